Source: an optimization exercise on an open RTL-to-GDS flow (aim: small area). Production flows keep margins and buffers that such runs may drop. Where RTL was checked, it was by simulation tests only, not by an equivalence proof against the original. Runs are listed by start time; runs that overlapped did not see each other's results, and the first one shown may already differ from the original design. Some runs may be left out. An edit can pass the tests and still lose a function that they never use. The RTL of runs 2 and 3 was laid out without a check of its function. No activity file was given, so power comes from the tool's default toggle rates.

File: design/flow/config.mk
export PLATFORM = sky130hd
export DESIGN_NAME = exe
export DESIGN_NICKNAME = exe
export VERILOG_FILES = /design/flow/design.v
export SDC_FILE = /design/flow/constraint.sdc
export NUM_CORES = 8
export LEC_CHECK = 0
export CAP_MARGIN = 20
export CORE_MARGIN = 2
export CORE_UTILIZATION = 40
export SETUP_SLACK_MARGIN = 0.3
export SLEW_MARGIN = 20
File: design/flow/run.sh
#!/bin/bash
# synth_recipe.tcl (not shown) runs the flow's synth.tcl, then flattens the netlist and writes it again
# the make line also repeats each setting of config.mk as NAME=value (left out here)
make -C /OpenROAD-flow-scripts/flow DESIGN_CONFIG=/design/flow/config.mk WORK_HOME=/design/flow/orfs CLKGATE_MAP_FILE= SYNTH_SCRIPT=/design/flow/synth_recipe.tcl finish
File: design/flow/constraint.sdc
create_clock -name core_clock -period 8.5 [get_ports {clk}]
set_input_delay 1.7000 -clock core_clock [delete_from_list [all_inputs] [get_ports {clk}]]
set_output_delay 1.7000 -clock core_clock [all_outputs]
set_load 0.01 [all_outputs]
File: design/flow/design.v
`timescale 1ns / 1ps
module alu(a,b,aluctrl,o_p,zero,shift_amt,flag,shift_ctrl);
input [31:0] a,b;
input [4:0] shift_amt;
input [3:0] aluctrl;
input shift_ctrl;
output reg [31:0]o_p;
output reg zero;
output reg flag;
always@(*)
begin
flag = 1'b0;
case(aluctrl)
default :begin
o_p = 32'b0;
zero = 1'b0;
end 
4'b0000 : begin
{flag,o_p} = a + b;
zero = (o_p==32'b0);
end
4'b0001 : begin
o_p = a-b;
zero = (o_p==32'b0);
end
4'b0010 : begin
o_p = a & b;
end
4'b0011 : begin
o_p = a | b;
end
4'b0100 : begin
if(shift_ctrl==1'b0)
begin
o_p = ($signed(b)>>>shift_amt);
end
else
begin
o_p = ($signed(b)>>>a);
end
end
4'b0101 : begin
o_p = ~(a | b);
end
4'b0110 : begin 
o_p = a^b;
end
4'b0111 : begin
if(shift_ctrl==1'b0)
begin
o_p = (b<<shift_amt);
end
else
begin
o_p = (b<<a);
end
end 
4'b1000 : begin
if(shift_ctrl==1'b0)
begin
o_p = (b>>shift_amt);
end
else
begin
o_p = (b>>a);
end
end
4'b1001 : begin
o_p = ($signed(a) > $signed(b));
end
4'b1010 : begin
o_p= ($signed(a) < $signed(b));
end
4'b1011 : begin
o_p= (a==b);
end
4'b1100 : begin
o_p= (a!=b);
end
4'b1101 : begin
o_p= (a<b);
end
4'b1110 : begin
o_p= ($signed(a) <= $signed(b));
end
endcase
if(o_p==32'b0)
begin
zero = 1'b1;
end
else
begin
zero=1'b0;
end
end
endmodule
`timescale 1ns / 1ps
module decode(instr,immi,rs,rt,rd,aluselect,regdest,memwrite,regwrite,memtoreg,branch,jump,aluctrl,shift,targ_addr,offset,shift_ctrl,immidiate);
input [31:0] instr;
output reg [31:0] immi;
output reg [4:0] rs,rt,rd;
output  reg [4:0] shift;
output reg  [25:0] targ_addr;
output  reg aluselect,regdest,memwrite,regwrite,memtoreg;
output  reg [3:0] aluctrl;
output  reg branch,jump;
output reg [15:0] offset;
output reg shift_ctrl,immidiate;
always@(instr)
begin
 rs = instr[25:21];
 rt =instr[20:16];
 rd =instr[15:11];
 shift=instr[10:6];
targ_addr=instr[25:0];
immi=32'h0000;
branch = 0;
jump=0;
aluselect=1'b0;
regdest=1'b0;
memwrite=0;
regwrite=0;
memtoreg=1'b0;
aluctrl=4'b0000;
immidiate=0;
shift_ctrl=0;
offset=instr[15:0];
if(instr[15]==1)
begin
 immi={16'hFFFF,instr[15:0]};
end
else if(instr[15]==0)
begin
immi={16'h0000,instr[15:0]};
end
if(instr[31:26]==6'b000000)   
begin
branch = 0;
jump=0;
aluselect=0;
regdest=1;
memwrite=0;
regwrite=1;
memtoreg=0;
if(instr[5:0]==6'b100000)	 
begin
aluctrl=4'b0000;
end
else if(instr[5:0]==6'b100010)  
begin
aluctrl=4'b0001;
end
else if(instr[5:0]==6'b101010)  
begin
aluctrl=4'b1010;
end
else if(instr[5:0]==6'b101011)  
begin
aluctrl=4'b1101;
end
else if(instr[5:0]==6'b100100)	 
begin
aluctrl = 4'b0010;
immidiate=1;
end
else if(instr[5:0]==6'b100101)	 
begin
aluctrl = 4'b0011;
immidiate=1;
end
else if(instr[5:0]==6'b100111)		 
begin
aluctrl = 4'b0101;
end
else if(instr[5:0]==6'b100110)		 
begin
aluctrl = 4'b0110;
immidiate=1;
end
else if(instr[5:0]==6'b000000)		 
begin
if(instr[10:6]==5'b00000)				
begin
shift_ctrl=1'b1;
end
aluctrl = 4'b0111;
end
else if(instr[5:0]==6'b000010)		 
begin
if(instr[10:6]==5'b00000)
begin
shift_ctrl=1'b1;
end
aluctrl = 4'b1000;
end
else if(instr[5:0]==6'b000011)		 
begin
if(instr[10:6]==5'b00000)
begin
shift_ctrl=1'b1;
end
aluctrl = 4'b0100;
end
end
else if (instr[31:26]==6'b001000)   
begin
branch=0;
jump=0;
aluctrl=4'b0000;
aluselect=1;
regdest=0;
memwrite=0;
regwrite=1;
memtoreg=0;
end
else if(instr[31:26]==6'b001100)  
begin
branch=0;
jump=0;
aluctrl=4'b0010;
aluselect=1;
regdest=0;
memwrite=0;
regwrite=1;
memtoreg=0;
immidiate=1;
end
else if(instr[31:26]==6'b001101)  
begin
branch=0;
jump=0;
aluctrl=4'b0011;
aluselect=1;
regdest=0;
memwrite=0;
regwrite=1;
memtoreg=0;
immidiate=1;
end
else if(instr[31:26]==6'b001110)  
begin
branch=0;
jump=0;
aluctrl=4'b0110;
aluselect=1;
regdest=0;
memwrite=0;
regwrite=1;
memtoreg=0;
immidiate=1;
end
else if(instr[31:26]==6'b001010)  
begin
branch=0;
jump=0;
aluctrl=4'b1010;
aluselect=1;
regdest=0;
memwrite=0;
regwrite=1;
memtoreg=0;
end
else if(instr[31:26]==6'b001011)  
begin
branch=0;
jump=0;
aluctrl=4'b1101;
aluselect=1;
regdest=0;
memwrite=0;
regwrite=1;
memtoreg=0;
immidiate=1;
end
else if(instr[31:26]==6'b100011)  
begin
branch=0;
jump=0;
aluctrl=4'b0000;
aluselect=1;
regdest=0;
memwrite=0;
regwrite=1;
memtoreg=1;
end
else if(instr[31:26]==6'b101011)  
begin
branch=0;
jump=0;
aluctrl=4'b0000;
aluselect=1;
regdest=0;
memwrite=1;
regwrite=0;
memtoreg=0;
end
else if(instr[31:26]==6'b000100)  
begin
branch=1;
jump=0;
aluctrl=4'b0001;
aluselect=0;
regdest=0;
memwrite=0;
regwrite=0;
memtoreg=0;
end
else if(instr[31:26]==6'b000101)  
begin
branch=1;
jump=0;
aluctrl=4'b1011;
aluselect=0;
regdest=0;
memwrite=0;
regwrite=0;
memtoreg=0;
end
else if(instr[31:26]==6'b000110)  
begin
branch=1;
jump=0;
aluselect=0;
regdest=0;
memwrite=0;
regwrite=0;
memtoreg=0;
aluctrl=4'b1001;
end
else if(instr[31:26]==6'b000111)  
begin
branch=1;
jump=0;
aluselect=0;
regdest=0;
memwrite=0;
regwrite=0;
memtoreg=0;
aluctrl=4'b1110;
end
else if(instr[31:26]==6'b000010)  
begin
branch=0;
jump=1;
aluctrl=4'b0000;
aluselect=0;
regdest=0;
memwrite=0;
regwrite=0;
memtoreg=0;
end
end
endmodule
`timescale 1ns / 1ps
module exe(clk,rst,o_p,instr,imem_addr,imem_data,dmem_addr,dmem_wdata,dmem_we,dmem_re,dmem_rdata);
input clk;
input rst;
output [31:0] instr;
output reg [31:0] o_p;
output [31:0] imem_addr;
input [31:0] imem_data;
output [31:0] dmem_addr;
output [31:0] dmem_wdata;
output dmem_we;
output dmem_re;
input [31:0] dmem_rdata;
  wire branch,jump,flag,zero;
 wire [31:0] immi;
 wire [4:0] rs,rt,rd;
  wire [4:0] shift;
 wire  [25:0] targ_addr;
  wire aluselect,regdest,memwrite,regwrite,memtoreg,shift_ctrl,immidiate;
  wire [3:0] aluctrl;
 wire [15:0] offset;
reg [4:0] Rd;
wire [31:0] A;
wire [31:0] o_p_alu,o_p_mem;
wire [31:0] reg_B;
reg [31:0] B;
reg [31:0] reg_file[1:31];    
reg [31:0] pc;
wire [29:0] PC_add;
wire [29:0] PC_jump;
reg [29:0] PC_1;
reg [29:0] PC_2;
reg [31:0] instr_out;
assign PC_jump = {pc[31:28],targ_addr[25:0]};
assign PC_add = pc[31:2] + 30'd1;
always@(*)
begin
if(branch == 1'b1 & zero == 1'b1)
begin
PC_1 = PC_add + {{14{offset[15]}},offset[15:0]}-1;
end
else
begin
PC_1 = PC_add;
end
end
always@(*)
begin
if(jump == 1'b1)
begin
PC_2 = PC_jump;
end
else
begin
PC_2 = PC_1;
end
end
always@(posedge clk)
begin
if(rst)
begin
instr_out <= 32'b0;
pc <= 32'b0;
end
else
begin
instr_out <= imem_data;
pc[31:0] <= {PC_2,{2{1'b0}}};
end
end
assign imem_addr = pc;
assign instr = instr_out;
decode modu(instr,immi,rs,rt,rd,aluselect,regdest,memwrite,regwrite,memtoreg,branch,jump,aluctrl,shift,targ_addr,offset,shift_ctrl,immidiate);
assign A = (rs == 5'd0) ? 32'b0 : reg_file[rs];
assign reg_B = (rt == 5'd0) ? 32'b0 : reg_file[rt];
always@(*)
begin
if(regdest==1)
begin
Rd=rd;
end
else
begin
Rd=rt;
end
if(aluselect==1)
begin
if(immidiate==0)
begin
B=immi;
end
else
begin
B={16'b0,offset};
end
end
else
begin
B=reg_B;
end
end
alu g1(A,B,aluctrl,o_p_alu,zero,shift,flag,shift_ctrl);
assign o_p_mem = dmem_rdata;
assign dmem_addr = o_p_alu;
assign dmem_wdata = reg_B;
assign dmem_we = memwrite & ~rst;
assign dmem_re = regwrite & memtoreg & ~rst;
always@(posedge clk)
begin
if(rst)
begin
o_p <= 32'b0;
end
else
begin
if(regwrite==1 && memtoreg==0)
begin
o_p <= o_p_alu;
end
if(regwrite==1 && memtoreg==1)
begin
o_p <= o_p_mem;
end
if(memwrite==1)
begin
o_p <= reg_B;
end
end
end
always@(posedge clk)
begin
if(!rst && regwrite==1 && Rd != 5'd0)
begin
if(memtoreg==0)
reg_file[Rd] <= o_p_alu;
else
reg_file[Rd] <= o_p_mem;
end
end
endmodule
==> results of run 1 <==
## final timing paths
check                             end  depth (start not counted)
setup / recovery        dmem_addr[31]                         28
hold / removal    o_p[3]$_SDFFE_PP0P_                          2
setup reg to reg    pc[27]$_SDFF_PP0_                         33
hold reg to reg   o_p[3]$_SDFFE_PP0P_                          2
## cells by family (layout without fill, tap and decap cells)
kind of cell / after synthesis / after routing
flip-flops: 1086 / 1086
buffers and inverters: 561 / 1393
AND/OR/NAND/NOR: 1208 / 1208
multiplexers: 801 / 801
AO/OA/AOI/OAI: 1205 / 1206
other: 1 / 9
adder cells (fa/ha/maj): 157 / 157
XOR/XNOR: 76 / 76
## cells in the mapped netlist, drive strengths merged (41+ instances only)
| cell type | instances |
|---|---|
| clkbuf | 169 |
| a21oi | 234 |
| nor3 | 115 |
| o22ai | 59 |
| o21ai | 178 |
| mux4 | 379 |
| xnor2 | 46 |
| a22oi | 94 |
| and3 | 41 |
| nand3 | 93 |
| ha | 154 |
| buf | 205 |
| o211ai | 49 |
| nor2b | 62 |
| inv | 184 |
| a221oi | 73 |
| a31oi | 48 |
| dfxtp | 94 |
| a22o | 41 |
| nor2 | 399 |
| nand2 | 264 |
| mux2 | 103 |
| edfxtp | 992 |
| mux2i | 319 |
| a211oi | 85 |
## worst max-delay path: cells and delay by family, from the launching register on
kind                       cells  cell delay (ns)
AOI/OAI and AO/OA             12             2.29
DFF                            1             0.50
and+or+nand+nor                4             0.92
buffers and inverters          9             1.59
muxes                          1             0.08
xor gates and xnor gates       1             0.13
adders and majority gates      1             0.30
## area by class of cell
class	count	area (um^2)
clock inverters	75	767
well taps	2160	2700
inverters	187	702
fillers	13914	80500
diodes	7	17.5
multi-input cells	3450	31600
clock buffers	143	3090
flip-flops and latches	1086	31700
repair buffers	988	9180
## through the flow
step           hold WS, ns  instances  worst slack, ns  setup TNS, ns  utilization [%]
3_5_place_dp         0.500       7712           -0.196         -0.335             45.5
6_report             0.514       8096            0.192              0             49.8
5_1_grt              0.525       8091           0.0774              0             49.8
2_1_floorplan        0.546       5096            0.767              0                -
4_1_cts              0.517       8032            0.150              0             49.2
3_3_place_gp         0.491       7712           -0.231         -0.585             45.5
## metal layers
| metal | vias up | track usage, % | part of all wire (%) |
|---|---|---|---|
| met5 | - | 0 | 0.019 |
| met4 | 10 | 26.0 | 8.4 |
| met3 | 1011 | 8.80 | 11 |
| met2 | 3999 | 56.3 | 44 |
| met1 | 27398 | 45.7 | 36 |
| li1 | 21820 | - | - |
## flip-flops by register name (all words and copies together), names as in the netlist
register and count:
pc 30, o_p 32, instr_out 32, reg_file 992
## report_power, final
| group | internal, mW | switching, mW |
|---|---|---|
| sequential | 6.60 | 0.0693 |
| combinational | 1.98 | 3.53 |
| clock | 2.93 | 2.25 |
## repair_timing
action / CTS / global route
gates resized for setup: 227 / 104
endpoints found under the setup margin: 45 / 32
cloned: 5 / 4
endpoints found under the hold margin: 0 / 0
pin swaps: 68 / 66
setup buffers: 97 / 52
==> results.cfg, run 1 <==
[layout]
syn_to_final_growth_pct = 23.8
finalNetCount = 6054
final_common_cell = edfxtp_1
mostFrequentLayoutCells = edfxtp_1, buf_4, mux4_2, nor2_1, mux2i_1
drive_above_1_share_pct = 29.0
design_area_um2 = 79700

[detailed_routing]
drtAntennaViolNets = 0
drt_pre_antenna_iters = 8
drt_iter0_markers = 7473
drt_wl_total_mm = 308
drcViolationCount = 0
avgViaCountPerCell = 6.70
wl_per_cell_um = 38.1
routed-via-count = 54238

[worst_setup_path]
cp_common_cell = buf_4
cp_data_required_time_ns = 6.80
cp_max_fo = 15
crit_type = reg -> out
crit_slowest_cell = dfxtp_4
start_kind = flop
end_kind = output pin
crit_path_start = instr_out[18]$_SDFF_PP0_
r2r-start = instr_out[18]$_SDFF_PP0_
max_stage_delay_ns = 0.50
worstPathArrival_ns = 6.61
r2r_slack_ns = 0.77

[clocking]
ctsHoldBuffers = 0
clk_pin_slew_worst_paths_ns = 0.07
root_buffer = clkbuf_16
clockBufferDepth = 3
clock-sinks = 1086
tritoncts = yes
clkLatencyLatePin_ns = 0.78
numCtsBuffers = 118
htreeDepth = 3

[yosys]
synth.top_cell.area_share_pct = 46.3
synth_edf_count = 992
synthCells = 5095
synth-xor-area-share_pct = 1.03
ys_async_sr_fraction_pct = 0
synthSimpleGateAreaFrac_pct = 9.09
ys_types = 114
synth_compound_area_share_pct = 13.3
synth.area.top_cells = edfxtp_1, mux4_2, mux2i_1, ha_1, dfxtp_1
synth_top_family_by_area = multiplexers
synthMuxAreaShare_pct = 20.0
postSynthAreaPerCell_um2 = 12.6
yosys_register_bits = 1086
syn_area_um2 = 64400
synth_ff_type = edfxtp_1
synthAdderAreaFrac_pct = 3.09
synth_seq_area_share_pct = 49.2
yosysWarnings = 3
yosys.area.top_type = edfxtp_1

[job]
maxCapViolCount = 0

[grt]
grt_usage_pct = 36.8
grt-ovfl-total = 0
grt_max_degree = 46
grt_pass1_vias = 52143
grt_pass1_wl_mm = 419
grt_antenna_before_repair = 14

[timing]
fin_skew_ns = 0.0583
min_period_ns = 8.31
maxSlewViolCount = 0
worst_slew_pin_slew_ns = 1.17
fin_crit_sh_pct = 97.7
clock.fmax_mhz = 120
finalHoldViolCount = 0
maxSlewHeadroom_pct = 21.8
setup_viol = 0
rsz0062_at_grt = yes

[run_status]
status = no timing/DRC/antenna violations

[die]
core_um2 = 160000
die_w_um = 405
start_util_pct = 40.2
die_y_um = 405
rows = 147
dieArea_um2 = 164000
ios = 228

[min_path]
worstHoldStart = o_p[3]$_SDFFE_PP0P_
hold_class = reg -> reg

[power]
peakVddDrop_mv = 0.185
p_per_area_nw_per_um2 = 218
p_total_mw = 17.4
p_leak_nw = 27.9

[placement]
placed_area_um2 = 72900
gp_congestion = 1.00
port_buffers = 225
hpwlAfterDp_mm = 216
==> run 2: changes to the inputs <==
==> design/flow/design.v (replaced) <==
module alu (
    input  [31:0] a,
    input  [31:0] b,           
    input  [31:0] rt,          
    input  [4:0]  sh,          
    input         sub,
    input         sel_add, sel_slt, sel_sltu,
    input         sel_and, sel_or, sel_xor, sel_nor,
    input         sel_sll, sel_srl, sel_sra,
    output [31:0] sum,         
    output [31:0] result,
    output        eq,          
    output        lt           
);
    wire [31:0] bx = b ^ {32{sub}};
    add32 u_add (.a(a), .b(bx), .ci(sub), .s(sum));
    wire [31:0] x = a ^ b;
    assign eq = ~|x;
    assign lt = (a[31] ^ b[31]) ? a[31] : sum[31];
    wire ltu  = (a[31] ^ b[31]) ? b[31] : sum[31];
    wire        var_sh = (sh == 5'd0);
    wire [4:0]  amt    = var_sh ? a[4:0] : sh;
    wire        big    = var_sh & (|a[31:5]);
    wire        fill   = sel_sra & rt[31];
    wire [31:0] rt_rev;
    genvar i;
    generate
        for (i = 0; i < 32; i = i + 1) begin : g_rev
            assign rt_rev[i] = rt[31 - i];
        end
    endgenerate
    wire [31:0] s0 = sel_sll ? rt_rev : rt;
    wire [31:0] s1 = amt[0] ? {fill, s0[31:1]} : s0;
    wire [31:0] s2 = amt[1] ? {{2{fill}}, s1[31:2]} : s1;
    wire [31:0] s3 = amt[2] ? {{4{fill}}, s2[31:4]} : s2;
    wire [31:0] s4 = amt[3] ? {{8{fill}}, s3[31:8]} : s3;
    wire [31:0] s5 = amt[4] ? {{16{fill}}, s4[31:16]} : s4;
    wire [31:0] sr = big ? {32{fill}} : s5;
    wire [31:0] sl;
    generate
        for (i = 0; i < 32; i = i + 1) begin : g_rev2
            assign sl[i] = sr[31 - i];
        end
    endgenerate
    assign result = ({32{sel_add}} & sum)
                  | ({32{sel_and}} & (a & b))
                  | ({32{sel_or}}  & (a | b))
                  | ({32{sel_xor}} & x)
                  | ({32{sel_nor}} & ~(a | b))
                  | ({32{sel_sll}} & sl)
                  | ({32{sel_srl | sel_sra}} & sr)
                  | {31'b0, (sel_slt & lt) | (sel_sltu & ltu)};
endmodule
module add32 (
    input  [31:0] a,
    input  [31:0] b,
    input         ci,
    output [31:0] s
);
    wire [31:0] p = a ^ b;
    wire [31:0] g = a & b;
    reg  [31:0] G, P;
    integer i, d;
    always @(*) begin
        G = g;
        P = p;
        G[0] = g[0] | (p[0] & ci);
        for (d = 1; d < 32; d = d * 2)
            for (i = 0; i < 32; i = i + 1)
                if ((i / d) % 2 == 1) begin
                    G[i] = G[i] | (P[i] & G[(i / d) * d - 1]);
                    P[i] = P[i] & P[(i / d) * d - 1];
                end
    end
    assign s = p ^ {G[30:0], ci};
endmodule
module decode (
    input  [31:0] instr,
    output        regwrite,    
    output        regdest,     
    output        memwrite,    
    output        memread,     
    output        use_imm,     
    output        imm_zext,    
    output        sub,         
    output        sel_add,     
    output        sel_slt,     
    output        sel_sltu,    
    output        sel_and,
    output        sel_or,
    output        sel_xor,
    output        sel_nor,
    output        sel_sll,
    output        sel_srl,
    output        sel_sra,
    output        branch,
    output        jump
);
    wire [5:0] op = instr[31:26];
    wire [5:0] fn = instr[5:0];
    wire rtype = (op == 6'b000000);
    wire addi  = (op == 6'b001000);
    wire andi  = (op == 6'b001100);
    wire ori   = (op == 6'b001101);
    wire xori  = (op == 6'b001110);
    wire slti  = (op == 6'b001010);
    wire sltiu = (op == 6'b001011);
    wire lw    = (op == 6'b100011);
    wire sw    = (op == 6'b101011);
    wire r_sub  = rtype & (fn == 6'b100010);
    wire r_slt  = rtype & (fn == 6'b101010);
    wire r_sltu = rtype & (fn == 6'b101011);
    wire r_and  = rtype & (fn == 6'b100100);
    wire r_or   = rtype & (fn == 6'b100101);
    wire r_nor  = rtype & (fn == 6'b100111);
    wire r_xor  = rtype & (fn == 6'b100110);
    wire r_sll  = rtype & (fn == 6'b000000);
    wire r_srl  = rtype & (fn == 6'b000010);
    wire r_sra  = rtype & (fn == 6'b000011);
    wire r_add  = rtype & ~(r_sub | r_slt | r_sltu | r_and | r_or | r_nor | r_xor |
                            r_sll | r_srl | r_sra);
    assign branch   = (op[5:2] == 4'b0001);
    assign jump     = (op == 6'b000010);
    assign regwrite = rtype | addi | andi | ori | xori | slti | sltiu | lw;
    assign regdest  = rtype;
    assign memwrite = sw;
    assign memread  = lw;
    assign use_imm  = ~rtype & ~branch;
    assign imm_zext = andi | ori | xori | sltiu;
    assign sub      = r_sub | r_slt | r_sltu | slti | sltiu | branch;
    assign sel_add  = r_add | r_sub | addi;
    assign sel_slt  = r_slt | slti;
    assign sel_sltu = r_sltu | sltiu;
    assign sel_and  = r_and | andi;
    assign sel_or   = r_or | ori;
    assign sel_xor  = r_xor | xori;
    assign sel_nor  = r_nor;
    assign sel_sll  = r_sll;
    assign sel_srl  = r_srl;
    assign sel_sra  = r_sra;
endmodule
module exe (clk, rst, o_p, instr, imem_addr, imem_data, dmem_addr, dmem_wdata,
            dmem_we, dmem_re, dmem_rdata);
    input         clk;
    input         rst;
    output reg [31:0] o_p;
    output [31:0] instr;
    output [31:0] imem_addr;
    input  [31:0] imem_data;
    output [31:0] dmem_addr;
    output [31:0] dmem_wdata;
    output        dmem_we;
    output        dmem_re;
    input  [31:0] dmem_rdata;
    reg [31:0] instr_q;
    reg [29:0] pc;                  
    reg [31:0] rf [1:31];           
    assign instr     = instr_q;
    assign imem_addr = {pc, 2'b00};
    wire regwrite, regdest, memwrite, memread, use_imm, imm_zext, sub;
    wire sel_add, sel_slt, sel_sltu, sel_and, sel_or, sel_xor, sel_nor;
    wire sel_sll, sel_srl, sel_sra, branch, jump;
    decode u_dec (
        .instr(instr_q), .regwrite(regwrite), .regdest(regdest),
        .memwrite(memwrite), .memread(memread), .use_imm(use_imm),
        .imm_zext(imm_zext), .sub(sub), .sel_add(sel_add), .sel_slt(sel_slt),
        .sel_sltu(sel_sltu), .sel_and(sel_and), .sel_or(sel_or),
        .sel_xor(sel_xor), .sel_nor(sel_nor), .sel_sll(sel_sll),
        .sel_srl(sel_srl), .sel_sra(sel_sra), .branch(branch), .jump(jump));
    wire [4:0]  rs  = instr_q[25:21];
    wire [4:0]  rt  = instr_q[20:16];
    wire [4:0]  rd  = instr_q[15:11];
    wire [15:0] imm = instr_q[15:0];
    reg [31:0] a, rtv;
    integer k;
    always @(*) begin
        a   = 32'd0;
        rtv = 32'd0;
        for (k = 1; k < 32; k = k + 1) begin
            a   = a   | ({32{rs == k}} & rf[k]);
            rtv = rtv | ({32{rt == k}} & rf[k]);
        end
    end
    wire [31:0] immx = {imm_zext ? 16'd0 : {16{imm[15]}}, imm};
    wire [31:0] b   = use_imm ? immx : rtv;
    wire [31:0] sum, result;
    wire        eq, lt;
    alu u_alu (
        .a(a), .b(b), .rt(rtv), .sh(instr_q[10:6]), .sub(sub),
        .sel_add(sel_add), .sel_slt(sel_slt), .sel_sltu(sel_sltu),
        .sel_and(sel_and), .sel_or(sel_or), .sel_xor(sel_xor), .sel_nor(sel_nor),
        .sel_sll(sel_sll), .sel_srl(sel_srl), .sel_sra(sel_sra),
        .sum(sum), .result(result), .eq(eq), .lt(lt));
    wire cond  = instr_q[27] ? (lt | eq) : eq;
    wire taken = branch & (cond ^ instr_q[26]);
    wire [29:0] pc_seq;
    wire [31:0] pc_br_s;
    wire [30:0] inc_c;    
    assign inc_c[0] = 1'b1;
    genvar gi;
    generate
        for (gi = 0; gi < 30; gi = gi + 1) begin : g_inc
            assign inc_c[gi + 1] = inc_c[gi] & pc[gi];
            assign pc_seq[gi]    = pc[gi] ^ inc_c[gi];
        end
    endgenerate
    add32 u_pcadd (.a({2'b00, pc}), .b({{16{imm[15]}}, imm}), .ci(1'b0), .s(pc_br_s));
    wire [29:0] pc_br = pc_br_s[29:0];
    wire [29:0] pc_next = jump ? {pc[29:26], instr_q[25:0]} : (taken ? pc_br : pc_seq);
    always @(posedge clk) begin
        if (rst) begin
            instr_q <= 32'd0;
            pc      <= 30'd0;
        end else begin
            instr_q <= imem_data;
            pc      <= pc_next;
        end
    end
    assign dmem_addr  = sum;
    assign dmem_wdata = rtv;
    assign dmem_we    = memwrite & ~rst;
    assign dmem_re    = memread & ~rst;
    wire [31:0] wdata = memread ? dmem_rdata : result;
    wire [4:0]  wreg  = regdest ? rd : rt;
    always @(posedge clk) begin
        if (rst)
            o_p <= 32'd0;
        else if (regwrite)
            o_p <= wdata;
        else if (memwrite)
            o_p <= rtv;
    end
    always @(posedge clk) begin
        if (!rst && regwrite && wreg != 5'd0)
            rf[wreg] <= wdata;
    end
endmodule
==> run 2 against run 1 <==
  * Non-clock buffer count fell by 149
  * Flip-flop and latch count did not move
  * Clock skew rose by 0.016 ns
  * Hold slack got worse by 0.012 ns
  * Core utilization fell by 0.14 points
  * Clock power rose by 11%
  * Via count rose by 12%
  * Cell count fell by 1.8%
  * Sequential power fell by 7.8%
  * Cell area fell by 8.1%
  * Power fell by 11%
==> results.cfg, run 2 <==
[run_status]
status = no timing/DRC/antenna violations

[grt]
grt_max_degree = 60
grt_pass1_vias = 54892
grt_antenna_before_repair = 44
grt-ovfl-total = 0
grt_usage_pct = 45.8
grt_pass1_wl_mm = 476

[worst_setup_path]
r2r_slack_ns = 1.13
cp_max_fo = 12
reg2regPathDepth = 17
r2r-end = rf[17][28]$_DFFE_PP_
start_kind = flop
cp_data_required_time_ns = 6.80
crit_type = reg -> out
endpoint = dmem_addr[23]
worstPathArrival_ns = 6.67
crit_path_start = instr_q[23]$_SDFF_PP0_
end_kind = output pin
r2r-start = instr_q[21]$_SDFF_PP0_

[detailed_routing]
drcViolationCount = 0
drtAntennaViolNets = 0
drt_pre_antenna_iters = 13
wl_per_cell_um = 45.6
avgViaCountPerCell = 7.66
drt_iter0_markers = 13231
drt_wl_total_mm = 362
routed-via-count = 60905

[clocking]
clkLatencyLatePin_ns = 0.85
htreeDepth = 3
clk_pin_slew_worst_paths_ns = 0.07
clock-sinks = 1086
ctsHoldBuffers = 0
tritoncts = yes
root_buffer = clkbuf_16
numCtsBuffers = 118
clockBufferDepth = 3

[placement]
gp_congestion = 1.08
hpwlAfterDp_mm = 240
port_buffers = 225
place_ws_ns = 0.204

[power]
peakVddDrop_mv = 0.185
p_per_area_nw_per_um2 = 210
p_leak_nw = 29.9

[yosys]
yosys.area.top_type = edfxtp_1
synth_commonest_cells = edfxtp_1, and3_1, clkbuf_1, nor2_1, a2111oi_0
yosysWarnings = 2
syn_area_um2 = 59500
postSynthAreaPerCell_um2 = 11.1
synth_ff_type = edfxtp_1
synth.top_cell.area_share_pct = 50.1
ys_async_sr_fraction_pct = 0
synth_seq_area_share_pct = 53.3
synth_edf_count = 992
synthCells = 5343
yosys_register_bits = 1086
synth.area.top_cells = edfxtp_1, and3_1, a2111oi_0, dfxtp_1, ha_1
ys_types = 104
yosysMostFrequentCell = edfxtp_1

[die]
core_um2 = 148000
die_w_um = 390
rows = 141
ios = 228
start_util_pct = 40.3
dieArea_um2 = 152000
die_y_um = 390

[timing]
worst_slew_pin_slew_ns = 1.37
maxSlewHeadroom_pct = 8.89
fin_tns_setup_ns = 0
clock.fmax_mhz = 119
setup_ws_ns = 0.131
maxSlewViolCount = 0
fin_crit_sh_pct = 98.5
rsz0062_at_grt = yes
fin_skew_ns = 0.0739
finalHoldViolCount = 0
setup_viol = 0
min_period_ns = 8.37

[layout]
top_regs = rf (992), instr_q (32), o_p (32)
top_register = rf
syn_to_final_growth_pct = 23.3
finalNetCount = 6091
mostFrequentLayoutCells = edfxtp_1, and3_1, buf_4, clkdlybuf4s50_1, a2111oi_0
final_common_cell = edfxtp_1
drive_above_1_share_pct = 18.9
largest_register_ffs = 992

[min_path]
hold_class = reg -> reg

[job]
maxCapViolCount = 0
run 2: cell count changes after synthesis, moves of 54 or more:
cell       before  now
mux4_2        379    5
a22oi_1        93  173
and3_1         38  987
a2111oi_0       8  263
mux2i_1       316   65
mux2_2         79   14
a211oi_1       84   30
clkbuf_1      169  354
a21oi_1       228  145
o21ai_0       152   80
nor2_1        398  281
nand4_1        29  117
nand2_1       262  198
run 2: worst min-delay path by stage:
| stage | from | endpoint | slack [ns] | depth (start not counted) |
|---|---|---|---|---|
| finish | o_p[21]$_SDFFE_PP0P_ | o_p[21]$_SDFFE_PP0P_ | 0.50 | 2 |
| global route | o_p[21]$_SDFFE_PP0P_ | o_p[21]$_SDFFE_PP0P_ | 0.53 | 2 |
| CTS | o_p[21]$_SDFFE_PP0P_ | o_p[21]$_SDFFE_PP0P_ | 0.50 | 2 |
| detailed placement | o_p[21]$_SDFFE_PP0P_ | o_p[21]$_SDFFE_PP0P_ | 0.50 | 2 |
| global placement | o_p[21]$_SDFFE_PP0P_ | o_p[21]$_SDFFE_PP0P_ | 0.49 | 2 |
| floorplan | o_p[28]$_SDFFE_PP0P_ | o_p[28]$_SDFFE_PP0P_ | 0.52 | 2 |
run 2: cell type report:
| cell class | count | area, um^2 |
|---|---|---|
| fillers | 13136 | 74400 |
| flip-flops and latches | 1086 | 31700 |
| multi-input cells | 3695 | 26800 |
| repair buffers | 839 | 7570 |
| clock buffers | 130 | 3000 |
| well taps | 1930 | 2410 |
| clock inverters | 93 | 1230 |
| inverters | 126 | 473 |
| diodes | 52 | 130 |
run 2: where the power goes:
part	switching, mW	total, mW	leakage [nW]	internal [mW]
combinational	2.33	3.50	18.0	1.16
clock	2.49	5.74	2.01	3.25
sequential	0.0599	6.15	9.91	6.09
run 2: metal layers:
layer  wire length (um)  vias to the layer above  track usage, %
met5                499                        -            1.85
met4              39800                       32            38.4
met3              63500                     2175            23.4
met2             139000                     6885            61.9
met1             119000                    29254            53.4
li1                   -                    22559               -
run 2: logic make-up (layout without fill, tap and decap cells):
logic type,after synthesis,after routing,share of synthesized area (%)
compound gates,1211,1211,15.8
fa+ha+maj,159,159,3.47
xor+xnor,71,71,1.05
other cells,1,54,0.00631
flops,1086,1086,53.3
mux,84,84,1.55
simple gates,2160,2168,20.9
buf+inv,571,1188,3.97
run 2: repair_timing:
action                                  in CTS  in global routing
pin swaps                                   28                 24
cloned                                       6                  2
endpoints found under the setup margin      24                 22
gates resized for setup                    127                118
buffers inserted                            64                 29
run 2: stage by stage:
step	hold WS (ns)	instance area, um^2	util [%]	total power [mW]	std cells
after detailed placement	0.495	67200	45.5	9.42	7571
final	0.503	73300	49.6	15.4	7951
after CTS	0.504	72400	49.1	15.1	7864
after global placement	0.489	67100	45.4	9.42	7565
after floorplan	0.518	59500	-	7.64	5344
after global routing	0.527	73200	49.6	15.6	7913
run 2: worst max-delay path, stage by stage (launching register included):
cell and delay [ns]:
dfxtp_2 0.40, buf_6 0.21, buf_4 0.22, or3b_4 0.49, nor2_2 0.57, buf_4 0.57, a22oi_1 0.19, nand4_1 0.12
nor3_1 0.05, nand2_1 0.29, ha_1 0.34, and4_1 0.22, o21ai_0 0.08, o22ai_1 0.13, buf_4 0.15, a211o_4 0.38
buf_4 0.17, a21oi_2 0.13, nor2b_1 0.06, nor2_1 0.12, o21bai_1 0.09, xor2_1 0.14, buf_4 0.14, clkdlybuf4s50_1 0.53
==> run 3: changes to the inputs <==
--- a/design/flow/design.v
+++ b/design/flow/design.v
@@ -13,7 +13,7 @@
     output        lt           
 );
     wire [31:0] bx = b ^ {32{sub}};
-    add32 u_add (.a(a), .b(bx), .ci(sub), .s(sum));
+    assign sum = a + bx + {31'b0, sub};
     wire [31:0] x = a ^ b;
     assign eq = ~|x;
     assign lt = (a[31] ^ b[31]) ? a[31] : sum[31];
@@ -50,29 +50,6 @@
                   | ({32{sel_sll}} & sl)
                   | ({32{sel_srl | sel_sra}} & sr)
                   | {31'b0, (sel_slt & lt) | (sel_sltu & ltu)};
-endmodule
-module add32 (
-    input  [31:0] a,
-    input  [31:0] b,
-    input         ci,
-    output [31:0] s
-);
-    wire [31:0] p = a ^ b;
-    wire [31:0] g = a & b;
-    reg  [31:0] G, P;
-    integer i, d;
-    always @(*) begin
-        G = g;
-        P = p;
-        G[0] = g[0] | (p[0] & ci);
-        for (d = 1; d < 32; d = d * 2)
-            for (i = 0; i < 32; i = i + 1)
-                if ((i / d) % 2 == 1) begin
-                    G[i] = G[i] | (P[i] & G[(i / d) * d - 1]);
-                    P[i] = P[i] & P[(i / d) * d - 1];
-                end
-    end
-    assign s = p ^ {G[30:0], ci};
 endmodule
 module decode (
     input  [31:0] instr,
@@ -155,6 +132,9 @@
     reg [31:0] instr_q;
     reg [29:0] pc;                  
     reg [31:0] rf [1:31];           
+    wire [31:0] wdata;
+    wire [4:0]  wreg;
+    wire        rf_we;
     assign instr     = instr_q;
     assign imem_addr = {pc, 2'b00};
     wire regwrite, regdest, memwrite, memread, use_imm, imm_zext, sub;
@@ -171,15 +151,29 @@
     wire [4:0]  rt  = instr_q[20:16];
     wire [4:0]  rd  = instr_q[15:11];
     wire [15:0] imm = instr_q[15:0];
-    reg [31:0] a, rtv;
+    wire [4:0] rs_f = imem_data[25:21];
+    wire [4:0] rt_f = imem_data[20:16];
+    reg [31:0] a_f, rt_fv;
     integer k;
     always @(*) begin
-        a   = 32'd0;
-        rtv = 32'd0;
+        a_f   = 32'd0;
+        rt_fv = 32'd0;
         for (k = 1; k < 32; k = k + 1) begin
-            a   = a   | ({32{rs == k}} & rf[k]);
-            rtv = rtv | ({32{rt == k}} & rf[k]);
-        end
+            a_f   = a_f   | ({32{rs_f == k}} & rf[k]);
+            rt_fv = rt_fv | ({32{rt_f == k}} & rf[k]);
+        end
+    end
+    assign rf_we = ~rst & regwrite;
+    wire wr_any = rf_we & (wreg != 5'd0);
+    wire fwd_a  = wr_any & (wreg == rs_f);
+    wire fwd_b  = wr_any & (wreg == rt_f);
+    reg [31:0] a, rtv;              
+    always @(posedge clk) begin
+        a <= fwd_a ? wdata : a_f;
+        if (rst)
+            rtv <= 32'd0;
+        else
+            rtv <= fwd_b ? wdata : rt_fv;
     end
     wire [31:0] immx = {imm_zext ? 16'd0 : {16{imm[15]}}, imm};
     wire [31:0] b   = use_imm ? immx : rtv;
@@ -193,9 +187,8 @@
         .sum(sum), .result(result), .eq(eq), .lt(lt));
     wire cond  = instr_q[27] ? (lt | eq) : eq;
     wire taken = branch & (cond ^ instr_q[26]);
-    wire [29:0] pc_seq;
-    wire [31:0] pc_br_s;
-    wire [30:0] inc_c;    
+    wire [29:0] pc_seq;             
+    wire [30:0] inc_c;
     assign inc_c[0] = 1'b1;
     genvar gi;
     generate
@@ -204,8 +197,7 @@
             assign pc_seq[gi]    = pc[gi] ^ inc_c[gi];
         end
     endgenerate
-    add32 u_pcadd (.a({2'b00, pc}), .b({{16{imm[15]}}, imm}), .ci(1'b0), .s(pc_br_s));
-    wire [29:0] pc_br = pc_br_s[29:0];
+    wire [29:0] pc_br   = pc + {{14{imm[15]}}, imm};
     wire [29:0] pc_next = jump ? {pc[29:26], instr_q[25:0]} : (taken ? pc_br : pc_seq);
     always @(posedge clk) begin
         if (rst) begin
@@ -220,8 +212,8 @@
     assign dmem_wdata = rtv;
     assign dmem_we    = memwrite & ~rst;
     assign dmem_re    = memread & ~rst;
-    wire [31:0] wdata = memread ? dmem_rdata : result;
-    wire [4:0]  wreg  = regdest ? rd : rt;
+    assign wdata = memread ? dmem_rdata : result;
+    assign wreg  = regdest ? rd : rt;
     always @(posedge clk) begin
         if (rst)
             o_p <= 32'd0;
@@ -231,7 +223,7 @@
             o_p <= rtv;
     end
     always @(posedge clk) begin
-        if (!rst && regwrite && wreg != 5'd0)
+        if (rf_we && wreg != 5'd0)
             rf[wreg] <= wdata;
     end
 endmodule
==> run 3 against run 2 <==
  * Still clean
  * Worst setup slack improved by 0.56 ns
  * Power fell by 3.7%
  * Hold slack got worse by 0.0063 ns
  * Clock skew fell by 0.028 ns
  * Synthesized cell count fell by 14%
  * Core utilization fell by 2.3 points
  * Critical path type unchanged
  * Largest cell class unchanged
==> results.cfg, run 3 <==
[die]
die_w_um = 382
dieArea_um2 = 146000
start_util_pct = 40.3
die_y_um = 382
rows = 138
core_um2 = 142000
ios = 228

[timing]
fin_crit_sh_pct = 91.9
finalHoldViolCount = 0
worst_slew_pin_slew_ns = 1.32
maxSlewViolCount = 0
setup_viol = 0
rsz0062_at_grt = no
fin_skew_ns = 0.0455
maxSlewHeadroom_pct = 11.9
clock.fmax_mhz = 128
setup_ws_ns = 0.689
fin_tns_setup_ns = 0
min_period_ns = 7.81

[yosys]
yosysMostFrequentCell = edfxtp_1
synth_edf_count = 992
synth_ff_type = edfxtp_1
yosysWarnings = 1
ys_types = 92
synth.top_cell.area_share_pct = 52.2
yosys.area.top_type = edfxtp_1
synth.area.top_cells = edfxtp_1, dfxtp_1, a221oi_1, a22o_1, a22oi_1
postSynthAreaPerCell_um2 = 12.4
synthCells = 4614
yosys_register_bits = 1150
synth_commonest_cells = edfxtp_1, a221oi_1, a22o_1, clkbuf_1, a22oi_1
ys_async_sr_fraction_pct = 0
synth_seq_area_share_pct = 57.8
syn_area_um2 = 57000

[power]
peakVddDrop_mv = 0.186
intPower_mw = 10.4
comb_power_share_pct = 18.8
pwr-share-seq_pct = 44.6
p_clk_share_pct = 36.6
p_leak_nw = 22.7
p_per_area_nw_per_um2 = 221
switching_power_mw = 4.37
switching_share_pct = 29.5

[worst_setup_path]
r2r-start = instr_q[29]$_SDFF_PP0_
worstPathArrival_ns = 6.11
cp_max_fo = 20
crit_type = reg -> out
start_kind = flop
end_kind = output pin
r2r_slack_ns = 1.74
r2r-end = rf[21][28]$_DFFE_PP_
cp_data_required_time_ns = 6.80
reg2regPathDepth = 15

[layout]
design_area_um2 = 67000
mostFrequentLayoutCells = edfxtp_1, a221oi_1, a22o_1, a22oi_1, clkdlybuf4s50_1
final_common_cell = edfxtp_1
top_register = rf
syn_to_final_growth_pct = 17.5
largest_register_ffs = 992
drive_above_1_share_pct = 12.7
stdcell_count = 6846
nFillCells = 12514
finalNetCount = 5061

[clocking]
ctsHoldBuffers = 0
clockBufferDepth = 3
numCtsBuffers = 116
htreeDepth = 3
root_buffer = clkbuf_16
tritoncts = yes
clock-sinks = 1150
clkLatencyLatePin_ns = 0.77
clk_pin_slew_worst_paths_ns = 0.07

[detailed_routing]
drt_wl_total_mm = 300
drt_iter0_markers = 12244
routed-via-count = 52321
avgViaCountPerCell = 7.64
drt_pre_antenna_iters = 12
drcViolationCount = 0
wl_per_cell_um = 43.9
drtAntennaViolNets = 0

[grt]
grt_usage_pct = 39.7
grt-ovfl-total = 0
grt_pass1_wl_mm = 403
grt_max_degree = 53
grt_pass1_vias = 48700
grt_antenna_before_repair = 20

[min_path]
worstHoldStart = o_p[0]$_SDFFE_PP0P_
whs_path_depth = 2
min_to = o_p[0]$_SDFFE_PP0P_
hold_class = reg -> reg

[placement]
hpwlAfterDp_mm = 181
gp_congestion = 1.03
placed_area_um2 = 62900
place_ws_ns = 1.34
port_buffers = 225
dp_cells = 6611

[job]
maxCapViolCount = 0

[run_status]
status = no timing/DRC/antenna violations
==> run 3: changes by cell type in the layout (fill, tap and decap cells not counted), moves of 34 or more <==
cell       change
buf_4        -323
a2111oi_0    -196
dfxtp_1       +74
diode_2       -41
nor2_2        -35
a22oi_1       +98
and3_1       -970
a221oi_1     +232
a2111oi_1     -34
a222oi_1      +57
buf_12        -41
a22o_1       +314
xnor2_1       +41
nand3b_1      -41
==> run 3: layout make-up <==
class                   count  area [um^2]  area share [%]
flip-flops and latches   1150        33000            49.2
clock inverters            73          845            1.26
inverters                 122          458           0.683
multi-input cells        2997        23100            34.5
diodes                     11         27.5          0.0411
repair buffers            455         4090            6.11
clock buffers             148         3140            4.68
well taps                1890         2360            3.53
==> run 3: power by group through the flow <==
stage	logic (mW)	registers [mW]	clock network, mW
finish	2.78	6.61	5.41
global route	2.88	6.61	5.62
CTS	2.66	6.60	5.39
detailed placement	2.65	6.72	0
global placement	2.65	6.72	0
floorplan	1.38	6.65	0
==> run 3: metal layers <==
layer	global-route usage, %	wire [um]	share of wire [%]
met1	47.8	100000	33
met2	57.5	122000	41
met3	15.8	48400	16
met4	28.7	29200	9.7
met5	0.529	257	0.086
==> run 3: how the worst max path moves through the flow <==
stage / start / to / slack (ns) / cells past startpoint
after floorplan: instr_q[31]$_SDFF_PP0_ / dmem_addr[24] / 2.29 / 15
after CTS: instr_q[27]$_SDFF_PP0_ / dmem_addr[24] / 0.50 / 14
after global placement: instr_q[27]$_SDFF_PP0_ / dmem_addr[24] / 1.29 / 14
after detailed placement: instr_q[27]$_SDFF_PP0_ / dmem_addr[24] / 1.34 / 14
after global routing: instr_q[29]$_SDFF_PP0_ / dmem_addr[24] / 0.33 / 15
final: instr_q[29]$_SDFF_PP0_ / dmem_addr[31] / 0.69 / 14
==> run 3: through the flow <==
step | util (%) | power (mW) | hold slack, ns
finish | 47.3 | 14.8 | 0.496
global route | 47.3 | 15.1 | 0.539
CTS | 47.2 | 14.7 | 0.499
detailed placement | 44.4 | 9.37 | 0.489
global placement | 44.4 | 9.37 | 0.484
floorplan | - | 8.03 | 0.513
==> run 3: cell families after synthesis <==
| group | synth area share [%] |
|---|---|
| and+or+nand+nor | 8.85 |
| DFF | 57.8 |
| buffers and inverters | 3.19 |
| AOI/OAI and AO/OA | 22.7 |
| adders and majority gates | 3.40 |
| muxes | 2.80 |
| xor gates and xnor gates | 1.31 |
| other | 0.00658 |
==> run 3: timing repair <==
item,CTS,global route
setup buffers,0,0
endpoints found under the setup margin,0,2
gates resized for setup,0,1
hold endpoints to repair,0,0
==> run 3: critical path: stages (launching register included) <==
cell and delay, ns:
dfxtp_1 0.48, or3_1 0.52, nor2_4 0.49, buf_4 0.38
mux2i_1 0.39, xnor2_1 0.11, ha_1 0.28, a211oi_1 0.23
nor3b_1 0.10, o41a_1 0.38, a22o_1 0.28, nor4_1 0.38
nor2_1 0.10, xor2_1 0.55, clkdlybuf4s50_1 0.67
==> run 4: changes to the inputs <==
--- a/design/flow/design.v
+++ b/design/flow/design.v
@@ -187,16 +187,7 @@
         .sum(sum), .result(result), .eq(eq), .lt(lt));
     wire cond  = instr_q[27] ? (lt | eq) : eq;
     wire taken = branch & (cond ^ instr_q[26]);
-    wire [29:0] pc_seq;             
-    wire [30:0] inc_c;
-    assign inc_c[0] = 1'b1;
-    genvar gi;
-    generate
-        for (gi = 0; gi < 30; gi = gi + 1) begin : g_inc
-            assign inc_c[gi + 1] = inc_c[gi] & pc[gi];
-            assign pc_seq[gi]    = pc[gi] ^ inc_c[gi];
-        end
-    endgenerate
+    wire [29:0] pc_seq  = pc + 30'd1;
     wire [29:0] pc_br   = pc + {{14{imm[15]}}, imm};
     wire [29:0] pc_next = jump ? {pc[29:26], instr_q[25:0]} : (taken ? pc_br : pc_seq);
     always @(posedge clk) begin
==> run 4 against run 3 <==
  * Still clean on timing, DRC and antenna
  * Hold slack got worse by 0.0071 ns
  * Via count is 5.0% lower
  * Clock skew is 0.039 ns higher
  * Non-clock buffer count up 1
  * Combinational power decreased by 3%
  * Cell area fell by 1.6%
  * Wire length fell by 3.4%
  * Critical endpoint is now dmem_addr[25]
  * Largest power group unchanged
==> results.cfg, run 4 <==
[power]
intPower_mw = 10.6
p_clk_share_pct = 37.9
peakVddDrop_mv = 0.188
switching_power_mw = 4.34
pwr-share-seq_pct = 44.1
p_per_area_nw_per_um2 = 227
comb_power_share_pct = 18.0
p_leak_nw = 23.0
switching_share_pct = 29.0

[timing]
finalHoldViolCount = 0
clock.fmax_mhz = 126
fin_skew_ns = 0.0843
min_period_ns = 7.91
fin_tns_setup_ns = 0
fin_crit_sh_pct = 93.0
maxSlewViolCount = 0
setup_viol = 0
worst_slew_pin_slew_ns = 1.41
maxSlewHeadroom_pct = 4.96
holdWs_ns = 0.489
rsz0062_at_grt = yes

[yosys]
synth_seq_area_share_pct = 59.1
synth_commonest_cells = edfxtp_1, a221oi_1, a22o_1, clkbuf_1, nor2_1
ys_types = 87
ys_async_sr_fraction_pct = 0
yosys.area.top_type = edfxtp_1
postSynthAreaPerCell_um2 = 12.6
yosysMostFrequentCell = edfxtp_1
yosysWarnings = 1
synth_ff_type = edfxtp_1
synthCells = 4425
yosys_register_bits = 1150
synth.top_cell.area_share_pct = 53.4
synth.area.top_cells = edfxtp_1, a221oi_1, a22o_1, dfxtp_1, mux2i_1
syn_area_um2 = 55700
synth_edf_count = 992

[detailed_routing]
drcViolationCount = 0
drtAntennaViolNets = 0
wl_per_cell_um = 44.1
met3WireLength_mm = 48.3
drt_wl_total_mm = 290
wl_met2_mm = 119
route.top_layer_used = met5
drt_pre_antenna_iters = 13
routed-via-count = 49715
drt_iter0_markers = 11224
met1_length_mm = 95.9
avgViaCountPerCell = 7.56

[grt]
grt_pass1_wl_mm = 386
grt-ovfl-total = 0
grt_max_degree = 54
grt_antenna_before_repair = 12
grt_pass1_vias = 46187
grt_usage_pct = 39.4

[clocking]
ctsHoldBuffers = 0
root_buffer = clkbuf_16
clkLatencyLatePin_ns = 0.81
clockBufferDepth = 3
tritoncts = yes
clk_pin_slew_worst_paths_ns = 0.05
numCtsBuffers = 119
clock-sinks = 1150
htreeDepth = 3

[layout]
finalNetCount = 4864
final_core_util_pct = 47.8
largest_register_ffs = 992
top_register = rf
nFillCells = 12172
syn_to_final_growth_pct = 18.2
final_common_cell = edfxtp_1
drive_above_1_share_pct = 12.7
mostFrequentLayoutCells = edfxtp_1, a221oi_1, a22o_1, clkdlybuf4s50_1, buf_4

[worst_setup_path]
cp.depth = 17
cp_max_fo = 30
r2r-end = pc[26]$_SDFFE_PP0N_
crit_type = reg -> out
cp_top_family = compound AO/OA/AOI/OAI gates
worstPathArrival_ns = 6.21
end_kind = output pin
reg2regPathDepth = 33
max_stage_delay_ns = 0.69
path_buf_inv = 3
crit_path_start = instr_q[28]$_SDFF_PP0_
start_kind = flop
r2r-start = instr_q[2]$_SDFF_PP0_
r2r_slack_ns = 0.76
crit_slowest_cell = a221oi_1
endpoint = dmem_addr[25]
cp_data_required_time_ns = 6.80
cp_cell_sequence = o21bai_1 -> and2_1 -> buf_12 -> mux2i_1 -> xnor2_1 -> ha_1 -> a21o_1 -> a21oi_1 -> nor2_1 -> a311oi_1 -> o31a_1 -> buf_4 -> o21ai_1 -> a221oi_1 -> o31ai_1 -> xnor2_1 -> clkdlybuf4s50_1
cp_common_cell = xnor2_1

[die]
rows = 136
dieArea_um2 = 142000
core_um2 = 138000
start_util_pct = 40.4
die_w_um = 377
ios = 228
die_y_um = 377

[placement]
hpwlAfterDp_mm = 175
port_buffers = 225
gp_congestion = 0.997

[run_status]
status = no timing/DRC/antenna violations

[job]
maxCapViolCount = 0

[min_path]
hold_class = reg -> reg
[run 4: changes by cell type after synthesis, sizes merged, moves of 37 or more]
cell and delta:
mux2i +131, a221oi +64, o211ai -37, a22oi -131, mux4 -37, a22o +57, nor2 -57, nand3 -40
[run 4: cell families (layout without fill, tap and decap cells)]
family,after synthesis,in the layout,synth area share (%)
xor+xnor,96,96,1.51
flops,1150,1150,59.1
buf+inv,445,795,3.06
mux,230,230,4.24
simple gates,849,849,7.55
compound gates,1529,1529,21.7
fa+ha+maj,125,125,2.83
other cells,1,7,0.00673
[run 4: routing by layer]
metal  vias to the layer above  global-route usage (%)
met5                         -                       0
met2                      5358                    57.2
met3                      1610                    17.8
met1                     23969                    46.3
li1                      18766                       -
met4                        12                    27.3
[run 4: per-stage QoR]
step	instances	instance area [um^2]	total power, mW	setup WS [ns]
finish	6575	65900	14.9	0.592
global route	6570	65900	15.2	0.295
CTS	6567	65800	14.8	0.322
detailed placement	6343	61600	9.25	0.278
global placement	6342	61600	9.25	0.287
floorplan	4426	55700	7.91	1.28
[run 4: power by group through the flow]
stage,logic (mW),registers (mW),clock network (mW)
after floorplan,1.26,6.65,0
after global placement,2.55,6.70,0
after detailed placement,2.55,6.70,0
after CTS,2.56,6.57,5.65
after global routing,2.76,6.58,5.87
final,2.69,6.58,5.66
[run 4: tightest hold or removal path: cells and delay by family (launching register included)]
kind,cells,cell delay [ns]
flops,1,0.33
simple gates,1,0.06
compound gates,1,0.05
[run 4: final cells by class]
type / instances / area (um^2) / share of cell area (%)
flip-flops and latches: 1150 / 33000 / 50.0
multi-input cells: 2831 / 22000 / 33.4
repair buffers: 456 / 4090 / 6.21
clock buffers: 139 / 3060 / 4.65
well taps: 1794 / 2240 / 3.41
clock inverters: 85 / 1120 / 1.70
inverters: 115 / 432 / 0.655
diodes: 5 / 12.5 / 0.0190
[run 4: worst min-delay path by stage]
stage / end / from / cells past startpoint / slack, ns
detailed placement: pc[21]$_SDFF_PP0_ / instr_q[21]$_SDFF_PP0_ / 2 / 0.46
floorplan: pc[22]$_SDFF_PP0_ / instr_q[22]$_SDFF_PP0_ / 2 / 0.48
global placement: pc[21]$_SDFF_PP0_ / instr_q[21]$_SDFF_PP0_ / 2 / 0.45
finish: pc[19]$_SDFF_PP0_ / instr_q[19]$_SDFF_PP0_ / 2 / 0.49
global route: pc[21]$_SDFF_PP0_ / instr_q[21]$_SDFF_PP0_ / 2 / 0.49
CTS: pc[21]$_SDFF_PP0_ / instr_q[21]$_SDFF_PP0_ / 2 / 0.47
[run 4: what timing repair did]
item,4_1_cts,5_1_grt
gates resized for setup,2,10
buffers inserted,0,1
pin swaps,0,0
cloned,0,0
endpoints found under the setup margin,2,12
==> run 5: changes to the inputs <==
--- a/design/flow/config.mk
+++ b/design/flow/config.mk
@@ -7,6 +7,9 @@
 export LEC_CHECK = 0
 export CAP_MARGIN = 20
 export CORE_MARGIN = 2
-export CORE_UTILIZATION = 40
+export CORE_UTILIZATION = 75
+export CTS_BUF_LIST = sky130_fd_sc_hd__clkbuf_8
+export CTS_CLUSTER_DIAMETER = 80
+export CTS_CLUSTER_SIZE = 30
 export SETUP_SLACK_MARGIN = 0.3
 export SLEW_MARGIN = 20
==> run 5 against run 4 <==
  * Synthesized cell count unchanged
  * Synthesized area unchanged
  * The run now fails in 5_1_grt
==> results.cfg, run 5 <==
[yosys]
synth_compound_area_share_pct = 21.7
syn_area_um2 = 55700
yosysWarnings = 1
synthSimpleGateAreaFrac_pct = 7.55
synth_commonest_cells = edfxtp_1, a221oi_1, a22o_1, clkbuf_1, nor2_1
yosys.area.top_type = edfxtp_1
synth_edf_count = 992
ys_types = 87
yosysMostFrequentCell = edfxtp_1
ys_async_sr_fraction_pct = 0
postSynthAreaPerCell_um2 = 12.6
synth_top_family_by_area = compound AO/OA/AOI/OAI gates
synth.top_cell.area_share_pct = 53.4
synth_ff_type = edfxtp_1
yosys_register_bits = 1150
synthMuxAreaShare_pct = 4.24
synth-xor-area-share_pct = 1.51
synth.area.top_cells = edfxtp_1, a221oi_1, a22o_1, dfxtp_1, mux2i_1
synthCells = 4425
synth_seq_area_share_pct = 59.1
synthAdderAreaFrac_pct = 2.83

[timing]
endpoint_type = register data pin
worstEndpointGrtRepair = pc[26]$_SDFFE_PP0N_/D

[placement]
place_ws_ns = 0.0982
port_buffers = 225
gp_congestion = 1.06
dp_cells = 5453
hpwlAfterDp_mm = 155

[die]
start_util_pct = 76.1
ios = 228
rows = 99
die_y_um = 277
die_w_um = 277

[clocking]
root_buffer = clkbuf_8
clockBufferDepth = 3
ctsHoldBuffers = 0
numCtsBuffers = 48
htreeDepth = 2
clock-sinks = 1150

[grt]
grt-ovfl-total = 101
grt_antenna_before_repair = 40
grt_max_degree = 88
grt_usage_pct = 83.6

[run_status]
status = did not finish
first-error = [ERROR GRT-0232] Routing congestion too high. Check the congestion heatmap in the GUI.
failing_step = 5_1_grt
==> run 5: cells by family after synthesis <==
logic type | Yosys count
AO/OA/AOI/OAI | 1529
adder cells (fa/ha/maj) | 125
multiplexers | 230
XOR/XNOR | 96
AND/OR/NAND/NOR | 849
flip-flops | 1150
other | 1
buffers and inverters | 445
==> run 5: power by group through the flow <==
stage,sequential [mW],clock [mW],combinational [mW]
floorplan,6.65,0,1.26
global placement,6.71,0,2.34
detailed placement,6.72,0,2.39
CTS,6.59,2.25,2.42
==> run 5: how the worst max path moves through the flow <==
| stage | from | endpoint | cells past startpoint |
|---|---|---|---|
| after CTS | instr_q[5]$_SDFF_PP0_ | pc[26]$_SDFFE_PP0N_ | 34 |
| after detailed placement | instr_q[5]$_SDFF_PP0_ | pc[26]$_SDFFE_PP0N_ | 34 |
| after global placement | instr_q[5]$_SDFF_PP0_ | pc[26]$_SDFFE_PP0N_ | 34 |
| after floorplan | instr_q[5]$_SDFF_PP0_ | pc[29]$_SDFFE_PP0N_ | 30 |
==> run 5: routing by layer <==
| layer | global-route usage [%] | overflow |
|---|---|---|
| met1 | 83.4 | 11 |
| met2 | 94.2 | 43 |
| met3 | 76.5 | 11 |
| met4 | 79.6 | 36 |
| met5 | 53.6 | 0 |
==> run 5: through the flow <==
| step | instance area (um^2) | power (mW) |
|---|---|---|
| after floorplan | 55700 | 7.91 |
| after CTS | 61000 | 11.3 |
| after detailed placement | 60100 | 9.11 |
| after global placement | 60100 | 9.06 |
==> run 5: repair_timing <==
item | CTS
endpoints found under the setup margin | 3
pin swaps | 1
cloned | 0
setup buffers | 1
resized for setup | 3
==> run 6: changes to the inputs <==
--- a/design/flow/design.v
+++ b/design/flow/design.v
@@ -7,6 +7,7 @@
     input         sel_add, sel_slt, sel_sltu,
     input         sel_and, sel_or, sel_xor, sel_nor,
     input         sel_sll, sel_srl, sel_sra,
+    input         sel_st,      
     output [31:0] sum,         
     output [31:0] result,
     output        eq,          
@@ -18,6 +19,14 @@
     assign eq = ~|x;
     assign lt = (a[31] ^ b[31]) ? a[31] : sum[31];
     wire ltu  = (a[31] ^ b[31]) ? b[31] : sum[31];
+    wire [3:0] f = {sel_and | sel_or, sel_or | sel_xor, sel_or | sel_xor, sel_nor};
+    wire [31:0] lg;
+    genvar j;
+    generate
+        for (j = 0; j < 32; j = j + 1) begin : g_lg
+            assign lg[j] = f[{a[j], b[j]}];
+        end
+    endgenerate
     wire        var_sh = (sh == 5'd0);
     wire [4:0]  amt    = var_sh ? a[4:0] : sh;
     wire        big    = var_sh & (|a[31:5]);
@@ -35,20 +44,22 @@
     wire [31:0] s3 = amt[2] ? {{4{fill}}, s2[31:4]} : s2;
     wire [31:0] s4 = amt[3] ? {{8{fill}}, s3[31:8]} : s3;
     wire [31:0] s5 = amt[4] ? {{16{fill}}, s4[31:16]} : s4;
-    wire [31:0] sr = big ? {32{fill}} : s5;
+    wire [31:0] sr = s5;
     wire [31:0] sl;
     generate
         for (i = 0; i < 32; i = i + 1) begin : g_rev2
             assign sl[i] = sr[31 - i];
         end
     endgenerate
+    wire sr_en  = (sel_srl | sel_sra) & ~big;
+    wire sl_en  = sel_sll & ~big;
+    wire fill_v = sel_sra & big & rt[31];
     assign result = ({32{sel_add}} & sum)
-                  | ({32{sel_and}} & (a & b))
-                  | ({32{sel_or}}  & (a | b))
-                  | ({32{sel_xor}} & x)
-                  | ({32{sel_nor}} & ~(a | b))
-                  | ({32{sel_sll}} & sl)
-                  | ({32{sel_srl | sel_sra}} & sr)
+                  | lg
+                  | ({32{sel_st}}  & rt)
+                  | ({32{sl_en}} & sl)
+                  | ({32{sr_en}} & sr)
+                  | {32{fill_v}}
                   | {31'b0, (sel_slt & lt) | (sel_sltu & ltu)};
 endmodule
 module decode (
@@ -153,28 +164,38 @@
     wire [15:0] imm = instr_q[15:0];
     wire [4:0] rs_f = imem_data[25:21];
     wire [4:0] rt_f = imem_data[20:16];
-    reg [31:0] a_f, rt_fv;
-    integer k;
+    reg [7:0] rs_lo, rt_lo;
+    reg [3:0] rs_hi, rt_hi;
+    integer k, h;
+    always @(posedge clk) begin
+        for (k = 0; k < 8; k = k + 1) begin
+            rs_lo[k] <= (rs_f[2:0] == k);
+            rt_lo[k] <= (rt_f[2:0] == k);
+        end
+        for (h = 0; h < 4; h = h + 1) begin
+            rs_hi[h] <= ~rst & (rs_f[4:3] == h);
+            rt_hi[h] <= ~rst & (rt_f[4:3] == h);
+        end
+    end
+    wire [31:0] rf0 = 32'd0;
+    reg [31:0] a, rtv;              
+    reg [31:0] ga, gb;
     always @(*) begin
-        a_f   = 32'd0;
-        rt_fv = 32'd0;
-        for (k = 1; k < 32; k = k + 1) begin
-            a_f   = a_f   | ({32{rs_f == k}} & rf[k]);
-            rt_fv = rt_fv | ({32{rt_f == k}} & rf[k]);
+        a   = 32'd0;
+        rtv = 32'd0;
+        for (h = 0; h < 4; h = h + 1) begin
+            ga = 32'd0;
+            gb = 32'd0;
+            for (k = 0; k < 8; k = k + 1)
+                if (h * 8 + k != 0) begin
+                    ga = ga | ({32{rs_lo[k]}} & rf[h * 8 + k]);
+                    gb = gb | ({32{rt_lo[k]}} & rf[h * 8 + k]);
+                end
+            a   = a   | ({32{rs_hi[h]}} & ga);
+            rtv = rtv | ({32{rt_hi[h]}} & gb);
         end
     end
     assign rf_we = ~rst & regwrite;
-    wire wr_any = rf_we & (wreg != 5'd0);
-    wire fwd_a  = wr_any & (wreg == rs_f);
-    wire fwd_b  = wr_any & (wreg == rt_f);
-    reg [31:0] a, rtv;              
-    always @(posedge clk) begin
-        a <= fwd_a ? wdata : a_f;
-        if (rst)
-            rtv <= 32'd0;
-        else
-            rtv <= fwd_b ? wdata : rt_fv;
-    end
     wire [31:0] immx = {imm_zext ? 16'd0 : {16{imm[15]}}, imm};
     wire [31:0] b   = use_imm ? immx : rtv;
     wire [31:0] sum, result;
@@ -184,12 +205,16 @@
         .sel_add(sel_add), .sel_slt(sel_slt), .sel_sltu(sel_sltu),
         .sel_and(sel_and), .sel_or(sel_or), .sel_xor(sel_xor), .sel_nor(sel_nor),
         .sel_sll(sel_sll), .sel_srl(sel_srl), .sel_sra(sel_sra),
+        .sel_st(1'b0),
         .sum(sum), .result(result), .eq(eq), .lt(lt));
     wire cond  = instr_q[27] ? (lt | eq) : eq;
     wire taken = branch & (cond ^ instr_q[26]);
     wire [29:0] pc_seq  = pc + 30'd1;
     wire [29:0] pc_br   = pc + {{14{imm[15]}}, imm};
-    wire [29:0] pc_next = jump ? {pc[29:26], instr_q[25:0]} : (taken ? pc_br : pc_seq);
+    wire        seq     = ~jump & ~taken;
+    wire [29:0] pc_next = ({30{jump}}  & {pc[29:26], instr_q[25:0]})
+                        | ({30{taken}} & pc_br)
+                        | ({30{seq}}   & pc_seq);
     always @(posedge clk) begin
         if (rst) begin
             instr_q <= 32'd0;
==> design/flow/config.mk (replaced) <==
export PLATFORM = sky130hd
export DESIGN_NAME = exe
export DESIGN_NICKNAME = exe
export VERILOG_FILES = /design/flow/design.v
export SDC_FILE = /design/flow/constraint.sdc
export NUM_CORES = 8
export LEC_CHECK = 0
export CAP_MARGIN = 20
export CORE_MARGIN = 2
export CORE_UTILIZATION = 50
export SETUP_SLACK_MARGIN = 0.3
export SLEW_MARGIN = 20
==> run 6 against run 5 <==
  * Synthesized cell count fell by 0.75%
  * The run now finishes clean
  * Synthesized area shrank 1.5%
==> results.cfg, run 6 <==
[run_status]
status = no timing/DRC/antenna violations

[layout]
syn_to_final_growth_pct = 15.1
regArea_um2 = 32200
multi_input_area_um2 = 21100
mostFrequentLayoutCells = edfxtp_1, a22oi_1, clkdlybuf4s50_1, buf_4, nor2_1
top_register = rf
largest_register_ffs = 992
stdcell_count = 6061
final_common_cell = edfxtp_1
top_regs = rf (992), instr_q (32), o_p (32)
nFillCells = 8770
drive_above_1_share_pct = 12.2
finalNetCount = 4679

[yosys]
synth_edf_count = 992
ys_async_sr_fraction_pct = 0
synthCells = 4392
synth_commonest_cells = edfxtp_1, a22oi_1, nor2_1, clkbuf_1, a41oi_1
synth.top_cell.area_share_pct = 54.3
syn_area_um2 = 54900
postSynthAreaPerCell_um2 = 12.5
synth_ff_type = edfxtp_1
synth.area.top_cells = edfxtp_1, a22oi_1, dfxtp_1, a41oi_1, mux2i_1
synth_seq_area_share_pct = 58.6
yosys.area.top_type = edfxtp_1
yosysMostFrequentCell = edfxtp_1
yosys_register_bits = 1110
ys_types = 91
yosysWarnings = 1

[power]
intPower_mw = 10.1
p_clk_share_pct = 36.3
p_leak_nw = 19.9
switching_power_mw = 4.03
p_per_area_nw_per_um2 = 223
switching_share_pct = 28.6
pwr-share-seq_pct = 45.6
comb_power_share_pct = 18.1
peakVddDrop_mv = 0.215

[timing]
fin_tns_setup_ns = 0
worst_slew_pin_slew_ns = 1.25
min_period_ns = 8.13
rsz0062_at_grt = yes
fin_crit_sh_pct = 95.7
holdWs_ns = 0.544
setup_viol = 0
finalHoldViolCount = 0
maxSlewHeadroom_pct = 17.0
clock.fmax_mhz = 123
fin_skew_ns = 0.0796
maxSlewViolCount = 0

[worst_setup_path]
cp_max_fo = 48
r2r-end = pc[17]$_SDFF_PP0_
worstPathArrival_ns = 6.43
reg2regPathDepth = 19
crit_slowest_cell = dfxtp_4
crit_type = reg -> out
r2r-start = rt_lo[0]$_DFF_P_
r2r_slack_ns = 1.69
start_kind = flop
cp_cell_sequence = a22oi_1 -> a41oi_1 -> or4_1 -> o21ai_0 -> xnor2_1 -> ha_1 -> nand2_1 -> nor3_1 -> nand2_1 -> or4_1 -> a211oi_4 -> o21ai_0 -> nand3_1 -> nor2b_1 -> clkdlybuf4s50_1
cp_data_required_time_ns = 6.80
end_kind = output pin
max_stage_delay_ns = 1.00

[detailed_routing]
routed-via-count = 45996
avgViaCountPerCell = 7.59
drtAntennaViolNets = 0
wl_per_cell_um = 39.3
drt_iter0_markers = 8682
drcViolationCount = 0
drt_pre_antenna_iters = 10
drt_wl_total_mm = 238

[grt]
grt_antenna_before_repair = 10
grt_pass1_wl_mm = 326
grt-ovfl-total = 0
grt_pass1_vias = 43126
grt_max_degree = 60
grt_usage_pct = 40.8

[clocking]
clockBufferDepth = 3
clkLatencyLatePin_ns = 0.74
htreeDepth = 3
root_buffer = clkbuf_16
clk_pin_slew_worst_paths_ns = 0.06
ctsHoldBuffers = 0
numCtsBuffers = 113
tritoncts = yes
clock-sinks = 1110

[min_path]
worstHoldStart = instr_q[23]$_SDFF_PP0_
whs_path_depth = 2
hold_class = reg -> reg
min_to = pc[23]$_SDFF_PP0_

[placement]
dp_cells = 5838
gp_congestion = 1.06
port_buffers = 225
hpwlAfterDp_mm = 143

[die]
ios = 228
rows = 121
dieArea_um2 = 112000
die_w_um = 335
start_util_pct = 50.4
die_y_um = 335
core_um2 = 109000

[job]
maxCapViolCount = 0
run 6: worst max-delay path by stage:
stage,start,endpoint,depth (start not counted),slack (ns)
global placement,rt_lo[6]$_DFF_P_,dmem_addr[31],16,0.87
detailed placement,rt_lo[6]$_DFF_P_,dmem_addr[31],16,0.91
global route,rs_lo[4]$_DFF_P_,dmem_addr[31],16,0.26
finish,rt_lo[0]$_DFF_P_,dmem_addr[31],15,0.37
floorplan,instr_q[31]$_SDFF_PP0_,dmem_addr[31],19,2.01
CTS,rt_lo[5]$_DFF_P_,dmem_addr[30],18,0.27
run 6: what timing repair did:
action                                  4_1_cts  5_1_grt
resized for setup                             3       23
endpoints found under the setup margin        5       10
cloned                                        0        0
pin swaps                                     0        1
buffers inserted                              4        8
run 6: power by group through the flow:
stage          Sequential [mW]  Combinational, mW  Clock, mW
6_report                  6.44               2.56       5.12
5_1_grt                   6.44               2.66       5.35
4_1_cts                   6.44               2.45       5.14
3_5_place_dp              6.56               2.43          0
3_3_place_gp              6.56               2.42          0
2_1_floorplan             6.49               1.31          0
run 6: layout make-up:
class	instances	share of cell area [%]
diodes	2	0.00792
clock buffers	136	4.75
clock inverters	73	1.27
inverters	36	0.216
multi-input cells	2836	33.3
flip-flops and latches	1110	51.0
well taps	1414	2.80
repair buffers	454	6.65
run 6: cell families after synthesis:
kind of cell,synth area share (%)
xor gates and xnor gates,2.09
adders and majority gates,1.44
AOI/OAI and AO/OA,24.4
muxes,3.32
and+or+nand+nor,6.27
other,0.00683
buffers and inverters,3.89
DFF,58.6
run 6: layer usage:
layer | share of wire, % | global-route usage, % | routed length [um] | vias up
met4 | 6.6 | 22.4 | 15600 | 6
met5 | 0.016 | 0 | 37 | -
met1 | 36 | 53.7 | 86100 | 22645
met3 | 14 | 11.2 | 33400 | 826
met2 | 43 | 61.4 | 103000 | 4053
li1 | - | - | - | 18466
run 6: stage by stage:
stage / utilization (%) / area [um^2] / total power [mW] / setup WS, ns
3_5_place_dp: 54.3 / 59100 / 8.99 / 0.909
4_1_cts: 57.8 / 63000 / 14.0 / 0.269
5_1_grt: 58.0 / 63200 / 14.4 / 0.258
2_1_floorplan: - / 54900 / 7.81 / 2.01
3_3_place_gp: 54.2 / 59100 / 8.98 / 0.866
6_report: 58.0 / 63200 / 14.1 / 0.366
run 6: worst max-delay path, delay by kind of cell (launching register included):
family,cells,cell delay [ns]
AOI/OAI and AO/OA,5,1.38
xor gates and xnor gates,1,0.23
adders and majority gates,1,0.39
buffers and inverters,1,0.59
DFF,1,1.00
and+or+nand+nor,7,2.04
==> run 7: changes to the inputs <==
==> design/flow/flow/run.sh (new file) <==
#!/bin/bash
# Layout: the standard flow (synthesis unchanged) with two changes:
#  - ports are buffered with the smallest buffer (buf_1) instead of a delay cell,
#  - the clock tree uses clkbuf_8 with clusters of up to 30 sinks within 50 um
#    and no dummy loads.
# ORFS writes each tool's full log under orfs/logs/; make's output is in flow.log.
set -euo pipefail
bash standard.sh \
  "BUFFER_PORTS_ARGS=-buffer_cell sky130_fd_sc_hd__buf_1" \
  "CTS_ARGS=-sink_clustering_enable -repair_clock_nets -buf_list sky130_fd_sc_hd__clkbuf_8 -sink_clustering_size 30 -sink_clustering_max_diameter 50 -dont_use_dummy_load" \
  finish > flow.log 2>&1
==> design/flow/standard.sh (new file) <==
#!/bin/bash
# synth_recipe.tcl (not shown) runs the flow's synth.tcl, then flattens the netlist and writes it again
# the make line also repeats each setting of config.mk as NAME=value (left out here)
make -C /OpenROAD-flow-scripts/flow DESIGN_CONFIG=/design/flow/config.mk WORK_HOME=/design/flow/orfs CLKGATE_MAP_FILE= SYNTH_SCRIPT=/design/flow/synth_recipe.tcl "${@:-finish}"
removed: design/flow/run.sh
==> run 7 against run 6 <==
  * Core utilization fell by 3.4 points
  * Cell area fell by 5.8%
  * Highest routed layer unchanged
  * Synthesized cell count did not move
  * Clock skew rose by 0.051 ns
  * Flip-flop and latch count did not move
  * Via count rose by 0.47%
==> results.cfg, run 7 <==
[timing]
fin_crit_sh_pct = 95.3
holdWs_ns = 0.571
maxSlewViolCount = 0
fin_tns_setup_ns = 0
rsz0062_at_grt = yes
setup_viol = 0
clock.fmax_mhz = 124
setup_ws_ns = 0.404
min_period_ns = 8.10
worst_slew_pin_slew_ns = 1.20
fin_skew_ns = 0.131
maxSlewHeadroom_pct = 19.8
finalHoldViolCount = 0

[worst_setup_path]
crit_slowest_cell = dfxtp_4
max_stage_delay_ns = 1.10
reg2regPathDepth = 16
start_kind = flop
end_kind = output pin
cp_data_required_time_ns = 6.80
crit_type = reg -> out
cp_max_fo = 57
cp_cell_sequence = buf_12 -> a22oi_1 -> a41oi_1 -> or4_1 -> inv_1 -> fa_1 -> nor2b_1 -> o21a_1 -> o21ai_0 -> a21oi_1 -> a41oi_1 -> o31ai_2 -> a21o_1 -> a41o_1 -> a211oi_1 -> xnor2_1 -> buf_4 -> buf_1
worstPathArrival_ns = 6.40
cp_common_cell = a41oi_1

[grt]
grt-ovfl-total = 0
grt_antenna_before_repair = 22
grt_max_degree = 58
grt_pass1_wl_mm = 327
grt_pass1_vias = 43196
grt_usage_pct = 41.0

[placement]
gp_congestion = 1.07
placed_area_um2 = 57700
hpwlAfterDp_mm = 144
port_buffers = 225
place_ws_ns = 0.975

[die]
rows = 121
start_util_pct = 50.4
die_w_um = 335
ios = 228
die_y_um = 335
core_um2 = 109000
dieArea_um2 = 112000

[detailed_routing]
routed-via-count = 46213
avgViaCountPerCell = 7.75
drt_wl_total_mm = 239
drt_iter0_markers = 8646
wl_per_cell_um = 40.0
drtAntennaViolNets = 0
drcViolationCount = 0
drt_pre_antenna_iters = 10

[yosys]
synth_edf_count = 992
synth_seq_area_share_pct = 58.6
postSynthAreaPerCell_um2 = 12.5
yosysMostFrequentCell = edfxtp_1
yosys_register_bits = 1110
synth.area.top_cells = edfxtp_1, a22oi_1, dfxtp_1, a41oi_1, mux2i_1
yosys.area.top_type = edfxtp_1
syn_area_um2 = 54900
yosysWarnings = 1
ys_types = 91
synthCells = 4392
synth_commonest_cells = edfxtp_1, a22oi_1, nor2_1, clkbuf_1, a41oi_1
synth.top_cell.area_share_pct = 54.3
synth_ff_type = edfxtp_1
ys_async_sr_fraction_pct = 0

[min_path]
whs_path_depth = 2
hold_class = reg -> reg

[clocking]
clock-sinks = 1110
clockBufferDepth = 3
tritoncts = yes
ctsHoldBuffers = 0
numCtsBuffers = 109
clkLatencyLatePin_ns = 0.87
htreeDepth = 3
root_buffer = clkbuf_8
clk_pin_slew_worst_paths_ns = 0.10

[job]
maxCapViolCount = 0

[power]
intPower_mw = 8.12
p_per_area_nw_per_um2 = 197
comb_power_share_pct = 20.5
pwr-share-seq_pct = 54.9
switching_share_pct = 30.7
switching_power_mw = 3.59
peakVddDrop_mv = 0.112
p_total_mw = 11.7
p_leak_nw = 18.3
p_clk_share_pct = 24.6

[layout]
finalNetCount = 4669
top_register = rf
final_common_cell = edfxtp_1
mostFrequentLayoutCells = edfxtp_1, a22oi_1, buf_1, buf_4, nor2_1
design_area_um2 = 59500
largest_register_ffs = 992
top_regs = rf (992), instr_q (32), o_p (32)
syn_to_final_growth_pct = 8.47
drive_above_1_share_pct = 11.1

[run_status]
status = no timing/DRC/antenna violations
==> run 7: worst max-delay path, delay by kind of cell (launching register included) <==
kind / cells / cell delay [ns]
compound gates: 10 / 2.16
xor+xnor: 1 / 0.17
fa+ha+maj: 1 / 0.45
buf+inv: 4 / 0.89
flops: 1 / 1.10
simple gates: 2 / 0.69
==> run 7: through the flow <==
stage | instances | utilization [%]
floorplan | 4393 | -
global placement | 5833 | 53.0
detailed placement | 5833 | 53.0
CTS | 5944 | 54.4
global route | 5955 | 54.7
finish | 5964 | 54.7
==> run 7: cells by family after synthesis <==
group           synth area share (%)
compound gates                  24.4
xor+xnor                        2.09
fa+ha+maj                       1.44
buf+inv                         3.89
flops                           58.6
mux                             3.32
other cells                  0.00683
simple gates                    6.27
==> run 7: cell type report <==
type | instances | area, um^2
multi-input cells | 2836 | 21000
diodes | 11 | 27.5
flip-flops and latches | 1110 | 32200
inverters | 36 | 135
well taps | 1414 | 1770
clock buffers | 109 | 1500
fillers | 9121 | 49300
repair buffers | 448 | 2850
==> run 7: power by group through the flow <==
stage	logic [mW]	clock network, mW	registers [mW]
finish	2.40	2.88	6.43
global route	2.49	3.08	6.43
CTS	2.27	2.89	6.43
detailed placement	2.26	0	6.56
global placement	2.25	0	6.56
floorplan	1.31	0	6.49
==> run 7: routing by layer <==
metal / track usage (%) / part of all wire [%]
met3: 13.3 / 15
met2: 60.5 / 43
met1: 52.0 / 35
met4: 26.0 / 7.5
met5: 0 / 0.017
==> run 7: what timing repair did <==
| item | in CTS | in global routing |
|---|---|---|
| buffers inserted | 2 | 6 |
| pin swaps | 0 | 1 |
| resized for setup | 5 | 13 |
| endpoints found under the setup margin | 3 | 6 |
==> run 7: final timing paths <==
| path | from | end | slack [ns] |
|---|---|---|---|
| min | o_p[15]$_SDFFE_PP0P_ | o_p[15]$_SDFFE_PP0P_ | 0.57 |
| min reg2reg | o_p[15]$_SDFFE_PP0P_ | o_p[15]$_SDFFE_PP0P_ | 0.57 |
| max | rs_lo[6]$_DFF_P_ | dmem_addr[30] | 0.40 |
| max reg2reg | rs_lo[4]$_DFF_P_ | pc[5]$_SDFF_PP0_ | 1.29 |
==> run 8: changes to the inputs <==
==> design/flow/flow/run.sh (replaced) <==
#!/bin/bash
# Layout: the standard flow (synthesis unchanged) with these changes:
#  - ports are buffered with the smallest buffer (buf_1) instead of a delay cell,
#  - global placement packs cells to a density of 0.8 (shorter wires),
#  - the clock tree uses clkbuf_8 with clusters of up to 15 sinks within 60 um
#    and no dummy loads.
# ORFS writes each tool's full log under orfs/logs/; make's output is in flow.log.
set -euo pipefail
bash standard.sh \
  "BUFFER_PORTS_ARGS=-buffer_cell sky130_fd_sc_hd__buf_1" \
  PLACE_DENSITY=0.8 \
  "CTS_ARGS=-sink_clustering_enable -repair_clock_nets -buf_list sky130_fd_sc_hd__clkbuf_8 -sink_clustering_size 15 -sink_clustering_max_diameter 60 -dont_use_dummy_load" \
  finish > flow.log 2>&1
==> run 8 against run 7 <==
  * Still clean on timing, DRC and antenna
  * Clock power decreased by 9.7%
  * Fmax shrank 0.66%
  * Combinational power is 3% lower
  * Via count is 0.45% higher
  * Sequential power hardly changed
  * Highest routed layer unchanged
==> results.cfg, run 8 <==
[worst_setup_path]
r2r-start = rs_lo[6]$_DFF_P_
cp_cell_sequence = inv_2 -> buf_4 -> a41oi_1 -> or4_1 -> mux2i_1 -> xnor2_1 -> ha_1 -> nand2_1 -> nor3_1 -> nand2_1 -> or4_1 -> a211oi_2 -> o21ai_0 -> nand3_1 -> nor2b_1 -> buf_1
cp.depth = 16
path_buf_inv = 3
endpoint = dmem_addr[31]
cp_top_family = simple AND/OR/NAND/NOR gates
worstPathArrival_ns = 6.45
cp_max_fo = 14
reg2regPathDepth = 14
crit_path_start = rt_hi[2]$_DFF_P_
r2r_slack_ns = 1.47
start_kind = flop
crit_slowest_cell = or4_1
cp_data_required_time_ns = 6.80
end_kind = output pin
r2r-end = rf[4][15]$_DFFE_PP_
crit_type = reg -> out
max_stage_delay_ns = 0.78

[yosys]
ys_async_sr_fraction_pct = 0
ys_types = 91
synth.top_cell.area_share_pct = 54.3
synth_seq_area_share_pct = 58.6
yosys.area.top_type = edfxtp_1
synth_ff_type = edfxtp_1
synth.area.top_cells = edfxtp_1, a22oi_1, dfxtp_1, a41oi_1, mux2i_1
yosysWarnings = 1
yosysMostFrequentCell = edfxtp_1
synth_edf_count = 992
synth_commonest_cells = edfxtp_1, a22oi_1, nor2_1, clkbuf_1, a41oi_1
syn_area_um2 = 54900
postSynthAreaPerCell_um2 = 12.5
synthCells = 4392
yosys_register_bits = 1110

[power]
switching_power_mw = 3.48
comb_power_share_pct = 20.5
peakVddDrop_mv = 0.141
switching_share_pct = 30.6
intPower_mw = 7.89
pwr-share-seq_pct = 56.6
p_clk_share_pct = 22.9
p_per_area_nw_per_um2 = 194
p_total_mw = 11.4
p_leak_nw = 17.9

[timing]
maxSlewHeadroom_pct = 19.5
min_period_ns = 8.15
rsz0062_at_grt = no
fin_tns_setup_ns = 0
finalHoldViolCount = 0
maxSlewViolCount = 0
fin_crit_sh_pct = 95.9
clock.fmax_mhz = 123
setup_viol = 0
setup_ws_ns = 0.350
fin_skew_ns = 0.0935
worst_slew_pin_slew_ns = 1.21

[detailed_routing]
avgViaCountPerCell = 7.90
drcViolationCount = 0
drt_pre_antenna_iters = 17
routed-via-count = 46423
drt_wl_total_mm = 218
drtAntennaViolNets = 0
drt_iter0_markers = 10473
wl_per_cell_um = 37.2

[clocking]
tritoncts = yes
clockBufferDepth = 3
htreeDepth = 3
root_buffer = clkbuf_8
clk_pin_slew_worst_paths_ns = 0.09
numCtsBuffers = 89
clock-sinks = 1110
clkLatencyLatePin_ns = 0.80
ctsHoldBuffers = 0

[layout]
drive_above_1_share_pct = 9.39
largest_register_ffs = 992
finalNetCount = 4591
final_common_cell = edfxtp_1
mostFrequentLayoutCells = edfxtp_1, a22oi_1, buf_1, nor2_1, a41oi_1
syn_to_final_growth_pct = 6.83
top_register = rf
stdcell_count = 5878
top_regs = rf (992), instr_q (32), o_p (32)
design_area_um2 = 58600

[grt]
grt_max_degree = 76
grt_antenna_before_repair = 4
grt_pass1_wl_mm = 304
grt_usage_pct = 37.2
grt-ovfl-total = 0
grt_pass1_vias = 43428

[die]
dieArea_um2 = 112000
rows = 121
die_w_um = 335
core_um2 = 109000
ios = 228
start_util_pct = 50.4
die_y_um = 335

[min_path]
worstHoldStart = o_p[18]$_SDFFE_PP0P_
hold_class = reg -> reg

[job]
maxCapViolCount = 0

[placement]
dp_cells = 5783
hpwlAfterDp_mm = 132
place_ws_ns = 1.14
placed_area_um2 = 57300
port_buffers = 225
gp_congestion = 1.04

[run_status]
status = no timing/DRC/antenna violations
[run 8: cell counts after synthesis]
Identical to the previous run, type by type.
[run 8: through the flow]
step,util [%],hold slack [ns]
final,53.9,0.577
after global routing,53.9,0.609
after CTS,53.7,0.577
after detailed placement,52.6,0.546
after global placement,52.6,0.529
after floorplan,-,0.503
[run 8: timing repair]
item / 4_1_cts / 5_1_grt
resized for setup: 0 / 10
endpoints found under the setup margin: 0 / 5
buffers inserted: 0 / 3
[run 8: worst min path at each step]
stage                     slack, ns                   end  cells past startpoint
after CTS                      0.58     pc[29]$_SDFF_PP0_                      2
after global placement         0.53     pc[23]$_SDFF_PP0_                      2
after global routing           0.61  o_p[18]$_SDFFE_PP0P_                      2
final                          0.58  o_p[18]$_SDFFE_PP0P_                      2
after floorplan                0.50     pc[23]$_SDFF_PP0_                      2
after detailed placement       0.55     pc[23]$_SDFF_PP0_                      2
[run 8: final cells by class]
class                   instances  area (um^2)
diodes                          3         7.51
clock buffers                  89         1220
fillers                      8822        50200
inverters                      36          135
multi-input cells            2836        21000
flip-flops and latches       1110        32200
well taps                    1414         1770
repair buffers                390         2270
[run 8: power by group through the flow]
stage          Clock [mW]  Combinational (mW)  Sequential [mW]
2_1_floorplan           0                1.31             6.49
3_3_place_gp            0                2.15             6.55
3_5_place_dp            0                2.18             6.55
4_1_cts              2.57                2.18             6.43
5_1_grt              2.76                2.40             6.43
6_report             2.60                2.33             6.44
[run 8: logic make-up (layout without fill, tap and decap cells)]
group	count (synthesis)	after routing	synth area share [%]
simple gates	693	693	6.27
fa+ha+maj	62	62	1.44
xor+xnor	131	131	2.09
mux	152	152	3.32
other cells	1	5	0.00683
compound gates	1796	1796	24.4
buf+inv	447	515	3.89
flops	1110	1110	58.6
[run 8: layer usage]
metal | share of wire [%] | GRT usage (%) | up-vias | wire, um
li1 | - | - | 18180 | -
met1 | 32 | 46.1 | 21788 | 69700
met2 | 42 | 54.1 | 5160 | 91200
met3 | 18 | 13.4 | 1293 | 38600
met4 | 8.7 | 25.6 | 2 | 18900
met5 | 0.0055 | 0 | - | 12
[run 8: tightest hold or removal path: stages (launching register included)]
cell and delay [ns]:
dfxtp_1 0.33, a22o_1 0.13, o21a_1 0.10
==> run 9: changes to the inputs <==
==> design/flow/run.sh (new file) <==
#!/bin/bash
# synth_recipe.tcl (not shown) runs the flow's synth.tcl, then flattens the netlist and writes it again
# the make line also repeats each setting of config.mk as NAME=value (left out here)
make -C /OpenROAD-flow-scripts/flow DESIGN_CONFIG=/design/flow/config.mk WORK_HOME=/design/flow/orfs CLKGATE_MAP_FILE= SYNTH_SCRIPT=/design/flow/synth_recipe.tcl finish
--- a/design/flow/config.mk
+++ b/design/flow/config.mk
@@ -8,5 +8,9 @@
 export CAP_MARGIN = 20
 export CORE_MARGIN = 2
 export CORE_UTILIZATION = 50
+export CTS_BUF_LIST = sky130_fd_sc_hd__clkbuf_8
+export CTS_CLUSTER_DIAMETER = 60
+export CTS_CLUSTER_SIZE = 15
+export PLACE_DENSITY = 0.8
 export SETUP_SLACK_MARGIN = 0.3
 export SLEW_MARGIN = 20
removed: design/flow/flow/run.sh
removed: design/flow/standard.sh
==> run 9 against run 8 <==
  * Core utilization is 2.5 points higher
  * Largest cell class unchanged
  * Critical path type unchanged
  * Power rose by 7.5%
  * Non-clock buffer count increased by 51
==> results.cfg, run 9 <==
[run_status]
status = no timing/DRC/antenna violations

[grt]
grt_pass1_wl_mm = 312
grt_pass1_vias = 44006
grt_usage_pct = 38.5
grt_antenna_before_repair = 10
grt-ovfl-total = 0
grt_max_degree = 57

[yosys]
synth.area.top_cells = edfxtp_1, a22oi_1, dfxtp_1, a41oi_1, mux2i_1
synth_commonest_cells = edfxtp_1, a22oi_1, nor2_1, clkbuf_1, a41oi_1
yosys_register_bits = 1110
synth_edf_count = 992
syn_area_um2 = 54900
postSynthAreaPerCell_um2 = 12.5
ys_async_sr_fraction_pct = 0
yosys.area.top_type = edfxtp_1
yosysWarnings = 1
synthCells = 4392
synth_ff_type = edfxtp_1
ys_types = 91
synth.top_cell.area_share_pct = 54.3
synth_seq_area_share_pct = 58.6
yosysMostFrequentCell = edfxtp_1

[placement]
hpwlAfterDp_mm = 136
port_buffers = 225
gp_congestion = 1.10
placed_area_um2 = 58900

[clocking]
clkLatencyLatePin_ns = 0.86
numCtsBuffers = 98
root_buffer = clkbuf_8
clockBufferDepth = 3
ctsHoldBuffers = 0
clk_pin_slew_worst_paths_ns = 0.10
tritoncts = yes
clock-sinks = 1110
htreeDepth = 3

[timing]
maxSlewHeadroom_pct = 15.6
finalHoldViolCount = 0
maxSlewViolCount = 0
fin_crit_sh_pct = 96.1
fin_skew_ns = 0.0643
min_period_ns = 8.16
rsz0062_at_grt = yes
clock.fmax_mhz = 122
setup_viol = 0
worst_slew_pin_slew_ns = 1.25
holdWs_ns = 0.542
fin_tns_setup_ns = 0

[worst_setup_path]
cp_common_cell = a21o_1
worstPathArrival_ns = 6.46
path_buf_inv = 2
end_kind = output pin
cp_cell_sequence = buf_4 -> a22oi_1 -> a41oi_1 -> or4_1 -> ha_1 -> nand2_1 -> o21ai_0 -> a21o_1 -> a21o_1 -> a31oi_1 -> o221ai_2 -> or3_1 -> nand3_1 -> nor2b_1 -> clkdlybuf4s50_1
crit_slowest_cell = dfxtp_4
cp_top_family = simple AND/OR/NAND/NOR gates
cp_data_required_time_ns = 6.80
max_stage_delay_ns = 0.89
start_kind = flop
cp_max_fo = 36
crit_type = reg -> out

[power]
p_total_mw = 12.2
p_per_area_nw_per_um2 = 199
p_leak_nw = 19.1
peakVddDrop_mv = 0.151

[layout]
finalNetCount = 4651
largest_register_ffs = 992
multi_input_area_um2 = 21100
top_register = rf
regArea_um2 = 32200
top_regs = rf (992), instr_q (32), o_p (32)
drive_above_1_share_pct = 11.7
nFillCells = 8498
syn_to_final_growth_pct = 11.8
design_area_um2 = 61400
final_common_cell = edfxtp_1
mostFrequentLayoutCells = edfxtp_1, a22oi_1, clkdlybuf4s50_1, nor2_1, a41oi_1

[detailed_routing]
drt_pre_antenna_iters = 13
drcViolationCount = 0
wl_per_cell_um = 37.7
drt_wl_total_mm = 226
drt_iter0_markers = 10808
drtAntennaViolNets = 0
avgViaCountPerCell = 7.85
routed-via-count = 47102

[min_path]
hold_class = reg -> reg

[die]
ios = 228
die_w_um = 335
rows = 121
start_util_pct = 50.4
core_um2 = 109000
die_y_um = 335
dieArea_um2 = 112000

[job]
maxCapViolCount = 0
-- run 9: changes by cell type in the layout (fill, tap and decap cells not counted), sizes merged --
| cell | previous run | this run |
|---|---|---|
| clkdlybuf4s50 | 0 | 224 |
| bufinv | 0 | 5 |
| clkinvlp | 0 | 4 |
| clkinv | 0 | 21 |
| diode | 3 | 9 |
| inv | 36 | 62 |
| buf | 389 | 217 |
| clkbuf | 90 | 100 |
-- run 9: cells by family (layout without fill, tap and decap cells) --
group,after synthesis,in the layout,share of synthesized area [%]
multiplexers,152,152,3.32
AO/OA/AOI/OAI,1796,1796,24.4
other,1,11,0.00683
adder cells (fa/ha/maj),62,62,1.44
XOR/XNOR,131,131,2.09
AND/OR/NAND/NOR,693,693,6.27
buffers and inverters,447,633,3.89
flip-flops,1110,1110,58.6
-- run 9: final timing paths --
kind                          startpoint                end  slack [ns]  cells past startpoint
setup reg to reg        rs_lo[0]$_DFF_P_   pc[8]$_SDFF_PP0_        1.74                     18
setup / recovery        rs_lo[0]$_DFF_P_      dmem_addr[31]        0.34                     15
hold reg to reg   instr_q[23]$_SDFF_PP0_  pc[23]$_SDFF_PP0_        0.54                      2
hold / removal    instr_q[23]$_SDFF_PP0_  pc[23]$_SDFF_PP0_        0.54                      2
-- run 9: routing by layer --
layer	GRT usage [%]	part of all wire (%)	vias up
li1	-	-	18373
met5	0.217	0.045	-
met1	46.5	32	21978
met2	56.2	41	5297
met3	15.5	18	1446
met4	26.6	9.1	8
-- run 9: tightest hold or removal path: stages, from the launching register on --
cell and delay [ns]:
dfxtp_1 0.38, nand2_1 0.06, o221ai_1 0.07
-- run 9: final cells by class --
type	instances	share of cell area [%]
flip-flops and latches	1110	52.5
multi-input cells	2836	34.4
repair buffers	441	6.83
well taps	1414	2.88
clock buffers	100	2.24
clock inverters	56	0.924
inverters	36	0.224
diodes	9	0.0367
-- run 9: power by group --
part | internal [mW] | leakage [nW] | switching (mW)
sequential | 6.31 | 10.0 | 0.124
combinational | 0.841 | 8.06 | 1.71
clock | 1.30 | 1.04 | 1.95
-- run 9: timing repair --
action                                  4_1_cts  5_1_grt
buffers inserted                              8        7
endpoints found under the setup margin        4        9
pin swaps                                     0        1
gates resized for setup                       7       31
hold endpoints to repair                      0        0
-- run 9: through the flow --
| step | setup WS [ns] | utilization, % | instances |
|---|---|---|---|
| 6_report | 0.336 | 56.4 | 6002 |
| 5_1_grt | 0.192 | 56.4 | 5994 |
| 4_1_cts | 0.304 | 56.1 | 5985 |
| 3_5_place_dp | 0.865 | 54.1 | 5821 |
| 3_3_place_gp | 0.909 | 54.1 | 5821 |
| 2_1_floorplan | 2.01 | - | 4393 |

## afterwards: timing with drivers on the ports
In the flow no input, the clock included, has a driving cell. The finished layouts below were timed again as built, in two steps.
Step 1 (the two cells are an assumption about what drives the block):
set clk [get_ports {clk}]
set_driving_cell -lib_cell sky130_fd_sc_hd__clkbuf_16 $clk
set_driving_cell -lib_cell sky130_fd_sc_hd__buf_2 [delete_from_list [all_inputs] $clk]
Step 2 times the ports against the registers' clock, not the clock port: input delays grow and output delays shrink by t, the midpoint of the rising clock arrivals with the driver on.
a / b / c = no drivers / after step 1 / after step 2; a / b = the first two.
run | t, ns | slack for setup (ns) | worst setup path after step 2 | clock arrival spread, ns | slew at the worst register clock pin (ns)
run 1 | 0.838 | 0.192 / 0.108 / 0.771 | register to register | 0.059 / 0.059 | 0.07 / 0.07
run 2 | 0.895 | 0.131 / 0.045 / 0.940 | register to output | 0.073 / 0.074 | 0.07 / 0.07
run 3 | 0.831 | 0.689 / 0.609 / 1.440 | register to output | 0.045 / 0.046 | 0.08 / 0.08
run 4 | 0.848 | 0.592 / 0.516 / 0.762 | register to register | 0.085 / 0.086 | 0.07 / 0.07
run 6 | 0.775 | 0.366 / 0.294 / 1.070 | register to output | 0.079 / 0.079 | 0.07 / 0.07
run 7 | 0.875 | 0.404 / 0.335 / 1.211 | register to output | 0.131 / 0.131 | 0.11 / 0.11
run 8 | 0.816 | 0.350 / 0.286 / 1.102 | register to output | 0.094 / 0.093 | 0.10 / 0.10
run 9 | 0.891 | 0.336 / 0.268 / 1.159 | register to output | 0.065 / 0.064 | 0.11 / 0.11
After both steps every run listed still meets setup and hold.
